Source: an optimization exercise on an open RTL-to-GDS flow (aim: small area). Production flows keep margins and buffers that such runs may drop.
In this exercise RTL edits were held to simulation tests only and were not proved equivalent to the original.
Runs are listed by start time; runs that overlapped did not see each other's results, and the first one shown may already differ from the original design.
Not every run is shown, and edits may drop behaviour that the tests do not exercise.
The flow treats the clock pin as an ideal source, which a real chip does not have.
Power and IR drop assume default switching activity.

[flow/design.v]
module ALU (
    input logic [31:0] SrcA,
    input logic [31:0] SrcB,
    input logic [2:0] ALUControl,
    output logic [31:0] ALUResult
);
always_comb begin
	case(ALUControl)
		3'b010: ALUResult = SrcA + SrcB;
		3'b110: ALUResult = SrcA - SrcB;
		default: ALUResult = 0;
	endcase
end
endmodule
module register_file (input logic clk, rst,
input logic [4:0] A1, A2, A3,
input logic [31:0] WD3,
input logic WE3,
output logic [31:0] RD1,
output logic [31:0] RD2,
output logic [31:0] prode
);
logic [31:0] rf_regs[31:0];
assign prode = rf_regs[1];
always_ff@(posedge clk or negedge rst)
begin
	if (!rst) begin 
		for (int i = 0; i<32; i++) begin
			rf_regs[i] <= i;
      end
   end
   else begin
	if (WE3) begin
			rf_regs[A3] <= WD3;
      end
   end
end
always_ff@(posedge clk)
begin
	if (rst) begin
    RD1 <= rf_regs[A1];
	RD2 <= rf_regs[A2];
   end
end
endmodule
module top (input logic clk, rst,
input logic [4:0] A1, A2, A3,
input logic [31:0] WD3,
input logic WE3,
input logic [31:0] SrcA,
input logic [31:0] SrcB,
input logic [2:0] ALUControl,
output logic [31:0] ALUResult,
output logic [31:0] RD1,
output logic [31:0] RD2,
output logic [31:0] prode
);
    register_file reg1 (clk, rst, A1, A2, A3, WD3, WE3, RD1, RD2, prode);
    ALU alu1 (SrcA, SrcB, ALUControl, ALUResult);
endmodule
[flow/constraint.sdc]
create_clock -name core_clock -period 10.0 [get_ports {clk}]
set_input_delay 2.0000 -clock core_clock [delete_from_list [all_inputs] [get_ports {clk}]]
set_output_delay 2.0000 -clock core_clock [all_outputs]
set_load 0.01 [all_outputs]
[flow/run.sh]
#!/bin/bash
# synth_recipe.tcl (not shown) runs the flow's synth.tcl, then flattens the netlist and writes it again
# the make line also repeats each setting of config.mk as NAME=value (left out here)
make -C /OpenROAD-flow-scripts/flow DESIGN_CONFIG=/design/flow/config.mk WORK_HOME=/design/flow/orfs CLKGATE_MAP_FILE= SYNTH_SCRIPT=/design/flow/synth_recipe.tcl finish
[flow/config.mk]
export PLATFORM = sky130hd
export DESIGN_NAME = top
export DESIGN_NICKNAME = top
export VERILOG_FILES = /design/flow/design.v
export SDC_FILE = /design/flow/constraint.sdc
export NUM_CORES = 4
export LEC_CHECK = 0
export CAP_MARGIN = 20
export CORE_MARGIN = 2
export CORE_UTILIZATION = 50
export SLEW_MARGIN = 20
==> reports/metrics.cfg, run 1 <==
[run_status]
status = finished clean

[worst_setup_path]
crit_fanout = 10
crit_arrival_ps = 6740
crit_buf_inv = 2
reg2regPathDepth = 5
cp.depth = 17
crit_slowest_cell = clkdlybuf4s50_1
crit_type = in -> out
path_cells = clkdlybuf4s50_1 -> nor4_1 -> nand2_1 -> or2_1 -> nor2_1 -> nand3b_1 -> nand2_1 -> xor2_1 -> ha_1 -> a21oi_1 -> o21bai_1 -> a21oi_1 -> nor4b_1 -> and3_1 -> nor3_1 -> nor3b_1 -> clkdlybuf4s50_1
critPathTopFamily = simple AND/OR/NAND/NOR gates
slowest_delay_ps = 630
reg2reg_slack_ps = 7670
worst_setup_path_end_kind = output pin
critPathLaunchType = primary input
cp.required_ps = 8000

[logic_synthesis]
synth_area_per_cell_um2 = 12.2
synth_commonest_cells = mux2_2 (987), dfrtp_1 (944), a22oi_1 (486), clkbuf_1 (224)
synthTopCellsByArea = dfrtp_1 (43%), mux2_2 (20%), a22oi_1 (6.7%)
synth-async-reset-ratio_pct = 94.1
synth_edf_count = 64
syn_area_mm2 = 0.0547
yosysMostFrequentCell = mux2_2
yosys_warnings = 3
synth.distinct_cells = 80
ys.flop_type = dfrtp_1
synth_largest_area_cell = dfrtp_1
yosys.area.top_type_share_pct = 43.2
ys_ff_latch = 1088
synthCells = 4497
synth-seq-area-share_pct = 50.6
syn_nets = 4647

[floorplan]
io_pins = 245
start_util_pct = 50.3
row_count = 121
core_area_mm2 = 0.109
die_area_mm2 = 0.112
die_w_um = 335
die_h_um = 335

[power]
peakVddDrop_uv = 154
p_sw_share_pct = 28.8
comb_power_share_pct = 15.1
switching_power_uw = 3620
internal_power_uw = 8920
power_density_mw_per_mm2 = 201
sequentialPowerShare_pct = 49.2
p_leak_uw = 0.0262
clockPowerShare_pct = 35.7

[placement]
io_buffer_count = 244
dpl.hpwl_mm = 140
gp_congestion = 0.924
dp.cells = 5846

[final_layout]
area_delta_synth_final_pct = 14.3
nets = 4697
drive_above_1_share_pct = 32.1
final_cells = 6069

[clocking]
clk_pin_slew_ps = 60
ctsResizeCount = 0
cts_root_buffer = clkbuf_16
postCtsSetupBuffers = 0
cts_tree = yes
h-tree-depth = 3
cts_buffers = 113
clock_latency_ps = 750
clockBufferDepth = 3
cts.sinks = 1088
hold_buffers = 0

[sta]
tns_ps = 0
slew_viol_final = 0
period_share_pct = 87.4
final.min_clock_period_ps = 8740
skew_ps = 34.9
fmax_ghz = 0.114
max_slew_margin_pct = 10.2
finalHoldViolations = 0
rsz0062_at_grt = false
setup_violations = 0
worstMarginPinSlew_ps = 1310

[global_route]
grt_max_degree = 146
grt_usage_pct = 45.2
grt_pass1_vias = 45100
grt_pass1_wl_mm = 356
grt_overflow = 0
antenna_found_initial = 16

[drt]
drt-initial-drc-count = 8954
firstDrtPassIters = 6
totalWireLength_mm = 258
route.detailed.drc = 0
ant_nets = 0
vias = 47300
post_drt_wl_per_cell_um = 42.5
viasPerCell = 7.80

[worst_hold_path]
min_path_type = reg -> reg
hold_path_depth = 1

[run]
drv_cap = 0

-- final cells by class --
type                       instances  area [µm²]
fill                            9116       46200
inverter                          20        75.1
clock buffer                     159        3210
timing repair buffer             370        3420
tap                             1414        1770
antenna                            8        20.0
sequential                      1088       27600
clock inverter                    56         653
multi-input combinational       2954       25700
-- cells by family (layout without fill, tap and decap cells) --
| group | Yosys count | in the layout | synth area share (%) |
|---|---|---|---|
| compound gates | 1203 | 1203 | 17.2 |
| flops | 1088 | 1088 | 50.6 |
| mux | 1030 | 1030 | 21.2 |
| simple gates | 640 | 640 | 5.95 |
| buf+inv | 455 | 605 | 3.56 |
| xor+xnor | 48 | 48 | 0.769 |
| fa+ha+maj | 33 | 33 | 0.769 |
| other cells | 0 | 8 | 0 |
-- path summary, 6_finish.rpt --
path / startpoint / to
hold / removal: reg1.rf_regs[12][23]$_DFFE_PN0P_ / reg1.rf_regs[12][23]$_DFFE_PN0P_
setup / recovery: SrcB[10] / ALUResult[31]
max in group asynchronous: rst / reg1.rf_regs[4][29]$_DFFE_PN0P_
min in group asynchronous: rst / reg1.rf_regs[10][16]$_DFFE_PN0P_
setup reg to reg: reg1.rf_regs[16][13]$_DFFE_PN0P_ / reg1.RD1[13]$_DFFE_PP_
hold reg to reg: reg1.rf_regs[12][23]$_DFFE_PN0P_ / reg1.rf_regs[12][23]$_DFFE_PN0P_
-- cells in the final DEF, fill, tap and decap left out, drive strengths merged, types with 16 or more instances in the layout --
cell type	instances
nor3	48
a221oi	220
edfxtp	64
nor2	171
nand4	122
o21ai	30
dfstp	80
mux2	1025
a21o	16
clkinv	35
dfrtp	944
nand2b	23
clkdlybuf4s50	231
nand2	88
buf	139
xnor2	22
a22o	220
a21oi	101
a22oi	486
inv	24
ha	32
nand3	98
o32a	31
xor2	26
clkbuf	159
-- sequential cells by signal (all words and copies together), names as in the netlist --
signal,count
reg1.RD1,32
reg1.RD2,32
reg1.rf_regs,1024
-- metal layers --
metal	track usage [%]	wire length (µm)	part of all wire (%)	up-vias
met5	0	110	0.043	-
li1	-	-	-	17700
met2	61.5	103000	40	4563
met3	18.8	40200	16	1236
met4	27.1	18500	7.2	18
met1	59.7	96000	37	23800
-- worst register-to-register path, delay by kind of cell (launching register included) --
kind | cells | cell delay, ps
AO/OA/AOI/OAI | 3 | 1480
AND/OR/NAND/NOR | 1 | 200
flip-flops | 1 | 390
buffers and inverters | 1 | 80
-- power by group through the flow --
stage,logic [µW],clock network [µW],registers (µW)
2_1_floorplan,1180,0,5920
3_3_place_gp,1820,0,6160
3_5_place_dp,1860,0,6180
4_1_cts,1860,4470,6110
5_1_grt,2010,4650,6230
6_report,1890,4480,6170
-- through the flow --
stage	total power (µW)	instance area (µm²)	utilization, %	worst slack [ps]	hold slack (ps)
2_1_floorplan	7100	54700	-	2910	482
4_1_cts	12400	62500	57.5	1340	523
5_1_grt	12900	62500	57.5	964	539
3_5_place_dp	8030	58700	54.0	1330	509
6_report	12500	62500	57.5	1260	526
3_3_place_gp	7980	58700	54.0	1260	500
==> run 2: changes to the inputs <==
==> flow/design.v (replaced) <==
module ALU (
    input logic [31:0] SrcA,
    input logic [31:0] SrcB,
    input logic [2:0] ALUControl,
    output logic [31:0] ALUResult
);
logic sub, en;
logic [31:0] b, p, g, c, s;
logic [8:0] bc;
assign sub = ALUControl[2];
assign en = (ALUControl[1:0] == 2'b10);
assign b = SrcB ^ {32{sub}};
assign p = SrcA ^ b;
assign g = SrcA & b;
assign bc[0] = sub;
genvar k;
generate for (k = 0; k < 8; k++) begin : blk
  logic [3:0] pp, gg;
  logic G, P;
  assign pp = p[4*k +: 4];
  assign gg = g[4*k +: 4];
  assign G = gg[3] | pp[3]&gg[2] | pp[3]&pp[2]&gg[1] | pp[3]&pp[2]&pp[1]&gg[0];
  assign P = &pp;
  assign bc[k+1] = G | P & bc[k];
  assign c[4*k]   = bc[k];
  assign c[4*k+1] = gg[0] | pp[0]&bc[k];
  assign c[4*k+2] = gg[1] | pp[1]&c[4*k+1];
  assign c[4*k+3] = gg[2] | pp[2]&c[4*k+2];
end endgenerate
assign s = p ^ c;
assign ALUResult = s & {32{en}};
endmodule
module rf_row (input logic clk,
input logic r, rn,
input logic [31:0] c,
output logic [31:0] q,
output logic [31:0] d
);
assign d = (q & {32{rn}}) | (c & {32{r}});
always_ff@(posedge clk)
	q <= d;
endmodule
module rf_aoi222 (input logic [2:0] a, b, output logic y);
assign y = ~|(a & b);
endmodule
module rf_aoi22 (input logic [1:0] a, b, output logic y);
assign y = ~|(a & b);
endmodule
module rf_rdbit #(parameter int N = 32) (input logic [N-1:0] s, d, output logic y);
localparam int G = N / 3;
localparam int R = N - 3 * G;
logic [G:0] n;
genvar g;
generate
	for (g = 0; g < G; g++) begin : grp
		rf_aoi222 u (.a(s[3*g +: 3]), .b(d[3*g +: 3]), .y(n[g]));
	end
	if (R == 2) begin : r2
		rf_aoi22 u (.a(s[N-1 -: 2]), .b(d[N-1 -: 2]), .y(n[G]));
	end else if (R == 1) begin : r1
		assign n[G] = ~(s[N-1] & d[N-1]);
	end else begin : r0
		assign n[G] = 1'b1;
	end
endgenerate
assign y = ~&n;
endmodule
module rf_rdport (input logic [31:0] sel,
input logic [1023:0] arr,
input logic [4:0] idx,
output logic [31:0] y
);
genvar b, i;
generate
	for (b = 0; b < 32; b++) begin : bit_
		logic [31:0] col;
		for (i = 0; i < 32; i++) begin : c
			assign col[i] = arr[32*i + b];
		end
		if (b < 5) begin : lo
			rf_rdbit #(.N(33)) u (.s({~|sel, sel}), .d({idx[b], col}), .y(y[b]));
		end else begin : hi
			rf_rdbit #(.N(32)) u (.s(sel), .d(col), .y(y[b]));
		end
	end
endgenerate
endmodule
module register_file (input logic clk, rst,
input logic [4:0] A1, A2, A3,
input logic [31:0] WD3,
input logic WE3,
output logic [31:0] RD1,
output logic [31:0] RD2,
output logic [31:0] prode
);
logic [1023:0] arr, nxt;
logic [31:0] wrow, V, Vn;
logic PV;
logic [4:0] PA;
logic [31:0] PD;
logic [4:0] A1r, A2r;
logic RV1, RV2;
logic [31:0] sel1, sel2;
always_ff@(posedge clk or negedge rst)
	if (!rst) PV <= 1'b0;
	else PV <= WE3;
always_ff@(posedge clk) begin
	PA <= A3;
	PD <= WD3;
end
always_comb
	for (int i = 0; i < 32; i++) wrow[i] = PV && (PA == i);
assign Vn = V | wrow;
always_ff@(posedge clk or negedge rst)
	if (!rst) V <= 32'b0;
	else V <= Vn;
genvar g;
generate
	for (g = 0; g < 32; g++) begin : row
		rf_row u (.clk(clk), .r(wrow[g]), .rn(~wrow[g]), .c(PD),
		          .q(arr[32*g +: 32]), .d(nxt[32*g +: 32]));
	end
endgenerate
always_ff@(posedge clk)
	if (rst) begin
		A1r <= A1;
		A2r <= A2;
		RV1 <= Vn[A1];
		RV2 <= Vn[A2];
	end
always_comb
	for (int i = 0; i < 32; i++) begin
		sel1[i] = RV1 && (A1r == i);
		sel2[i] = RV2 && (A2r == i);
	end
rf_rdport rp1 (.sel(sel1), .arr(arr), .idx(A1r), .y(RD1));
rf_rdport rp2 (.sel(sel2), .arr(arr), .idx(A2r), .y(RD2));
assign prode = Vn[1] ? nxt[63:32] : 32'd1;
endmodule
module top (input logic clk, rst,
input logic [4:0] A1, A2, A3,
input logic [31:0] WD3,
input logic WE3,
input logic [31:0] SrcA,
input logic [31:0] SrcB,
input logic [2:0] ALUControl,
output logic [31:0] ALUResult,
output logic [31:0] RD1,
output logic [31:0] RD2,
output logic [31:0] prode
);
    register_file reg1 (clk, rst, A1, A2, A3, WD3, WE3, RD1, RD2, prode);
    ALU alu1 (SrcA, SrcB, ALUControl, ALUResult);
endmodule
==> flow/flow/run.sh (new file) <==
#!/bin/bash
set -euo pipefail
export BUFFER_PORTS_ARGS="-buffer_cell sky130_fd_sc_hd__buf_1"
export CTS_ARGS="-sink_clustering_enable -repair_clock_nets -dont_use_dummy_load -buf_list sky130_fd_sc_hd__clkbuf_8 -sink_clustering_size 18 -sink_clustering_max_diameter 60"
bash standard.sh > standard.log 2>&1
==> flow/standard.sh (new file) <==
#!/bin/bash
# synth_recipe.tcl (not shown) runs the flow's synth.tcl, then flattens the netlist and writes it again
# the make line also repeats each setting of config.mk as NAME=value (left out here)
make -C /OpenROAD-flow-scripts/flow DESIGN_CONFIG=/design/flow/config.mk WORK_HOME=/design/flow/orfs CLKGATE_MAP_FILE= SYNTH_SCRIPT=/design/flow/synth_recipe.tcl "${@:-finish}"
--- a/flow/config.mk
+++ b/flow/config.mk
@@ -8,4 +8,5 @@
 export CAP_MARGIN = 20
 export CORE_MARGIN = 2
-export CORE_UTILIZATION = 50
+export CORE_UTILIZATION = 65
 export SLEW_MARGIN = 20
+export SYNTH_HIERARCHICAL = 1
removed: flow/run.sh
==> run 2 against run 1 <==
  * Highest routed layer unchanged
  * Maximum frequency grew 4.1%
  * Critical endpoint unchanged
  * Non-clock buffer count increased by 33
  * Critical path type unchanged
  * Clock skew rose by 22 ps
  * Clock power is 53% lower
  * Via count decreased by 5.2%
==> reports/metrics.cfg, run 2 <==
[worst_setup_path]
reg2reg_slack_ps = 6590  ; -1080 ps
critPathTopFamily = adder cells
crit_fanout = 35  ; +25
critPathLaunchType = primary input
crit_arrival_ps = 6400  ; -340 ps
crit_buf_inv = 2  ; unchanged
cp.required_ps = 8000  ; about the same
crit_slowest_cell = clkbuf_2
rr_startpoint = reg1.PA[0]$_DFF_P_
path_common_cell = fa_1
path_cells = clkbuf_2 -> xor2_1 -> ha_1 -> and3_1 -> a221oi_2 -> o211ai_2 -> a21oi_2 -> o31ai_1 -> fa_1 -> fa_1 -> fa_1 -> xnor2_1 -> xnor2_1 -> nor2_1 -> buf_1
reg2regPathDepth = 6  ; +1
crit_type = in -> out
reg2reg_to = reg1.row[2].u.q[18]$_DFF_P_
worst_setup_path_end_kind = output pin
slowest_delay_ps = 790  ; +160 ps

[clocking]
cts_root_buffer = clkbuf_8
h-tree-depth = 3  ; unchanged
ctsResizeCount = 0  ; unchanged
clockBufferDepth = 3  ; unchanged
cts_tree = yes
clk_pin_slew_ps = 60  ; about the same
cts_buffers = 77  ; -32%
postCtsSetupBuffers = 0  ; unchanged
cts.sinks = 1106  ; +1.7%
clock_latency_ps = 750  ; about the same
hold_buffers = 0  ; unchanged

[logic_synthesis]
synth-async-reset-ratio_pct = 2.98  ; -91 points
synth-seq-area-share_pct = 48.4  ; -2.2 points
synth.distinct_cells = 74  ; -7.5%
synthCells = 3872  ; -14%
syn_area_mm2 = 0.0463  ; -15%
yosys_warnings = 8  ; +5
synth_area_per_cell_um2 = 12.0  ; -1.6%
syn_nets = 4040  ; -13%
ys_ff_latch = 1106  ; +1.7%
synth_edf_count = 12  ; -81%
ys.flop_type = dfxtp_1
synthTopCellsByArea = dfxtp_1 (46%), a22o_1 (18%), a222oi_1 (14%)
yosysMostFrequentCell = dfxtp_1
synth_largest_area_cell = dfxtp_1
synth_commonest_cells = dfxtp_1 (1061), a22o_1 (961), a222oi_1 (650), buf_6 (195), nand4_1 (139)
yosys.area.top_type_share_pct = 45.8  ; +2.6 points

[final_layout]
largest_reg_flops = 1024  ; unchanged
final_cell_mix = dfxtp_1 (1061), a22o_1 (961), a222oi_1 (650)
drive_above_1_share_pct = 11.0  ; -21 points
fillCellCount = 5145  ; -44%
largest-register = reg1.row.u.q
final_cells = 5071  ; -16%
nets = 4292  ; -8.6%
area_delta_synth_final_pct = 5.67
final_util_pct = 69.7  ; +12 points
postLayoutCellArea_mm2 = 0.0490  ; -22%
reg_top3 = reg1.row.u.q x1024, reg1.PD x32, reg1.V x32
final_common_cell = dfxtp_1

[worst_hold_path]
hp-start = reg1.V[26]$_DFF_PN0_
hold_path_depth = 2  ; +1
hold_path_end = reg1.V[26]$_DFF_PN0_
min_path_type = reg -> reg

[sta]
max_slew_margin_pct = 12.2  ; +2.0 points
final.min_clock_period_ps = 8400  ; -347 ps
period_share_pct = 84.0  ; -3.5 points
worstMarginPinSlew_ps = 1310  ; +0.535 ps
fmax_ghz = 0.119  ; +4.1%
finalHoldViolations = 0  ; unchanged
tns_ps = 0  ; unchanged
setup_violations = 0  ; unchanged
skew_ps = 57.4  ; +22.4 ps
slew_viol_final = 0  ; unchanged
rsz0062_at_grt = false

[global_route]
grt_pass1_vias = 43700  ; -3.0%
antenna_found_initial = 12  ; -4
grt_max_degree = 46  ; -68%
grt_overflow = 0  ; unchanged
grt_pass1_wl_mm = 277  ; -22%
grt_usage_pct = 49.8  ; +4.6 points

[placement]
gp_congestion = 0.966  ; +4.6%
dpl.hpwl_mm = 114  ; -19%
place_area_mm2 = 0.0476  ; -19%
io_buffer_count = 244  ; unchanged
dp.cells = 4974  ; -15%

[floorplan]
die_area_mm2 = 0.0734  ; -34%
start_util_pct = 65.9  ; +16 points
die_w_um = 271  ; -19%
core_area_mm2 = 0.0703  ; -35%
row_count = 97  ; -20%
die_h_um = 271  ; -19%
io_pins = 245  ; unchanged

[drt]
firstDrtPassIters = 15  ; +9
drt-initial-drc-count = 13100  ; +47%
vias = 44900  ; -5.2%
route.detailed.drc = 0  ; unchanged
totalWireLength_mm = 194  ; -25%
post_drt_wl_per_cell_um = 38.2  ; -10%
ant_nets = 0  ; unchanged
viasPerCell = 8.85  ; +14%

[power]
p_leak_uw = 0.0184  ; -30%
power_density_mw_per_mm2 = 200  ; -0.31%
switching_power_uw = 2920  ; -19%
finalPower_uw = 9790  ; -22%
comb_power_share_pct = 17.5  ; +2.4 points
internal_power_uw = 6870  ; -23%
sequentialPowerShare_pct = 61.0  ; +12 points
clockPowerShare_pct = 21.5  ; -14 points
p_sw_share_pct = 29.8  ; +0.98 points
peakVddDrop_uv = 143  ; -7.0%

[run_status]
status = finished clean

[run]
drv_cap = 0  ; unchanged

[run 2: cell types whose count changed in the layout (fill, tap and decap cells not counted), sizes merged, moves of 262 or more]
cell,delta
dfxtp,+1061
mux2,-1024
dfrtp,-911
a22o,+805
a222oi,+636
a22oi,-432
buf,+262
[run 2: layout make-up]
cell class	instances	area (µm²)	share of cell area [%]
Antenna cell	9	22.5	0.0460
Clock buffer	77	1060	2.16
Inverter	56	210	0.429
Multi-Input combinational cell	2480	21700	44.3
Sequential cell	1106	22400	45.8
Tap cell	940	1180	2.40
Timing Repair Buffer	403	2380	4.87
[run 2: kinds of logic after synthesis]
logic type	Yosys count	share of synthesized area [%]
xor gates and xnor gates	44	0.832
DFF	1106	48.4
buffers and inverters	286	5.55
adders and majority gates	51	1.75
and+or+nand+nor	559	6.76
AOI/OAI and AO/OA	1812	36.3
muxes	14	0.386
[run 2: how the worst max path moves through the flow]
stage	start	endpoint	slack, ps	depth (start not counted)
2_1_floorplan	ALUControl[2]	ALUResult[31]	2520	15
6_report	ALUControl[2]	ALUResult[31]	1600	15
5_1_grt	ALUControl[2]	ALUResult[31]	1320	15
4_1_cts	ALUControl[2]	ALUResult[31]	1540	15
3_3_place_gp	ALUControl[2]	ALUResult[31]	1580	15
3_5_place_dp	ALUControl[2]	ALUResult[31]	1540	15
[run 2: modules after synthesis, one instance, submodules excluded, a selection]
module / copies in the design / area [µm²] / flip-flops and latches
register_file: 1 / 4080 / 82
ALU: 1 / 1710 / 0
rf_row: 32 / 991 / 32
rf_rdport: 2 / 72.6 / 0
rf_aoi22: 54 / 12.5 / 0
rf_aoi222: 650 / 10.0 / 0
[run 2: worst register-to-register path: stages, from the launching register on]
cell	delay (ps)
dfxtp_1	510
and2b_4	340
nand2_1	100
buf_4	460
clkinv_1	1020
buf_4	560
a22o_1	250
[run 2: routing by layer]
metal | global-route usage, % | wire length, µm | vias to the layer above
li1 | - | - | 17400
met1 | 62.7 | 64500 | 21300
met2 | 69.6 | 77600 | 4982
met3 | 18.2 | 34000 | 1206
met4 | 37.1 | 17400 | 8
met5 | 0.329 | 55 | -
[run 2: power groups by stage]
stage | sequential (µW) | combinational [µW] | clock, µW
finish | 5970 | 1720 | 2110
global route | 6040 | 1790 | 2230
CTS | 5910 | 1650 | 2070
detailed placement | 6010 | 1640 | 0
global placement | 5910 | 1570 | 0
floorplan | 5860 | 1180 | 0
[run 2: per-stage QoR]
stage	hold slack, ps	setup slack [ps]
2_1_floorplan	422	2520
3_3_place_gp	439	1580
3_5_place_dp	450	1540
4_1_cts	465	1540
5_1_grt	487	1320
6_report	471	1600
==> run 3: changes to the inputs <==
==> flow/flow/run.sh (replaced) <==
#!/bin/bash
set -euo pipefail
export BUFFER_PORTS_ARGS="-buffer_cell sky130_fd_sc_hd__buf_1"
export CTS_ARGS="-sink_clustering_enable -repair_clock_nets -dont_use_dummy_load -buf_list sky130_fd_sc_hd__clkbuf_8 -sink_clustering_size 18 -sink_clustering_max_diameter 60"
export RECOVER_POWER=100
bash standard.sh > standard.log 2>&1
--- a/flow/config.mk
+++ b/flow/config.mk
@@ -8,5 +8,5 @@
 export CAP_MARGIN = 20
 export CORE_MARGIN = 2
-export CORE_UTILIZATION = 65
+export CORE_UTILIZATION = 52
 export SLEW_MARGIN = 20
 export SYNTH_HIERARCHICAL = 1
==> run 3 against run 2 <==
  * Now fails the layout checks on capacitance limit, slew limit
  * Clock-buffer cell count up 14
  * Flip-flop and latch count is the same
  * Worst setup slack worse by 590 ps
  * Cell count up 4.6%
  * Register-to-register slack got worse by 2600 ps
  * Global-route usage shrank 7.8 points
  * Via count down 3.4%
  * Area after synthesis stayed put
  * Final area rose by 0.20%
  * First-iteration DRC count fell by 22%
  * Clock power increased by 8%
==> reports/metrics.cfg, run 3 <==
[worst_setup_path]
critPathLaunchType = primary input
reg2reg_slack_ps = 4010  ; -2580 ps
cp.required_ps = 8000  ; about the same
worstSetupStartpoint = ALUControl[2]
rr_startpoint = reg1.PA[0]$_DFF_P_
reg2regPathDepth = 6  ; unchanged
crit_fanout = 35  ; unchanged
worst_setup_path_end_kind = output pin
crit_type = in -> out
reg2reg_to = reg1.row[0].u.q[11]$_DFF_P_
endpoint = ALUResult[31]
crit_arrival_ps = 6980  ; +580 ps

[logic_synthesis]
synthTopCellsByArea = dfxtp_1 (46%), a22o_1 (18%), a222oi_1 (14%)
synth-seq-area-share_pct = 48.4  ; unchanged
yosys.area.top_type_share_pct = 45.8  ; unchanged
synth_largest_area_cell = dfxtp_1
ys_ff_latch = 1106  ; unchanged
synth_edf_count = 12  ; unchanged
syn_nets = 4040  ; unchanged
synth_area_per_cell_um2 = 12.0  ; unchanged
synth_commonest_cells = dfxtp_1 (1061), a22o_1 (961), a222oi_1 (650), buf_6 (195), nand4_1 (139)
synthCells = 3872  ; unchanged
synth.distinct_cells = 74  ; unchanged
synth-async-reset-ratio_pct = 2.98  ; unchanged
yosysMostFrequentCell = dfxtp_1
ys.flop_type = dfxtp_1
syn_area_mm2 = 0.0463  ; unchanged
yosys_warnings = 8  ; unchanged

[sta]
final.min_clock_period_ps = 8980  ; +585 ps
period_share_pct = 89.8  ; +5.9 points
holdWs_ps = 468  ; -2.55 ps
tns_ps = 0  ; unchanged
max_slew_margin_pct = -84.2  ; -96 points
slew_viol_final = 1916  ; +1916
rsz0062_at_grt = false
layout_setup_ws_ps = 1020  ; -585 ps
fmax_ghz = 0.111  ; -6.5%
worstMarginPinSlew_ps = 2760  ; +1450 ps
skew_ps = 103  ; +45.5 ps
setup_violations = 0  ; unchanged
finalHoldViolations = 0  ; unchanged

[drt]
route.detailed.drc = 0  ; unchanged
viasPerCell = 8.18  ; -7.6%
totalWireLength_mm = 202  ; +4.2%
drt-initial-drc-count = 10300  ; -22%
ant_nets = 0  ; unchanged
firstDrtPassIters = 13  ; -2
post_drt_wl_per_cell_um = 38.0  ; -0.37%
vias = 43400  ; -3.4%

[clocking]
h-tree-depth = 3  ; unchanged
ctsResizeCount = 0  ; unchanged
clock_latency_ps = 790  ; +40 ps
cts.sinks = 1106  ; unchanged
clk_pin_slew_ps = 80  ; +20 ps
postCtsSetupBuffers = 0  ; unchanged
clockBufferDepth = 3  ; unchanged
cts_tree = yes
cts_root_buffer = clkbuf_8
hold_buffers = 0  ; unchanged
cts_buffers = 91  ; +18%

[placement]
gp_congestion = 1.04  ; +8.0%
place_ws_ps = 1370  ; -170 ps
dpl.hpwl_mm = 121  ; +5.9%
io_buffer_count = 244  ; unchanged

[floorplan]
start_util_pct = 52.4  ; -14 points
io_pins = 245  ; unchanged
row_count = 109  ; +12%
die_h_um = 303  ; +12%
core_area_mm2 = 0.0884  ; +26%
die_w_um = 303  ; +12%
die_area_mm2 = 0.0915  ; +25%

[run]
drv_cap = 62  ; +62

[global_route]
grt_max_degree = 46  ; unchanged
grt_overflow = 0  ; unchanged
antenna_found_initial = 5  ; -7
grt_usage_pct = 42.0  ; -7.8 points
grt_pass1_wl_mm = 285  ; +2.9%
grt_pass1_vias = 42000  ; -3.9%

[final_layout]
largest-register = reg1.row.u.q
final_cell_mix = dfxtp_1 (1061), a22o_1 (961), a222oi_1 (650)
reg_top3 = reg1.row.u.q x1024, reg1.PD x32, reg1.V x32
fillCellCount = 7607  ; +48%
drive_above_1_share_pct = 9.38  ; -1.7 points
final_common_cell = dfxtp_1
nets = 4306  ; +0.33%
largest_reg_flops = 1024  ; unchanged
area_delta_synth_final_pct = 5.88

[run_status]
status = complete, but fails checks
violations = capacitance limit, slew limit

[power]
power_density_mw_per_mm2 = 202  ; +1.2%
peakVddDrop_uv = 155  ; +8.4%
p_leak_uw = 0.0182  ; -0.92%

[worst_hold_path]
min_path_type = reg -> reg

## run 3: modules after synthesis, one instance, submodules excluded, a selection
| module | flip-flops and latches | cell area [µm²] |
|---|---|---|
| rf_aoi222 | 0 | 10.0 |
| ALU | 0 | 1710 |
| rf_rdport | 0 | 72.6 |
| register_file | 82 | 4080 |
| rf_aoi22 | 0 | 12.5 |
| rf_row | 32 | 991 |
## run 3: cells by family after synthesis
logic type / share of synthesized area, %
adders and majority gates: 1.75
xor gates and xnor gates: 0.832
buffers and inverters: 5.55
DFF: 48.4
AOI/OAI and AO/OA: 36.3
muxes: 0.386
and+or+nand+nor: 6.76
## run 3: area by class of cell
cell class / count / area [µm²] / area share, %
flip-flops and latches: 1106 / 22400 / 45.7
clock buffers: 91 / 1250 / 2.55
repair buffers: 403 / 1990 / 4.05
multi-input cells: 2480 / 21700 / 44.3
well taps: 1165 / 1460 / 2.97
diodes: 3 / 7.51 / 0.0153
inverters: 56 / 210 / 0.428
## run 3: per-stage QoR
stage	power (µW)	util, %	std cells	instance area (µm²)
6_report	9930	55.5	5304	49100
3_5_place_dp	7650	54.3	5204	48000
3_3_place_gp	7520	54.3	5203	48000
2_1_floorplan	7040	-	3872	46300
4_1_cts	9840	55.7	5295	49200
5_1_grt	10300	55.5	5302	49100
## run 3: metal layers
metal / share of wire [%] / GRT usage [%] / vias to the layer above / wire length, µm
li1: - / - / 17400 / -
met1: 37 / 54.7 / 21400 / 74200
met2: 42 / 60.7 / 3902 / 84500
met3: 15 / 12.7 / 693 / 29400
met4: 6.8 / 26.5 / 4 / 13600
met5: 0.011 / 0 / - / 23
## run 3: worst max-delay path: stages
cell      delay, ps
buf_2           770
xor2_1          320
ha_1            310
and3_1          180
a221oi_1        550
o211ai_1        350
a21oi_1         370
o31ai_1         200
fa_1            460
fa_1            450
fa_1            420
xnor2_1         150
xnor2_1         170
nor2_1          110
buf_1           180
## run 3: where the power goes
group | internal, µW | switching [µW]
sequential | 5260 | 685
clock | 812 | 1470
combinational | 913 | 792
## run 3: how the worst min path moves through the flow
stage | from | endpoint | slack, ps | cells after the start
6_report | reg1.V[17]$_DFF_PN0_ | reg1.V[17]$_DFF_PN0_ | 470 | 2
5_1_grt | reg1.V[2]$_DFF_PN0_ | reg1.V[2]$_DFF_PN0_ | 500 | 1
4_1_cts | reg1.V[17]$_DFF_PN0_ | reg1.V[17]$_DFF_PN0_ | 460 | 2
3_5_place_dp | reg1.V[17]$_DFF_PN0_ | reg1.V[17]$_DFF_PN0_ | 450 | 2
3_3_place_gp | reg1.V[17]$_DFF_PN0_ | reg1.V[17]$_DFF_PN0_ | 440 | 2
2_1_floorplan | reg1.V[9]$_DFF_PN0_ | reg1.V[9]$_DFF_PN0_ | 420 | 2
==> run 4: changes to the inputs <==
==> flow/flow/run.sh (replaced) <==
#!/bin/bash
set -euo pipefail
export BUFFER_PORTS_ARGS="-buffer_cell sky130_fd_sc_hd__buf_1"
export CTS_ARGS="-sink_clustering_enable -repair_clock_nets -dont_use_dummy_load -buf_list sky130_fd_sc_hd__clkbuf_8 -sink_clustering_size 16 -sink_clustering_max_diameter 50"
bash standard.sh > standard.log 2>&1
--- a/flow/config.mk
+++ b/flow/config.mk
@@ -8,5 +8,5 @@
 export CAP_MARGIN = 20
 export CORE_MARGIN = 2
-export CORE_UTILIZATION = 52
+export CORE_UTILIZATION = 55
 export SLEW_MARGIN = 20
 export SYNTH_HIERARCHICAL = 1
==> run 4 against run 3 <==
  * The run now finishes clean
  * Wire length fell by 0.40%
  * Combinational power hardly changed
  * Clock-buffer cell count rose by 20
  * First-iteration DRC count up 9.4%
  * Critical endpoint unchanged
  * Largest power group unchanged
  * Highest routed layer unchanged
==> reports/metrics.cfg, run 4 <==
[logic_synthesis]
synth-seq-area-share_pct = 48.4  ; unchanged
syn_nets = 4040  ; unchanged
synthCells = 3872  ; unchanged
synth_largest_area_cell = dfxtp_1
synthTopCellsByArea = dfxtp_1 (46%), a22o_1 (18%), a222oi_1 (14%)
synth_edf_count = 12  ; unchanged
ys.flop_type = dfxtp_1
yosysMostFrequentCell = dfxtp_1
yosys.area.top_type_share_pct = 45.8  ; unchanged
synth_commonest_cells = dfxtp_1 (1061), a22o_1 (961), a222oi_1 (650), buf_6 (195), nand4_1 (139)
yosys_warnings = 8  ; unchanged
synth.distinct_cells = 74  ; unchanged
syn_area_mm2 = 0.0463  ; unchanged
synth_area_per_cell_um2 = 12.0  ; unchanged
synth-async-reset-ratio_pct = 2.98  ; unchanged
ys_ff_latch = 1106  ; unchanged

[final_layout]
final_common_cell = dfxtp_1
final_cell_mix = dfxtp_1 (1061), a22o_1 (961), a222oi_1 (650)
final_util_pct = 59.2  ; +3.7 points
largest-register = reg1.row.u.q
fillCellCount = 6873  ; -9.6%
drive_above_1_share_pct = 11.8  ; +2.4 points
largest_reg_flops = 1024  ; unchanged
nets = 4326  ; +0.46%
area_delta_synth_final_pct = 6.83
reg_top3 = reg1.row.u.q x1024, reg1.PD x32, reg1.V x32

[worst_setup_path]
cp.required_ps = 8000  ; about the same
crit_fanout = 35  ; unchanged
crit_type = in -> out
rr_startpoint = reg1.PA[1]$_DFF_P_
worstSetupStartpoint = ALUControl[2]
critPathLaunchType = primary input
crit_arrival_ps = 6520  ; -460 ps
worst_setup_path_end_kind = output pin

[sta]
fmax_ghz = 0.117  ; +5.4%
max_slew_margin_pct = 25.5  ; +110 points
skew_ps = 61.9  ; -41.0 ps
tns_ps = 0  ; unchanged
final.min_clock_period_ps = 8520  ; -461 ps
finalHoldViolations = 0  ; unchanged
setup_violations = 0  ; unchanged
rsz0062_at_grt = false
holdWs_ps = 460  ; -8.45 ps
worstMarginPinSlew_ps = 1120  ; -1640 ps
slew_viol_final = 0  ; -100%
period_share_pct = 85.2  ; -4.6 points

[floorplan]
core_area_mm2 = 0.0836  ; -5.5%
row_count = 106  ; -2.8%
io_pins = 245  ; unchanged
die_area_mm2 = 0.0866  ; -5.4%
start_util_pct = 55.5  ; +3.0 points
die_w_um = 294  ; -2.7%
die_h_um = 294  ; -2.7%

[global_route]
grt_usage_pct = 44.0  ; +2.1 points
use_met1_pct = 56.8  ; +2.1 points
grt_pass1_vias = 42100  ; +0.35%
grt_overflow = 0  ; unchanged
use_met2_pct = 64.0  ; +3.4 points
grtUsageMet3_pct = 13.3  ; +0.68 points
grt_busiest_layer = met2
grt_pass1_wl_mm = 284  ; -0.54%
grt_max_degree = 46  ; unchanged
antenna_found_initial = 5  ; unchanged

[drt]
post_drt_wl_per_cell_um = 38.4  ; +0.85%
vias = 43800  ; +0.96%
ant_nets = 0  ; unchanged
viasPerCell = 8.36  ; +2.2%
firstDrtPassIters = 15  ; +2
totalWireLength_mm = 201  ; -0.40%
drt-initial-drc-count = 11200  ; +9.4%
route.detailed.drc = 0  ; unchanged

[clocking]
h-tree-depth = 3  ; unchanged
clk_pin_slew_ps = 60  ; -20 ps
hold_buffers = 0  ; unchanged
cts.sinks = 1106  ; unchanged
clock_latency_ps = 800  ; about the same
ctsResizeCount = 0  ; unchanged
cts_tree = yes
cts_root_buffer = clkbuf_8
clockBufferDepth = 3  ; unchanged
cts_buffers = 111  ; +22%
postCtsSetupBuffers = 0  ; unchanged

[worst_hold_path]
min_path_type = reg -> reg
hp-start = reg1.V[17]$_DFF_PN0_

[power]
power_density_mw_per_mm2 = 205  ; +1.3%
peakVddDrop_uv = 137  ; -12%
p_leak_uw = 0.0186  ; +2.1%

[placement]
io_buffer_count = 244  ; unchanged
gp_congestion = 0.969  ; -7.2%
dpl.hpwl_mm = 118  ; -2.3%

[run_status]
status = finished clean

[run]
drv_cap = 0  ; -100%

-- run 4: per-module statistics from Yosys (local to each module, per instance), a selection --
module         copies in the design  flip-flops and latches  cells inside
register_file                     1                      82           472
ALU                               1                       0           178
rf_row                           32                      32            70
rf_rdport                         2                       0            11
rf_aoi22                         54                       0             1
rf_aoi222                       650                       0             1
-- run 4: path summary, 6_finish.rpt --
check | endpoint | slack, ps | depth (start not counted)
worst min register to register | reg1.V[17]$_DFF_PN0_ | 460 | 2
worst min-delay path | reg1.V[17]$_DFF_PN0_ | 460 | 2
worst max-delay path | ALUResult[31] | 1480 | 15
max in group asynchronous | reg1.V[11]$_DFF_PN0_ | 8270 | 2
min in group asynchronous | reg1.V[5]$_DFF_PN0_ | 1290 | 2
worst max register to register | reg1.row[23].u.q[4]$_DFF_P_ | 6620 | 6
-- run 4: logic make-up after synthesis --
| logic type | Yosys count | share of synthesized area (%) |
|---|---|---|
| AO/OA/AOI/OAI | 1812 | 36.3 |
| flip-flops | 1106 | 48.4 |
| AND/OR/NAND/NOR | 559 | 6.76 |
| buffers and inverters | 286 | 5.55 |
| adder cells (fa/ha/maj) | 51 | 1.75 |
| XOR/XNOR | 44 | 0.832 |
| multiplexers | 14 | 0.386 |
-- run 4: area by class of cell --
class                   count  area, µm²  area share [%]
well taps                1080       1350            2.73
multi-input cells        2480      21800            44.0
clock buffers             111       1530            3.09
inverters                  56        210           0.425
flip-flops and latches   1106      22400            45.3
repair buffers            403       2230            4.50
diodes                      2       5.00          0.0101
-- run 4: power breakdown --
| group | switching (µW) | leakage (µW) | internal [µW] |
|---|---|---|---|
| logic | 796 | 0.00846 | 917 |
| registers | 696 | 0.00933 | 5260 |
| clock network | 1500 | 0.000798 | 980 |
-- run 4: per-stage QoR --
stage | cell area (µm²) | cells | setup WS [ps] | total power [µW]
final | 49500 | 5238 | 1480 | 10200
after global routing | 49500 | 5237 | 1150 | 10500
after CTS | 49300 | 5230 | 1470 | 10000
after detailed placement | 47800 | 5119 | 1470 | 7650
after global placement | 47800 | 5119 | 1490 | 7510
after floorplan | 46300 | 3872 | 2520 | 7040
-- run 4: routing by layer --
layer,share of wire (%),vias up,wire (µm)
met5,0.0065,-,13
met4,7.2,2,14400
met3,15,863,31000
met2,42,4260,84300
met1,35,21200,71300
li1,-,17400,-
-- run 4: worst max-delay path, cell delays in order --
cell and delay [ps]:
clkbuf_2 810, xor2_1 310, ha_1 300, and3_1 190, a221oi_2 400, o211ai_2 220, a21oi_2 270, o31ai_1 160
fa_1 430, fa_1 420, fa_1 410, xnor2_1 150, xnor2_1 170, nor2_1 90, buf_1 170
==> run 5: changes to the inputs <==
==> flow/flow/run.sh (replaced) <==
#!/bin/bash
set -euo pipefail
export BUFFER_PORTS_ARGS="-buffer_cell sky130_fd_sc_hd__buf_1"
export CTS_ARGS="-sink_clustering_enable -repair_clock_nets -dont_use_dummy_load -buf_list sky130_fd_sc_hd__clkbuf_8 -sink_clustering_size 16 -sink_clustering_max_diameter 80"
bash standard.sh floorplan > standard_floorplan.log 2>&1
R=orfs/results/sky130hd/top/base
cp $R/2_floorplan.odb $R/2_floorplan_presize.odb
ODB_IN=$R/2_floorplan_presize.odb ODB_OUT=$R/2_floorplan.odb \
  openroad -no_init -exit flow/downsize.tcl > downsize.log 2>&1
bash standard.sh > standard.log 2>&1
==> flow/flow/downsize.tcl (new file) <==
# Swap every combinational cell of the synthesized netlist to the smallest
# drive strength of the same cell family (e.g. a22oi_2 -> a22oi_1).  Yosys's
# mapping upsizes some gates; the placement-stage repair_design later sizes up
# again whatever its slew and capacitance limits need.  Flip-flops, buffers,
# clock cells and tie cells are left alone.
read_db $::env(ODB_IN)
read_liberty $::env(FLOW_HOME)/platforms/sky130hd/lib/sky130_fd_sc_hd__tt_025C_1v80.lib
set n 0
set saved 0.0
foreach inst [[ord::get_db_block] getInsts] {
  set m [$inst getMaster]
  set name [$m getName]
  if {![regexp {^(sky130_fd_sc_hd__([a-z0-9]+))_([0-9]+)$} $name -> fam base drive]} continue
  if {[regexp {^(df|edf|sdf|dl|buf|clk|conb|tap|fill|decap|diode|bufinv|probe|lpflow)} $base]} continue
  set best $name
  set best_area [expr {[$m getWidth] * [$m getHeight]}]
  foreach cand [[ord::get_db] getLibs] {
    foreach cm [$cand getMasters] {
      set cn [$cm getName]
      if {![regexp "^${fam}_\[0-9\]+\$" $cn]} continue
      set a [expr {[$cm getWidth] * [$cm getHeight]}]
      if {$a < $best_area} { set best $cn; set best_area $a }
    }
  }
  if {$best ne $name} {
    set saved [expr {$saved + ([$m getWidth] * [$m getHeight] - $best_area) / 1e6}]
    replace_cell [$inst getName] $best
    incr n
  }
}
puts "downsize: swapped $n cells, saved [format %.1f $saved] um2"
write_db $::env(ODB_OUT)
==> run 5 against run 4 <==
  * Maximum frequency fell by 3.1%
  * Worst setup slack got worse by 280 ps
  * Synthesized cell count did not move
  * Global-route usage fell by 0.61 points
  * Critical endpoint unchanged
  * Final area fell by 1.9%
  * Flip-flop and latch count did not move
  * Cell count fell by 0.55%
  * Die area did not move
  * Wire length fell by 1.2%
  * Critical path type unchanged
==> reports/metrics.cfg, run 5 <==
[clocking]
h-tree-depth = 3  ; unchanged
clk_pin_slew_ps = 90  ; +30 ps
hold_buffers = 0  ; unchanged
ctsResizeCount = 0  ; unchanged
postCtsSetupBuffers = 0  ; unchanged
cts_root_buffer = clkbuf_8
clock_latency_ps = 760  ; -40 ps
cts_tree = yes
cts.sinks = 1106  ; unchanged
clockBufferDepth = 3  ; unchanged
cts_buffers = 79  ; -29%

[placement]
gp_congestion = 0.985  ; +1.7%
dp.cells = 5122  ; +0.059%
io_buffer_count = 244  ; unchanged
dpl.hpwl_mm = 117  ; -0.85%

[logic_synthesis]
synth_edf_count = 12  ; unchanged
synthTopCellsByArea = dfxtp_1 (46%), a22o_1 (18%), a222oi_1 (14%)
synthMuxAreaShare_pct = 0.386  ; unchanged
ys.flop_type = dfxtp_1
synth_fa_ha_area_share_pct = 1.75  ; unchanged
yosys.area.top_type_share_pct = 45.8  ; unchanged
syn_area_mm2 = 0.0463  ; unchanged
yosysMostFrequentCell = dfxtp_1
synth.distinct_cells = 74  ; unchanged
yosys.area_share.xor_xnor_pct = 0.832  ; unchanged
synth-async-reset-ratio_pct = 2.98  ; unchanged
syn_nets = 4040  ; unchanged
synth_top_family_by_area = compound AO/OA/AOI/OAI gates
synth-seq-area-share_pct = 48.4  ; unchanged
synth_area_per_cell_um2 = 12.0  ; unchanged
synth-compound-area-share_pct = 36.3  ; unchanged
synthCells = 3872  ; unchanged
synth_largest_area_cell = dfxtp_1
ys_ff_latch = 1106  ; unchanged
yosys.area_share.simple_pct = 6.76  ; unchanged
yosys_warnings = 8  ; unchanged
synth_commonest_cells = dfxtp_1 (1061), a22o_1 (961), a222oi_1 (650), buf_6 (195), nand4_1 (139)

[global_route]
grt_pass1_wl_mm = 280  ; -1.4%
grt_usage_pct = 43.4  ; -0.61 points
grt_max_degree = 46  ; unchanged
grt_overflow = 0  ; unchanged
grt_pass1_vias = 41700  ; -1.1%
antenna_found_initial = 8  ; +3

[final_layout]
reg_top3 = reg1.row.u.q x1024, reg1.PD x32, reg1.V x32
fillCellCount = 6941  ; +0.99%
largest_reg_flops = 1024  ; unchanged
final_util_pct = 58.1  ; -1.1 points
final_common_cell = dfxtp_1
drive_above_1_share_pct = 8.00  ; -3.8 points
area_delta_synth_final_pct = 4.80
final_cell_mix = dfxtp_1 (1061), a22o_1 (1025), a222oi_1 (650)
largest-register = reg1.row.u.q
final_cells = 5209  ; -0.55%
nets = 4293  ; -0.76%

[worst_setup_path]
crit_buf_inv = 3  ; +1
crit_fanout = 21  ; -40%
path_common_cell = fa_1
worst_setup_path_end_kind = output pin
cp.required_ps = 8000  ; about the same
critPathTopFamily = adder cells
crit_arrival_ps = 6800  ; +280 ps
path_cells = clkbuf_2 -> buf_4 -> xor2_1 -> ha_1 -> and3_1 -> a221oi_1 -> o21ai_0 -> a21oi_1 -> o31ai_1 -> fa_1 -> fa_1 -> fa_1 -> xnor2_1 -> xnor2_1 -> nor2_1 -> buf_1
slowest_delay_ps = 500  ; -310 ps
crit_type = in -> out
crit_slowest_cell = clkbuf_2
critPathLaunchType = primary input

[sta]
final.min_clock_period_ps = 8800  ; +276 ps
rsz0062_at_grt = false
setup_violations = 0  ; unchanged
max_slew_margin_pct = 14.1  ; -11 points
slew_viol_final = 0  ; unchanged
period_share_pct = 88.0  ; +2.8 points
fmax_ghz = 0.114  ; -3.1%
finalHoldViolations = 0  ; unchanged
holdWs_ps = 464  ; +4.07 ps
skew_ps = 70.8  ; +8.95 ps
tns_ps = 0  ; unchanged
worstMarginPinSlew_ps = 1280  ; +167 ps

[drt]
post_drt_wl_per_cell_um = 38.1  ; -0.67%
drt-initial-drc-count = 11000  ; -2.1%
ant_nets = 0  ; unchanged
firstDrtPassIters = 17  ; +2
route.detailed.drc = 0  ; unchanged
viasPerCell = 8.38  ; +0.20%
totalWireLength_mm = 198  ; -1.2%
vias = 43600  ; -0.36%

[worst_hold_path]
min_path_type = reg -> reg

[floorplan]
core_area_mm2 = 0.0836  ; unchanged
die_w_um = 294  ; unchanged
die_area_mm2 = 0.0866  ; unchanged
io_pins = 245  ; unchanged
start_util_pct = 55.5  ; unchanged
row_count = 106  ; unchanged
die_h_um = 294  ; unchanged

[run]
drv_cap = 0  ; unchanged

[run_status]
status = finished clean

[power]
peakVddDrop_uv = 139  ; +1.5%
p_leak_uw = 0.0183  ; -1.5%
power_density_mw_per_mm2 = 201  ; -1.8%

[run 5: cell types whose count changed in the layout (fill, tap and decap cells not counted), sizes merged]
cell    previous run  this run
clkbuf           114        81
clkinv             7         0
diode              2         6
inv               49        56
[run 5: layout make-up]
cell class              count  area, µm²  area share, %
clock buffers              79       1090           2.24
inverters                  56        210          0.433
diodes                      6       15.0         0.0309
multi-input cells        2480      21300           43.9
flip-flops and latches   1106      22400           46.2
repair buffers            402       2160           4.46
well taps                1080       1350           2.78
[run 5: worst reg2reg max path: cells and delay by family (launching register included)]
| family | cells | cell delay (ps) |
|---|---|---|
| buffers and inverters | 2 | 1300 |
| and+or+nand+nor | 2 | 1700 |
| AOI/OAI and AO/OA | 1 | 240 |
| DFF | 1 | 400 |
[run 5: power breakdown]
group          internal (µW)  switching, µW  leakage (µW)
sequential              5260            680       0.00933
combinational            900            792       0.00840
clock                    711           1440      0.000568
total                   6870           2910        0.0183
[run 5: cell families (layout without fill, tap and decap cells)]
logic type	count (synthesis)	after routing
flip-flops	1106	1106
other	0	6
multiplexers	14	14
adder cells (fa/ha/maj)	51	51
XOR/XNOR	44	44
AO/OA/AOI/OAI	1812	1812
AND/OR/NAND/NOR	559	559
buffers and inverters	286	537
[run 5: per-module statistics from Yosys (local to each module, per instance), excerpt]
| module | cells | copies in the design | flops+latches |
|---|---|---|---|
| rf_row | 70 | 32 | 32 |
| rf_aoi222 | 1 | 650 | 0 |
| rf_aoi22 | 1 | 54 | 0 |
| register_file | 472 | 1 | 82 |
| ALU | 178 | 1 | 0 |
| rf_rdport | 11 | 2 | 0 |
[run 5: per-layer routing]
metal,vias up,global-route usage (%),wire length (µm)
met5,-,0.170,34
met2,4196,63.0,82800
met4,6,27.9,14000
li1,17400,-,-
met1,21300,56.8,71900
met3,792,12.1,29800
[run 5: stage by stage]
stage | setup WS (ps) | cell area [µm²] | total power, µW
5_1_grt | 928 | 48600 | 10100
3_5_place_dp | 1290 | 47400 | 7620
3_3_place_gp | 1300 | 47400 | 7480
2_1_floorplan | 2520 | 46300 | 7040
4_1_cts | 1270 | 48500 | 9670
6_report | 1200 | 48600 | 9780
[run 5: worst paths after layout]
path,startpoint,endpoint,slack (ps),depth (start not counted)
max,ALUControl[2],ALUResult[31],1200,16
min,reg1.V[9]$_DFF_PN0_,reg1.V[9]$_DFF_PN0_,460,2
max reg2reg,reg1.PA[0]$_DFF_P_,reg1.row[6].u.q[10]$_DFF_P_,6310,5
min reg2reg,reg1.V[9]$_DFF_PN0_,reg1.V[9]$_DFF_PN0_,460,2
max in group asynchronous,rst,reg1.V[21]$_DFF_PN0_,8270,2
min in group asynchronous,rst,reg1.V[8]$_DFF_PN0_,1320,2
==> run 6: changes to the inputs <==
--- a/flow/config.mk
+++ b/flow/config.mk
@@ -8,5 +8,5 @@
 export CAP_MARGIN = 20
 export CORE_MARGIN = 2
-export CORE_UTILIZATION = 55
+export CORE_UTILIZATION = 65
 export SLEW_MARGIN = 20
 export SYNTH_HIERARCHICAL = 1
==> run 6 against run 5 <==
  * Sequential power is essentially flat
  * Largest cell class unchanged
  * Critical path type unchanged
  * Hold slack gained 1.6 ps
  * Clock skew fell by 1.8 ps
  * Worst setup slack improved by 430 ps
  * First-iteration DRC count is 21% higher
  * Utilization increased by 11 points
  * Clock power about the same
  * Clock-buffer cell count unchanged
  * Area after synthesis did not move
==> reports/metrics.cfg, run 6 <==
[drt]
post_drt_wl_per_cell_um = 37.6  ; -1.4%
ant_nets = 0  ; unchanged
drt-met1-wl_mm = 63.5  ; -12%
met3_length_mm = 33.9  ; +14%
firstDrtPassIters = 22  ; +5
drt-initial-drc-count = 13300  ; +21%
met2_length_mm = 76.7  ; -7.4%
top_layer = met5
viasPerCell = 8.82  ; +5.2%
route.detailed.drc = 0  ; unchanged
vias = 44800  ; +2.6%
totalWireLength_mm = 191  ; -3.9%

[floorplan]
io_pins = 245  ; unchanged
row_count = 97  ; -8.5%
core_area_mm2 = 0.0703  ; -16%
die_h_um = 271  ; -7.9%
die_w_um = 271  ; -7.9%
die_area_mm2 = 0.0734  ; -15%
start_util_pct = 65.9  ; +10 points

[sta]
period_share_pct = 83.7  ; -4.3 points
skew_ps = 69.1  ; -1.75 ps
finalHoldViolations = 0  ; unchanged
setup_violations = 0  ; unchanged
max_slew_margin_pct = 6.98  ; -7.2 points
slew_viol_final = 0  ; unchanged
rsz0062_at_grt = false
final.min_clock_period_ps = 8370  ; -432 ps
worstMarginPinSlew_ps = 1390  ; +107 ps
fmax_ghz = 0.120  ; +5.2%
tns_ps = 0  ; unchanged

[final_layout]
final_util_pct = 69.3  ; +11 points
postLayoutCellArea_mm2 = 0.0487  ; +0.29%
drive_above_1_share_pct = 7.93  ; -0.070 points
largest-register = reg1.row.u.q
reg_top3 = reg1.row.u.q x1024, reg1.PD x32, reg1.V x32
nets = 4304  ; +0.26%
final_cell_mix = dfxtp_1 (1061), a22o_1 (1025), a222oi_1 (650)
area_delta_synth_final_pct = 5.10
largest_reg_flops = 1024  ; unchanged
final_common_cell = dfxtp_1

[logic_synthesis]
synth_largest_area_cell = dfxtp_1
synth-async-reset-ratio_pct = 2.98  ; unchanged
synth_area_per_cell_um2 = 12.0  ; unchanged
synth.distinct_cells = 74  ; unchanged
yosysMostFrequentCell = dfxtp_1
yosys.area.top_type_share_pct = 45.8  ; unchanged
yosys_warnings = 8  ; unchanged
synthTopCellsByArea = dfxtp_1 (46%), a22o_1 (18%), a222oi_1 (14%)
synth_edf_count = 12  ; unchanged
syn_area_mm2 = 0.0463  ; unchanged
syn_nets = 4040  ; unchanged
synth-seq-area-share_pct = 48.4  ; unchanged
ys_ff_latch = 1106  ; unchanged
synthCells = 3872  ; unchanged
ys.flop_type = dfxtp_1
synth_commonest_cells = dfxtp_1 (1061), a22o_1 (961), a222oi_1 (650), buf_6 (195), nand4_1 (139)

[clocking]
h-tree-depth = 3  ; unchanged
clock_latency_ps = 770  ; about the same
cts_tree = yes
hold_buffers = 0  ; unchanged
postCtsSetupBuffers = 0  ; unchanged
cts_buffers = 79  ; unchanged
clk_pin_slew_ps = 100  ; about the same
cts.sinks = 1106  ; unchanged
cts_root_buffer = clkbuf_8
clockBufferDepth = 3  ; unchanged
ctsResizeCount = 0  ; unchanged

[placement]
gp_congestion = 1.01  ; +2.5%
io_buffer_count = 244  ; unchanged
dpl.hpwl_mm = 113  ; -3.2%
place_area_mm2 = 0.0473  ; -0.22%

[power]
clockPowerShare_pct = 21.8  ; -0.2 points
switching_power_uw = 2900  ; -0.40%
internal_power_uw = 6870  ; about the same
power_density_mw_per_mm2 = 201  ; -0.37%
comb_power_share_pct = 17.4  ; about the same
sequentialPowerShare_pct = 60.9  ; +0.2 points
p_leak_uw = 0.0184  ; +0.65%
peakVddDrop_uv = 159  ; +15%
p_sw_share_pct = 29.7  ; -0.095 points

[global_route]
grt_max_degree = 46  ; unchanged
antenna_found_initial = 11  ; +3
grt_usage_pct = 48.9  ; +5.5 points
grt_overflow = 0  ; unchanged
grt_pass1_vias = 43000  ; +3.2%
grt_pass1_wl_mm = 273  ; -2.3%

[worst_setup_path]
critPathLaunchType = primary input
cp.required_ps = 8000  ; about the same
crit_fanout = 18  ; -14%
worst_setup_path_end_kind = output pin
crit_arrival_ps = 6370  ; -430 ps
crit_type = in -> out

[run_status]
status = finished clean

[worst_hold_path]
min_path_type = reg -> reg

[run]
drv_cap = 0  ; unchanged

[run 6: changes by cell type in the layout (fill, tap and decap cells not counted), moves of 3 or more]
cell and delta:
clkinv_1 +3, nand2_1 +6, buf_12 +11, nor2_4 -10
nand2_2 -6, inv_2 -6, nor2_2 +10, inv_1 +3
buf_16 +8, buf_4 -9
[run 6: final timing paths]
path	startpoint	end	slack, ps	cells past startpoint
min in group asynchronous	rst	reg1.V[8]$_DFF_PN0_	1300	2
max in group asynchronous	rst	reg1.V[20]$_DFF_PN0_	8260	2
worst max-delay path	ALUControl[2]	ALUResult[31]	1630	16
worst min register to register	reg1.V[9]$_DFF_PN0_	reg1.V[9]$_DFF_PN0_	470	2
worst min-delay path	reg1.V[9]$_DFF_PN0_	reg1.V[9]$_DFF_PN0_	470	2
worst max register to register	reg1.PA[0]$_DFF_P_	reg1.row[7].u.q[24]$_DFF_P_	6710	6
[run 6: cells by family after synthesis]
group / Yosys count / synth area share, %
adder cells (fa/ha/maj): 51 / 1.75
XOR/XNOR: 44 / 0.832
flip-flops: 1106 / 48.4
buffers and inverters: 286 / 5.55
AND/OR/NAND/NOR: 559 / 6.76
AO/OA/AOI/OAI: 1812 / 36.3
multiplexers: 14 / 0.386
[run 6: area by class of cell]
| type | instances | area [µm²] |
|---|---|---|
| multi-input combinational | 2480 | 21200 |
| fill | 5236 | 21600 |
| sequential | 1106 | 22400 |
| timing repair buffer | 413 | 2550 |
| clock buffer | 79 | 1090 |
| tap | 940 | 1180 |
| antenna | 6 | 15.0 |
| inverter | 56 | 210 |
[run 6: metal layers]
layer,track usage [%],vias up
li1,-,17400
met1,61.9,21300
met2,68.4,4907
met3,18.3,1180
met4,34.4,6
met5,0.461,-
[run 6: Yosys stat by module, one instance, submodules excluded, excerpt]
module         flops+latches  copies in the design
register_file             82                     1
ALU                        0                     1
rf_row                    32                    32
rf_rdport                  0                     2
rf_aoi22                   0                    54
rf_aoi222                  0                   650
[run 6: worst max-delay path: stages]
cell,delay [ps]
clkbuf_2,430
buf_4,400
xor2_1,300
ha_1,310
and3_1,210
a221oi_1,330
o21ai_0,150
a21oi_1,250
o31ai_1,150
fa_1,430
fa_1,430
fa_1,410
xnor2_1,200
xnor2_1,150
nor2_1,50
buf_1,140
[run 6: power groups by stage]
stage	Combinational [µW]	Sequential, µW	Clock (µW)
2_1_floorplan	1180	5860	0
3_3_place_gp	1550	5900	0
3_5_place_dp	1620	5990	0
4_1_cts	1620	5890	2080
5_1_grt	1770	6020	2240
6_report	1700	5950	2130
[run 6: through the flow]
step	hold WS [ps]	std cells	worst slack (ps)	power [µW]
floorplan	422	3872	2520	7040
global placement	441	4972	1700	7450
detailed placement	442	4982	1640	7610
CTS	466	5061	1630	9600
global route	500	5076	1260	10000
finish	465	5080	1630	9770
==> run 7: changes to the inputs <==
--- a/flow/config.mk
+++ b/flow/config.mk
@@ -8,5 +8,5 @@
 export CAP_MARGIN = 20
 export CORE_MARGIN = 2
-export CORE_UTILIZATION = 65
+export CORE_UTILIZATION = 48
 export SLEW_MARGIN = 20
 export SYNTH_HIERARCHICAL = 1
==> run 7 against run 6 <==
  * Cell count rose by 6.4%
  * Utilization fell by 18 points
  * First-iteration DRC count fell by 24%
  * Via count fell by 6.1%
  * Global-route usage fell by 11 points
  * Maximum frequency rose by 0.16%
  * Worst setup slack improved by 13 ps
  * Synthesized cell count did not move
  * Largest power group unchanged
==> reports/metrics.cfg, run 7 <==
[logic_synthesis]
ys.flop_type = dfxtp_1
ys_ff_latch = 1106  ; unchanged
synthTopCellsByArea = dfxtp_1 (46%), a22o_1 (18%), a222oi_1 (14%)
synthCells = 3872  ; unchanged
syn_area_mm2 = 0.0463  ; unchanged
synth-seq-area-share_pct = 48.4  ; unchanged
yosys_warnings = 8  ; unchanged
synth_commonest_cells = dfxtp_1 (1061), a22o_1 (961), a222oi_1 (650), buf_6 (195), nand4_1 (139)
syn_nets = 4040  ; unchanged
synth-async-reset-ratio_pct = 2.98  ; unchanged
synth_largest_area_cell = dfxtp_1
yosysMostFrequentCell = dfxtp_1
synth_edf_count = 12  ; unchanged
synth_area_per_cell_um2 = 12.0  ; unchanged
synth.distinct_cells = 74  ; unchanged
yosys.area.top_type_share_pct = 45.8  ; unchanged

[run]
drv_cap = 0  ; unchanged

[global_route]
grt_busiest_layer = met2
grt_usage_pct = 37.5  ; -11 points
grt_overflow = 0  ; unchanged
use_met2_pct = 53.0  ; -15 points
grt_pass1_vias = 39200  ; -8.9%
antenna_found_initial = 8  ; -3
grt_max_degree = 46  ; unchanged
grt_pass1_wl_mm = 276  ; +0.87%
use_met1_pct = 52.2  ; -9.7 points
grtUsageMet3_pct = 9.61  ; -8.7 points

[worst_hold_path]
min_path_type = reg -> reg

[sta]
worstMarginPinSlew_ps = 1020  ; -375 ps
skew_ps = 68.2  ; -0.891 ps
final.min_clock_period_ps = 8350  ; -13.4 ps
rsz0062_at_grt = false
setup_violations = 0  ; unchanged
tns_ps = 0  ; unchanged
max_slew_margin_pct = 32.2  ; +25 points
fmax_ghz = 0.120  ; +0.16%
period_share_pct = 83.5  ; -0.13 points
finalHoldViolations = 0  ; unchanged
slew_viol_final = 0  ; unchanged

[floorplan]
die_w_um = 315  ; +16%
core_area_mm2 = 0.0953  ; +36%
die_h_um = 315  ; +16%
die_area_mm2 = 0.0990  ; +35%
io_pins = 245  ; unchanged
start_util_pct = 48.6  ; -17 points
row_count = 113  ; +16%

[worst_setup_path]
cp.required_ps = 8000  ; about the same
critPathLaunchType = primary input
crit_arrival_ps = 6350  ; -20 ps
crit_fanout = 21  ; +3
crit_type = in -> out
worst_setup_path_end_kind = output pin

[final_layout]
area_delta_synth_final_pct = 5.66
largest_reg_flops = 1024  ; unchanged
fillCellCount = 8632  ; +65%
final_common_cell = dfxtp_1
multi_input_area_mm2 = 0.0214  ; +0.89%
final_util_pct = 51.4  ; -18 points
largest-register = reg1.row.u.q
layout.area.seq_mm2 = 0.0224  ; unchanged
final_cell_mix = dfxtp_1 (1061), a22o_1 (1025), a222oi_1 (650)
drive_above_1_share_pct = 8.47  ; +0.53 points
nets = 4304  ; unchanged
reg_top3 = reg1.row.u.q x1024, reg1.PD x32, reg1.V x32

[placement]
io_buffer_count = 244  ; unchanged
dpl.hpwl_mm = 111  ; -1.8%
gp_congestion = 0.934  ; -7.5%

[drt]
firstDrtPassIters = 15  ; -32%
route.detailed.drc = 0  ; unchanged
viasPerCell = 7.78  ; -12%
totalWireLength_mm = 195  ; +2.4%
vias = 42000  ; -6.1%
post_drt_wl_per_cell_um = 36.1  ; -3.7%
drt-initial-drc-count = 10000  ; -24%
ant_nets = 0  ; unchanged

[clocking]
cts.sinks = 1106  ; unchanged
postCtsSetupBuffers = 0  ; unchanged
clockBufferDepth = 3  ; unchanged
h-tree-depth = 3  ; unchanged
cts_root_buffer = clkbuf_8
clk_pin_slew_ps = 80  ; -20 ps
cts_tree = yes
ctsResizeCount = 0  ; unchanged
clock_latency_ps = 770  ; about the same
hold_buffers = 0  ; unchanged
cts_buffers = 79  ; unchanged

[power]
p_leak_uw = 0.0184  ; -0.22%
peakVddDrop_uv = 132  ; -17%
power_density_mw_per_mm2 = 199  ; -0.82%

[run_status]
status = finished clean

run 7: changes by cell type in the layout (fill, tap and decap cells not counted), moves of 2 or more:
cell and delta:
nand2_2 +21, clkinv_1 -3, buf_4 +21, buf_16 -10, nor2_4 +26, inv_1 +3, diode_2 -2, nand2_1 -21
nor2_2 -26, buf_12 -10
run 7: path summary, 6_finish.rpt:
path,start,to,slack (ps),depth (start not counted)
min,reg1.V[19]$_DFF_PN0_,reg1.V[19]$_DFF_PN0_,460,2
min reg2reg,reg1.V[19]$_DFF_PN0_,reg1.V[19]$_DFF_PN0_,460,2
max,ALUControl[2],ALUResult[31],1650,16
min in group asynchronous,rst,reg1.V[31]$_DFF_PN0_,1350,2
max in group asynchronous,rst,reg1.V[21]$_DFF_PN0_,8240,2
max reg2reg,reg1.PA[3]$_DFF_P_,reg1.row[27].u.q[6]$_DFF_P_,6470,6
run 7: report_power, final:
group | switching, µW | total (µW) | internal (µW)
Sequential | 649 | 5910 | 5260
Combinational | 770 | 1670 | 896
Clock | 1460 | 2170 | 712
run 7: cell families after synthesis:
logic type	count (synthesis)	synth area share, %
AO/OA/AOI/OAI	1812	36.3
flip-flops	1106	48.4
AND/OR/NAND/NOR	559	6.76
buffers and inverters	286	5.55
adder cells (fa/ha/maj)	51	1.75
XOR/XNOR	44	0.832
multiplexers	14	0.386
run 7: per-module statistics from Yosys (local to each module, per instance), a selection:
module         flops+latches  cell area, µm²  times used
rf_aoi22                   0            12.5          54
register_file             82            4080           1
rf_row                    32             991          32
ALU                        0            1710           1
rf_rdport                  0            72.6           2
rf_aoi222                  0            10.0         650
run 7: worst max-delay path, cell delays in order:
cell and delay, ps:
clkbuf_2 370, buf_4 420, xor2_1 290, ha_1 280, and3_1 210, a221oi_1 330
o21ai_0 150, a21oi_1 290, o31ai_1 160, fa_1 430, fa_1 440, fa_1 420
xnor2_1 150, xnor2_1 140, nor2_1 90, buf_1 160
run 7: per-stage QoR:
step	hold slack [ps]	power [µW]	area, µm²	setup WS [ps]	instances
finish	460	9740	49000	1650	5403
global route	480	10100	49000	1240	5402
CTS	461	9680	48900	1580	5397
detailed placement	441	7580	47800	1600	5318
global placement	436	7530	47800	1690	5318
floorplan	422	7040	46300	2520	3872
run 7: final cells by class:
cell class	count	area share [%]
Timing Repair Buffer	413	4.53
Inverter	56	0.429
Clock buffer	79	2.22
Antenna cell	4	0.0204
Multi-Input combinational cell	2480	43.8
Tap cell	1265	3.23
Sequential cell	1106	45.8
run 7: layer usage:
layer	wire length, µm	vias to the layer above
li1	-	17400
met1	75900	20600
met2	79900	3540
met3	27300	567
met4	12200	0
met5	0	-
==> run 8: changes to the inputs <==
==> flow/flow/run.sh (replaced) <==
#!/bin/bash
set -euo pipefail
export BUFFER_PORTS_ARGS="-buffer_cell sky130_fd_sc_hd__buf_1"
export CTS_ARGS="-sink_clustering_enable -repair_clock_nets -dont_use_dummy_load -buf_list sky130_fd_sc_hd__clkbuf_8 -sink_clustering_size 16 -sink_clustering_max_diameter 60"
bash standard.sh floorplan > standard_floorplan.log 2>&1
R=orfs/results/sky130hd/top/base
cp $R/2_floorplan.odb $R/2_floorplan_presize.odb
ODB_IN=$R/2_floorplan_presize.odb ODB_OUT=$R/2_floorplan.odb \
  openroad -no_init -exit flow/downsize.tcl > downsize.log 2>&1
bash standard.sh > standard.log 2>&1
--- a/flow/config.mk
+++ b/flow/config.mk
@@ -8,5 +8,5 @@
 export CAP_MARGIN = 20
 export CORE_MARGIN = 2
-export CORE_UTILIZATION = 48
+export CORE_UTILIZATION = 55
 export SLEW_MARGIN = 20
 export SYNTH_HIERARCHICAL = 1
==> run 8 against run 7 <==
  * Clock skew grew 31 ps
  * Still clean
  * Critical path type unchanged
  * Critical endpoint unchanged
  * Non-clock buffer count shrank 11
  * Die area shrank 13%
  * Register-to-register slack lost 170 ps
==> reports/metrics.cfg, run 8 <==
[drt]
totalWireLength_mm = 199  ; +2.0%
firstDrtPassIters = 13  ; -2
viasPerCell = 8.40  ; +7.9%
top_layer = met5
post_drt_wl_per_cell_um = 38.2  ; +5.6%
met2_length_mm = 83.6  ; +4.6%
drt-met1-wl_mm = 71.8  ; -5.4%
vias = 43800  ; +4.3%
met3_length_mm = 30.0  ; +9.9%
ant_nets = 0  ; unchanged
drt-initial-drc-count = 11000  ; +9.5%
route.detailed.drc = 0  ; unchanged

[final_layout]
largest-register = reg1.row.u.q
final_cells = 5220  ; -3.4%
reg_top3 = reg1.row.u.q x1024, reg1.PD x32, reg1.V x32
drive_above_1_share_pct = 8.27  ; -0.20 points
final_common_cell = dfxtp_1
final_util_pct = 58.3  ; +6.9 points
nets = 4305  ; +0.023%
area_delta_synth_final_pct = 5.15
largest_reg_flops = 1024  ; unchanged
final_cell_mix = dfxtp_1 (1061), a22o_1 (1025), a222oi_1 (650)

[logic_synthesis]
yosys.area_share.simple_pct = 6.76  ; unchanged
synth-async-reset-ratio_pct = 2.98  ; unchanged
yosys.area_share.xor_xnor_pct = 0.832  ; unchanged
synthTopCellsByArea = dfxtp_1 (46%), a22o_1 (18%), a222oi_1 (14%)
synth-compound-area-share_pct = 36.3  ; unchanged
synth_edf_count = 12  ; unchanged
yosys_warnings = 8  ; unchanged
syn_area_mm2 = 0.0463  ; unchanged
synth_commonest_cells = dfxtp_1 (1061), a22o_1 (961), a222oi_1 (650), buf_6 (195), nand4_1 (139)
yosys.area.top_type_share_pct = 45.8  ; unchanged
synth_largest_area_cell = dfxtp_1
ys_ff_latch = 1106  ; unchanged
synthCells = 3872  ; unchanged
syn_nets = 4040  ; unchanged
synth_fa_ha_area_share_pct = 1.75  ; unchanged
synth_area_per_cell_um2 = 12.0  ; unchanged
synth.distinct_cells = 74  ; unchanged
synthMuxAreaShare_pct = 0.386  ; unchanged
synth-seq-area-share_pct = 48.4  ; unchanged
yosysMostFrequentCell = dfxtp_1
ys.flop_type = dfxtp_1
synth_top_family_by_area = compound AO/OA/AOI/OAI gates

[worst_setup_path]
slowest_delay_ps = 480  ; +40 ps
crit_fanout = 21  ; unchanged
critPathLaunchType = primary input
crit_type = in -> out
crit_arrival_ps = 6750  ; +400 ps
path_common_cell = fa_1
crit_slowest_cell = clkbuf_2
worst_setup_path_end_kind = output pin
path_cells = clkbuf_2 -> buf_4 -> xor2_1 -> ha_1 -> and3_1 -> a221oi_1 -> o21ai_0 -> a21oi_1 -> o31ai_1 -> fa_1 -> fa_1 -> fa_1 -> xnor2_1 -> xnor2_1 -> nor2_1 -> buf_1
cp.required_ps = 8000  ; about the same

[power]
peakVddDrop_uv = 152  ; +16%
p_leak_uw = 0.0184  ; about the same
power_density_mw_per_mm2 = 203  ; +2.3%

[clocking]
postCtsSetupBuffers = 0  ; unchanged
clockBufferDepth = 3  ; unchanged
h-tree-depth = 3  ; unchanged
clock_latency_ps = 810  ; +40 ps
cts_root_buffer = clkbuf_8
cts_buffers = 91  ; +15%
cts.sinks = 1106  ; unchanged
cts_tree = yes
ctsResizeCount = 0  ; unchanged
hold_buffers = 0  ; unchanged
clk_pin_slew_ps = 90  ; about the same

[sta]
finalHoldViolations = 0  ; unchanged
max_slew_margin_pct = 14.5  ; -18 points
layout_setup_ws_ps = 1250  ; -397 ps
skew_ps = 99.4  ; +31.2 ps
setup_violations = 0  ; unchanged
slew_viol_final = 0  ; unchanged
rsz0062_at_grt = false
tns_ps = 0  ; unchanged
worstMarginPinSlew_ps = 1280  ; +262 ps
final.min_clock_period_ps = 8750  ; +397 ps
fmax_ghz = 0.114  ; -4.5%
holdWs_ps = 458  ; -2.60 ps
period_share_pct = 87.5  ; +4.0 points

[global_route]
grt_overflow = 0  ; unchanged
grt_max_degree = 46  ; unchanged
grt_pass1_wl_mm = 280  ; +1.7%
grt_usage_pct = 43.5  ; +6.0 points
antenna_found_initial = 5  ; -3
grt_pass1_vias = 41800  ; +6.7%

[placement]
dpl.hpwl_mm = 117  ; +5.3%
dp.cells = 5122  ; -3.7%
gp_congestion = 0.985  ; +5.5%
place_ws_ps = 1290  ; -308 ps
io_buffer_count = 244  ; unchanged

[floorplan]
die_h_um = 294  ; -6.5%
start_util_pct = 55.5  ; +6.8 points
die_area_mm2 = 0.0866  ; -13%
row_count = 106  ; -6.2%
core_area_mm2 = 0.0836  ; -12%
die_w_um = 294  ; -6.5%
io_pins = 245  ; unchanged

[run]
drv_cap = 0  ; unchanged

[worst_hold_path]
min_path_type = reg -> reg

[run_status]
status = finished clean

## run 8: cell families (layout without fill, tap and decap cells)
family,Yosys count,in the layout
buffers and inverters,286,549
AND/OR/NAND/NOR,559,559
flip-flops,1106,1106
other,0,5
XOR/XNOR,44,44
multiplexers,14,14
AO/OA/AOI/OAI,1812,1812
adder cells (fa/ha/maj),51,51
## run 8: cell type report
cell class,instances,area [µm²]
Antenna cell,5,12.5
Clock buffer,91,1250
Fill cell,6947,34800
Inverter,56,210
Multi-Input combinational cell,2480,21300
Sequential cell,1106,22400
Tap cell,1080,1350
Timing Repair Buffer,402,2160
## run 8: path summary, 6_finish.rpt
| check | slack [ps] | cells past startpoint | endpoint | from |
|---|---|---|---|---|
| max | 1250 | 16 | ALUResult[31] | ALUControl[2] |
| min | 460 | 2 | reg1.V[9]$_DFF_PN0_ | reg1.V[9]$_DFF_PN0_ |
| max reg2reg | 6300 | 5 | reg1.row[6].u.q[0]$_DFF_P_ | reg1.PA[0]$_DFF_P_ |
| min reg2reg | 460 | 2 | reg1.V[9]$_DFF_PN0_ | reg1.V[9]$_DFF_PN0_ |
| max in group asynchronous | 8270 | 2 | reg1.V[1]$_DFF_PN0_ | rst |
| min in group asynchronous | 1320 | 2 | reg1.V[8]$_DFF_PN0_ | rst |
## run 8: metrics by stage
step / power (µW) / cell area [µm²]
floorplan: 7040 / 46300
global route: 10200 / 48700
finish: 9910 / 48700
CTS: 9800 / 48700
global placement: 7480 / 47400
detailed placement: 7620 / 47400
## run 8: modules after synthesis (local to each module, per instance), a selection
| module | times used | cells | flip-flops and latches | area, µm² |
|---|---|---|---|---|
| register_file | 1 | 472 | 82 | 4080 |
| ALU | 1 | 178 | 0 | 1710 |
| rf_row | 32 | 70 | 32 | 991 |
| rf_rdport | 2 | 11 | 0 | 72.6 |
| rf_aoi22 | 54 | 1 | 0 | 12.5 |
| rf_aoi222 | 650 | 1 | 0 | 10.0 |
## run 8: power by group
group	internal, µW	switching, µW
combinational	900	793
sequential	5260	679
clock	812	1470
total	6970	2940
## run 8: worst max-delay path: cells and delay by family
family	cells	cell delay, ps
compound gates	4	1190
xor+xnor	3	600
fa+ha+maj	4	1590
buf+inv	3	1040
simple gates	2	320
## run 8: per-layer routing
metal / up-vias / GRT usage (%)
li1: 17400 / -
met1: 21400 / 56.7
met2: 4257 / 63.6
met3: 811 / 12.1
met4: 2 / 27.5
met5: - / 0.170
==> run 9: changes to the inputs <==
==> flow/flow/run.sh (replaced) <==
#!/bin/bash
set -euo pipefail
export BUFFER_PORTS_ARGS="-buffer_cell sky130_fd_sc_hd__buf_1"
export CTS_ARGS="-sink_clustering_enable -repair_clock_nets -dont_use_dummy_load -buf_list sky130_fd_sc_hd__clkbuf_8 -sink_clustering_size 16 -sink_clustering_max_diameter 60"
R=orfs/results/sky130hd/top/base
bash standard.sh floorplan > standard_floorplan.log 2>&1
cp $R/2_floorplan.odb $R/2_floorplan_presize.odb
ODB_IN=$R/2_floorplan_presize.odb ODB_OUT=$R/2_floorplan.odb \
  openroad -no_init -exit flow/downsize.tcl > downsize.log 2>&1
bash standard.sh cts > standard_cts.log 2>&1
cp $R/4_cts.odb $R/4_cts_presize.odb
ODB_IN=$R/4_cts_presize.odb SDC_IN=$R/4_cts.sdc ODB_OUT=$R/4_cts.odb \
  openroad -no_init -exit flow/resize_cts.tcl > resize_cts.log 2>&1
bash standard.sh > standard.log 2>&1
==> flow/flow/resize_cts.tcl (new file) <==
# After clock tree synthesis: gates that placement sized up but that now
# drive at most two pins (typically one of the buffers repair_design added
# later on the same net) go back to the smallest drive strength of their
# family.  Each swap is kept only if it leaves no max-slew or
# max-capacitance violation and the worst setup slack stays above 0.3 ns.
# The smaller cell keeps its origin, so the placement stays legal.
read_db $::env(ODB_IN)
read_liberty $::env(FLOW_HOME)/platforms/sky130hd/lib/sky130_fd_sc_hd__tt_025C_1v80.lib
read_sdc $::env(SDC_IN)
source $::env(FLOW_HOME)/platforms/sky130hd/setRC.tcl
set_propagated_clock [all_clocks]
estimate_parasitics -placement
puts "before: area [rsz::design_area] wns [sta::worst_slack_cmd max]"
proc nviol {} {
  set s [sta::max_slew_violation_count]
  set c [sta::max_capacitance_violation_count]
  return [expr {$s + $c}]
}
set base_viol [nviol]
puts "violations before: $base_viol"
set n 0
foreach inst [[ord::get_db_block] getInsts] {
  set m [$inst getMaster]
  set name [$m getName]
  if {![regexp {^(sky130_fd_sc_hd__([a-z0-9]+))_([0-9]+)$} $name -> fam base drive]} continue
  if {[regexp {^(df|edf|sdf|dl|buf|clk|conb|tap|fill|decap|diode|bufinv|probe|lpflow)} $base]} continue
  set fo 0
  foreach it [$inst getITerms] {
    if {[$it isOutputSignal] && [$it getNet] ne "NULL"} {
      set net [$it getNet]
      set fo [expr {[llength [$net getITerms]] - 1 + [llength [$net getBTerms]]}]
    }
  }
  if {$fo < 1 || $fo > 2} continue
  set best $name
  set best_area [expr {[$m getWidth] * [$m getHeight]}]
  foreach lib [[ord::get_db] getLibs] {
    foreach cm [$lib getMasters] {
      set cn [$cm getName]
      if {![regexp "^${fam}_\[0-9\]+\$" $cn]} continue
      set a [expr {[$cm getWidth] * [$cm getHeight]}]
      if {$a < $best_area} { set best $cn; set best_area $a }
    }
  }
  if {$best eq $name} continue
  replace_cell [$inst getName] $best
  estimate_parasitics -placement
  if {[nviol] > $base_viol || [sta::worst_slack_cmd max] < 0.3e-9} {
    replace_cell [$inst getName] $name
    estimate_parasitics -placement
  } else {
    incr n
  }
}
puts "resize_cts: $n cells set to their smallest size"
puts "after: area [rsz::design_area] wns [sta::worst_slack_cmd max] violations [nviol]"
write_db $::env(ODB_OUT)
==> run 9 against run 8 <==
  * Sequential power about the same
  * Sequential share of layout area grew 0.37 points
  * Power is 0.21% lower
  * Utilization is 0.47 points lower
  * Wire length rose by 0.14%
  * Critical path type unchanged
  * Largest cell class unchanged
  * Largest power group unchanged
==> reports/metrics.cfg, run 9 <==
[run_status]
status = finished clean

[logic_synthesis]
synthCells = 3872  ; unchanged
yosysMostFrequentCell = dfxtp_1
synth-compound-area-share_pct = 36.3  ; unchanged
synth_edf_count = 12  ; unchanged
synthTopCellsByArea = dfxtp_1 (46%), a22o_1 (18%), a222oi_1 (14%)
yosys.area.top_type_share_pct = 45.8  ; unchanged
synth_area_per_cell_um2 = 12.0  ; unchanged
yosys.area_share.xor_xnor_pct = 0.832  ; unchanged
synth.distinct_cells = 74  ; unchanged
synth_largest_area_cell = dfxtp_1
synth_commonest_cells = dfxtp_1 (1061), a22o_1 (961), a222oi_1 (650), buf_6 (195), nand4_1 (139)
synth-seq-area-share_pct = 48.4  ; unchanged
syn_area_mm2 = 0.0463  ; unchanged
yosys.area_share.simple_pct = 6.76  ; unchanged
synthMuxAreaShare_pct = 0.386  ; unchanged
syn_nets = 4040  ; unchanged
yosys_warnings = 8  ; unchanged
ys_ff_latch = 1106  ; unchanged
ys.flop_type = dfxtp_1
synth_top_family_by_area = compound AO/OA/AOI/OAI gates
synth_fa_ha_area_share_pct = 1.75  ; unchanged
synth-async-reset-ratio_pct = 2.98  ; unchanged

[final_layout]
final_common_cell = dfxtp_1
largest-register = reg1.row.u.q
largest_reg_flops = 1024  ; unchanged
nets = 4305  ; unchanged
final_cell_mix = dfxtp_1 (1061), a22o_1 (1025), a222oi_1 (650)
drive_above_1_share_pct = 6.72  ; -1.5 points
reg_top3 = reg1.row.u.q x1024, reg1.PD x32, reg1.V x32
area_delta_synth_final_pct = 4.30

[sta]
setup_violations = 0  ; unchanged
fmax_ghz = 0.114  ; -0.27%
finalHoldViolations = 0  ; unchanged
worstMarginPinSlew_ps = 1270  ; -12.4 ps
tns_ps = 0  ; unchanged
max_slew_margin_pct = 15.3  ; +0.83 points
slew_viol_final = 0  ; unchanged
rsz0062_at_grt = false
final.min_clock_period_ps = 8770  ; +24.0 ps
layout_setup_ws_ps = 1230  ; -24.0 ps
period_share_pct = 87.7  ; +0.24 points
skew_ps = 93.0  ; -6.38 ps

[power]
peakVddDrop_uv = 152  ; -0.21%
p_leak_uw = 0.0184  ; about the same
p_sw_share_pct = 29.6  ; -0.12 points
power_density_mw_per_mm2 = 205  ; +0.60%
switching_power_uw = 2920  ; -0.62%
clockPowerShare_pct = 23.0  ; about the same
comb_power_share_pct = 17.0  ; about the same
sequentialPowerShare_pct = 60.0  ; about the same
internal_power_uw = 6970  ; about the same

[floorplan]
start_util_pct = 55.5  ; unchanged
core_area_mm2 = 0.0836  ; unchanged
die_w_um = 294  ; unchanged
row_count = 106  ; unchanged
die_h_um = 294  ; unchanged
io_pins = 245  ; unchanged
die_area_mm2 = 0.0866  ; unchanged

[worst_hold_path]
hold_path_depth = 2  ; unchanged
hold_path_end = reg1.V[9]$_DFF_PN0_
hp-start = reg1.V[9]$_DFF_PN0_
min_path_type = reg -> reg

[run]
drv_cap = 0  ; unchanged

[placement]
dpl.hpwl_mm = 117  ; unchanged
place_ws_ps = 1290  ; unchanged
io_buffer_count = 244  ; unchanged
gp_congestion = 0.985  ; unchanged

[global_route]
grt_pass1_wl_mm = 280  ; about the same
grt_usage_pct = 43.5  ; about the same
antenna_found_initial = 5  ; unchanged
grt_pass1_vias = 41800  ; +0.089%
grt_max_degree = 46  ; unchanged
grt_overflow = 0  ; unchanged

[drt]
viasPerCell = 8.40  ; about the same
firstDrtPassIters = 14  ; +1
route.detailed.drc = 0  ; unchanged
totalWireLength_mm = 199  ; +0.14%
vias = 43900  ; +0.048%
post_drt_wl_per_cell_um = 38.2  ; +0.16%
ant_nets = 0  ; unchanged
drt-initial-drc-count = 10900  ; -0.89%

[worst_setup_path]
reg2reg_to = reg1.row[6].u.q[0]$_DFF_P_
cp.required_ps = 8000  ; about the same
crit_fanout = 21  ; unchanged
worst_setup_path_end_kind = output pin
rr_startpoint = reg1.PA[0]$_DFF_P_
reg2regPathDepth = 5  ; unchanged
crit_arrival_ps = 6770  ; +20 ps
critPathLaunchType = primary input
reg2reg_slack_ps = 6330  ; +30 ps
crit_type = in -> out

[clocking]
hold_buffers = 0  ; unchanged
cts_buffers = 91  ; unchanged
h-tree-depth = 3  ; unchanged
cts.sinks = 1106  ; unchanged
clockBufferDepth = 3  ; unchanged
clk_pin_slew_ps = 90  ; about the same
clock_latency_ps = 800  ; about the same
cts_root_buffer = clkbuf_8
cts_tree = yes
postCtsSetupBuffers = 0  ; unchanged
ctsResizeCount = 0  ; unchanged

## run 9: cell families (layout without fill, tap and decap cells)
logic type	Yosys count	count (layout)
xor gates and xnor gates	44	44
AOI/OAI and AO/OA	1812	1812
adders and majority gates	51	51
DFF	1106	1106
other	0	4
and+or+nand+nor	559	559
muxes	14	14
buffers and inverters	286	549
## run 9: layout make-up
| class | count | area, µm² |
|---|---|---|
| fill | 7033 | 35200 |
| sequential | 1106 | 22400 |
| multi-input combinational | 2480 | 20900 |
| timing repair buffer | 402 | 2160 |
| tap | 1080 | 1350 |
| clock buffer | 91 | 1250 |
| inverter | 56 | 210 |
| antenna | 4 | 10.0 |
## run 9: per-module statistics from Yosys (local to each module, per instance), a selection
module	flops+latches	cell area [µm²]
rf_aoi22	0	12.5
rf_rdport	0	72.6
rf_aoi222	0	10.0
ALU	0	1710
register_file	82	4080
rf_row	32	991
## run 9: routing by layer
| layer | global-route usage, % | wire length (µm) |
|---|---|---|
| met5 | 0.170 | 12 |
| met4 | 28.0 | 14100 |
| met3 | 12.1 | 31000 |
| met2 | 63.4 | 83100 |
| met1 | 56.7 | 71300 |
## run 9: worst max path at each step
stage / start / endpoint / slack [ps] / cells after the start
final: ALUControl[2] / ALUResult[31] / 1230 / 16
after global routing: ALUControl[2] / ALUResult[31] / 930 / 16
after CTS: ALUControl[2] / ALUResult[31] / 1270 / 16
after detailed placement: ALUControl[2] / ALUResult[31] / 1290 / 16
after global placement: ALUControl[2] / ALUResult[31] / 1300 / 16
after floorplan: ALUControl[2] / ALUResult[31] / 2520 / 15
## run 9: critical path, stage by stage
cell	delay, ps
clkbuf_2	500
buf_4	390
xor2_1	310
ha_1	290
and3_1	240
a221oi_1	470
o21ai_0	160
a21oi_1	390
o31ai_1	170
fa_1	430
fa_1	440
fa_1	420
xnor2_1	210
xnor2_1	80
nor2_1	90
buf_1	180
## run 9: through the flow
stage	total power, µW	utilization (%)	instance area [µm²]	std cells	hold WS, ps
final	9890	57.8	48300	5219	458
after global routing	10200	57.8	48300	5217	469
after CTS	9800	58.2	48700	5213	460
after detailed placement	7620	56.7	47400	5122	439
after global placement	7480	56.7	47400	5121	438
after floorplan	7040	-	46300	3872	422
## run 9: power groups by stage
| stage | clock network, µW | logic, µW | registers [µW] |
|---|---|---|---|
| 2_1_floorplan | 0 | 1180 | 5860 |
| 6_report | 2280 | 1680 | 5940 |
| 5_1_grt | 2430 | 1760 | 6010 |
| 3_3_place_gp | 0 | 1580 | 5900 |
| 3_5_place_dp | 0 | 1640 | 5980 |
| 4_1_cts | 2270 | 1640 | 5890 |
==> run 10: changes to the inputs <==
==> flow/flow/resize_cts.tcl (replaced) <==
# After clock tree synthesis: each gate and (non-clock) buffer that
# placement sized up is tried at the smaller drive strengths of its family,
# smallest first.  A swap is kept only if it leaves no max-slew or
# max-capacitance violation and the worst setup slack stays above 0.3 ns.
# The smaller cell keeps its origin, so the placement stays legal.
read_db $::env(ODB_IN)
read_liberty $::env(FLOW_HOME)/platforms/sky130hd/lib/sky130_fd_sc_hd__tt_025C_1v80.lib
read_sdc $::env(SDC_IN)
source $::env(FLOW_HOME)/platforms/sky130hd/setRC.tcl
set_propagated_clock [all_clocks]
# keep 20% below the library slew limit, as the flow's repair does
set_max_transition 1.2 [current_design]
estimate_parasitics -placement
puts "before: area [rsz::design_area] wns [sta::worst_slack_cmd max]"
proc nviol {} {
  set s [sta::max_slew_violation_count]
  set c [sta::max_capacitance_violation_count]
  return [expr {$s + $c}]
}
set base_viol [nviol]
puts "violations before: $base_viol"
set n 0
foreach inst [[ord::get_db_block] getInsts] {
  set m [$inst getMaster]
  set name [$m getName]
  if {![regexp {^(sky130_fd_sc_hd__([a-z0-9]+))_([0-9]+)$} $name -> fam base drive]} continue
  if {[regexp {^(df|edf|sdf|dl|clk|conb|tap|fill|decap|diode|bufinv|probe|lpflow)} $base]} continue
  set fo 0
  foreach it [$inst getITerms] {
    if {[$it isOutputSignal] && [$it getNet] ne "NULL"} {
      set net [$it getNet]
      set fo [expr {[llength [$net getITerms]] - 1 + [llength [$net getBTerms]]}]
    }
  }
  if {$fo < 1} continue
  set area [expr {[$m getWidth] * [$m getHeight]}]
  set cands {}
  foreach lib [[ord::get_db] getLibs] {
    foreach cm [$lib getMasters] {
      set cn [$cm getName]
      if {![regexp "^${fam}_\[0-9\]+\$" $cn]} continue
      set a [expr {[$cm getWidth] * [$cm getHeight]}]
      if {$a < $area} { lappend cands [list $cn $a] }
    }
  }
  foreach c [lsort -integer -index 1 $cands] {
    replace_cell [$inst getName] [lindex $c 0]
    estimate_parasitics -placement
    if {[nviol] > $base_viol || [sta::worst_slack_cmd max] < 0.3e-9} {
      replace_cell [$inst getName] $name
      estimate_parasitics -placement
    } else {
      incr n
      break
    }
  }
}
puts "resize_cts: $n cells set to their smallest size"
puts "after: area [rsz::design_area] wns [sta::worst_slack_cmd max] violations [nviol]"
write_db $::env(ODB_OUT)
==> run 10 against run 9 <==
  * Via count up 0.28%
  * Wire length about the same
  * Area after synthesis unchanged
  * Global-route usage about the same
  * Sequential share of layout area up 0.40 points
  * Cell count about the same
  * Register-to-register slack worse by 530 ps
  * Power down 0.13%
  * Maximum frequency down 5.5%
  * Sequential power about the same
  * Worst setup slack worse by 520 ps
  * Critical path type unchanged
  * Critical endpoint unchanged
  * Largest cell class unchanged
==> reports/metrics.cfg, run 10 <==
[run_status]
status = finished clean

[global_route]
grt_pass1_wl_mm = 281  ; about the same
antenna_found_initial = 8  ; +3
grt_overflow = 0  ; unchanged
grt_pass1_vias = 41800  ; +0.014%
grt_max_degree = 46  ; unchanged
grt_usage_pct = 43.6  ; +0.046 points

[worst_setup_path]
critPathLaunchType = primary input
slowest_delay_ps = 820  ; +320 ps
cp.required_ps = 8000  ; about the same
rr_startpoint = reg1.PA[0]$_DFF_P_
path_common_cell = fa_1
crit_arrival_ps = 7290  ; +520 ps
reg2reg_slack_ps = 5800  ; -530 ps
reg2reg_to = reg1.row[25].u.q[0]$_DFF_P_
crit_slowest_cell = buf_1
crit_type = in -> out
path_cells = clkbuf_2 -> buf_1 -> xor2_1 -> ha_1 -> and3_1 -> a221oi_1 -> o21ai_0 -> a21oi_1 -> o31ai_1 -> fa_1 -> fa_1 -> fa_1 -> xnor2_1 -> xnor2_1 -> nor2_1 -> buf_1
worst_setup_path_end_kind = output pin
crit_fanout = 21  ; unchanged
reg2regPathDepth = 7  ; +2

[clocking]
clockBufferDepth = 3  ; unchanged
hold_buffers = 0  ; unchanged
clk_pin_slew_ps = 90  ; about the same
cts_root_buffer = clkbuf_8
h-tree-depth = 3  ; unchanged
clock_latency_ps = 800  ; about the same
cts_buffers = 91  ; unchanged
postCtsSetupBuffers = 0  ; unchanged
ctsResizeCount = 0  ; unchanged
cts_tree = yes
cts.sinks = 1106  ; unchanged

[drt]
drt-initial-drc-count = 11000  ; +1.1%
vias = 44000  ; +0.28%
ant_nets = 0  ; unchanged
firstDrtPassIters = 13  ; -1
post_drt_wl_per_cell_um = 38.2  ; about the same
totalWireLength_mm = 200  ; about the same
viasPerCell = 8.43  ; +0.24%
route.detailed.drc = 0  ; unchanged

[sta]
rsz0062_at_grt = false
max_slew_margin_pct = 14.8  ; -0.55 points
skew_ps = 94.2  ; +1.21 ps
final.min_clock_period_ps = 9290  ; +515 ps
period_share_pct = 92.9  ; +5.2 points
holdWs_ps = 458  ; +0.0890 ps
finalHoldViolations = 0  ; unchanged
slew_viol_final = 0  ; unchanged
worstMarginPinSlew_ps = 1280  ; +8.19 ps
setup_violations = 0  ; unchanged
fmax_ghz = 0.108  ; -5.5%
tns_ps = 0  ; unchanged

[logic_synthesis]
yosys.area.top_type_share_pct = 45.8  ; unchanged
synth_area_per_cell_um2 = 12.0  ; unchanged
ys.flop_type = dfxtp_1
syn_area_mm2 = 0.0463  ; unchanged
yosysMostFrequentCell = dfxtp_1
syn_nets = 4040  ; unchanged
synth-async-reset-ratio_pct = 2.98  ; unchanged
synth_largest_area_cell = dfxtp_1
synthTopCellsByArea = dfxtp_1 (46%), a22o_1 (18%), a222oi_1 (14%)
synth-seq-area-share_pct = 48.4  ; unchanged
synth_edf_count = 12  ; unchanged
yosys_warnings = 8  ; unchanged
synth_commonest_cells = dfxtp_1 (1061), a22o_1 (961), a222oi_1 (650), buf_6 (195), nand4_1 (139)
synth.distinct_cells = 74  ; unchanged
ys_ff_latch = 1106  ; unchanged
synthCells = 3872  ; unchanged

[floorplan]
io_pins = 245  ; unchanged
die_h_um = 294  ; unchanged
core_area_mm2 = 0.0836  ; unchanged
start_util_pct = 55.5  ; unchanged
die_area_mm2 = 0.0866  ; unchanged
row_count = 106  ; unchanged
die_w_um = 294  ; unchanged

[power]
sequentialPowerShare_pct = 60.1  ; about the same
p_leak_uw = 0.0183  ; -0.63%
switching_power_uw = 2920  ; -0.16%
clockPowerShare_pct = 23.0  ; about the same
p_sw_share_pct = 29.6  ; about the same
power_density_mw_per_mm2 = 206  ; +0.73%
internal_power_uw = 6960  ; -0.12%
comb_power_share_pct = 16.9  ; about the same
peakVddDrop_uv = 149  ; -2.4%

[run]
drv_cap = 0  ; unchanged

[final_layout]
nets = 4305  ; unchanged
final_cell_mix = dfxtp_1 (1061), a22o_1 (1025), a222oi_1 (650)
largest_reg_flops = 1024  ; unchanged
multi_input_area_mm2 = 0.0209  ; unchanged
final_common_cell = dfxtp_1
largest-register = reg1.row.u.q
layout.area.seq_mm2 = 0.0224  ; unchanged
drive_above_1_share_pct = 6.51  ; -0.22 points
area_delta_synth_final_pct = 3.40
postLayoutCellArea_mm2 = 0.0479  ; -0.86%
fillCellCount = 7140  ; +1.5%
final_util_pct = 57.3  ; -0.50 points
reg_top3 = reg1.row.u.q x1024, reg1.PD x32, reg1.V x32

[worst_hold_path]
hold_path_depth = 2  ; unchanged
min_path_type = reg -> reg
hp-start = reg1.V[9]$_DFF_PN0_
hold_path_end = reg1.V[9]$_DFF_PN0_

[placement]
gp_congestion = 0.985  ; unchanged
io_buffer_count = 244  ; unchanged
place_area_mm2 = 0.0474  ; unchanged
dpl.hpwl_mm = 117  ; unchanged

run 10: cell counts after synthesis:
No cell type changed its count.
run 10: Yosys stat by module (local to each module, per instance), a selection:
module / cells / area [µm²] / flops+latches / copies in the design
register_file: 472 / 4080 / 82 / 1
ALU: 178 / 1710 / 0 / 1
rf_row: 70 / 991 / 32 / 32
rf_rdport: 11 / 72.6 / 0 / 2
rf_aoi22: 1 / 12.5 / 0 / 54
rf_aoi222: 1 / 10.0 / 0 / 650
run 10: cell type report:
class,count,area share [%]
multi-input combinational,2480,43.7
inverter,56,0.439
timing repair buffer,402,3.64
clock buffer,91,2.61
sequential,1106,46.8
antenna,6,0.0313
tap,1080,2.82
run 10: worst max path at each step:
stage                  startpoint            end  slack, ps
floorplan           ALUControl[2]  ALUResult[31]       2520
global placement    ALUControl[2]  ALUResult[31]       1300
detailed placement  ALUControl[2]  ALUResult[31]       1290
CTS                 ALUControl[2]  ALUResult[31]       1270
global route        ALUControl[2]  ALUResult[31]        420
finish              ALUControl[2]  ALUResult[31]        710
run 10: kinds of logic (layout without fill, tap and decap cells):
group / Yosys count / after routing / synth area share, %
AO/OA/AOI/OAI: 1812 / 1812 / 36.3
adder cells (fa/ha/maj): 51 / 51 / 1.75
other: 0 / 6 / 0
multiplexers: 14 / 14 / 0.386
flip-flops: 1106 / 1106 / 48.4
AND/OR/NAND/NOR: 559 / 559 / 6.76
buffers and inverters: 286 / 549 / 5.55
XOR/XNOR: 44 / 44 / 0.832
run 10: worst max-delay path, delay by kind of cell:
kind | cells | cell delay (ps)
and+or+nand+nor | 2 | 330
AOI/OAI and AO/OA | 4 | 1220
buffers and inverters | 3 | 1480
xor gates and xnor gates | 3 | 650
adders and majority gates | 4 | 1580
run 10: power groups by stage:
stage          sequential [µW]  clock [µW]  combinational (µW)
4_1_cts                   5890        2270                1640
2_1_floorplan             5860           0                1180
6_report                  5940        2270                1670
5_1_grt                   6010        2430                1750
3_5_place_dp              5980           0                1640
3_3_place_gp              5900           0                1580
run 10: metal layers:
metal	part of all wire [%]	wire length (µm)	GRT usage, %	vias to the layer above
li1	-	-	-	17400
met1	36	72100	56.9	21500
met2	42	83200	63.5	4259
met3	15	29900	12.1	817
met4	7.1	14200	27.6	4
met5	0.016	31	0.340	-
run 10: metrics by stage:
step	power [µW]	cells	setup slack (ps)
floorplan	7040	3872	2520
global placement	7480	5121	1300
CTS	9800	5213	1270
finish	9880	5221	712
detailed placement	7620	5122	1290
global route	10200	5218	422

afterwards: timing with drivers on the ports:
The results above use ideal ports. As a check the final layouts listed here were re-extracted and re-timed, cells and wires unchanged.
Step 1 assumes that a clkbuf_16 drives the clock port and a buf_2 every other input.
Step 2 adds t to the input delays and takes it off the output delays; t is the mean of the earliest and latest rising clock arrival at the registers after step 1. Input paths then give back, and output paths get back, about the clock's delay inside the block.
Three values: ideal, step 1, step 2; two values: the first two.
run	t, ns	setup WS [ns]	worst data-port slew with drivers (ns)
run 1	0.803	1.255 / 1.228 / 1.228	0.18
run 2	0.791	1.602 / 1.579 / 1.579	0.06
run 3	0.805	1.017 / 0.986 / 0.986	0.10
run 4	0.829	1.478 / 1.456 / 1.456	0.10
run 5	0.810	1.202 / 1.179 / 1.179	0.10
run 6	0.810	1.634 / 1.607 / 1.607	0.07
run 7	0.809	1.648 / 1.625 / 1.625	0.07
run 8	0.823	1.251 / 1.227 / 1.227	0.10
run 9	0.820	1.227 / 1.204 / 1.204	0.10
run 10	0.820	0.712 / 0.688 / 0.688	0.10
For run 3, which loses most, drivers alone change the setup slack by -0.031 ns; drivers and shift together by -0.031 ns.
